This is an optimization exercise on Yosys and OpenROAD, whose aim is small area, not a production implementation.
The RTL was checked by simulation tests, not by an equivalence proof against the original design.
Order is by start time. A run may have started before the one above it ended, and the first run may already hold edits.
The series may have gaps, and a smaller design here may also do less where the tests do not look.
Power figures rest on the tool's default switching activity, not on a simulated workload.

## flow/config.mk

```make
export PLATFORM = sky130hd
export DESIGN_NAME = uart_frame_trx
export DESIGN_NICKNAME = uart_frame_trx
export VERILOG_FILES = /design/flow/design.v
export SDC_FILE = /design/flow/constraint.sdc
export NUM_CORES = 4
export LEC_CHECK = 0
export CAP_MARGIN = 20
export CORE_MARGIN = 2
export CORE_UTILIZATION = 40
export SLEW_MARGIN = 20
```

## flow/constraint.sdc

```tcl
create_clock -name core_clock -period 10.0 [get_ports {clk}]
set_input_delay 2.0000 -clock core_clock [delete_from_list [all_inputs] [get_ports {clk}]]
set_output_delay 2.0000 -clock core_clock [all_outputs]
set_load 0.01 [all_outputs]
```

## flow/design.v

```verilog
`timescale 1ns/1ps
module uart_frame_trx(
  input         clk,
  input         rst_n,
  input  [1:0]  mode,
  input         isHigh,
  input  [31:0] datain,
  input  [31:0] extra_data,
  input  [31:0] one_more_data,
  output        tx,
  output        tx_busy,
  input         rx,
  output [16:0] freq_out,
  output [16:0] amp_out,
  output        frame_error,
  output        frame_sig,
  output [3:0]  led
);
reg  [7:0] k;
reg        started;    
reg  [4:0] st;         
reg  [7:0] dout;       
wire take = (k == 8'd251);
wire m11 = mode[0] & mode[1];
wire m1x = mode[0] ^ mode[1];
reg [7:0] nbyte;
always @* begin
  case (st[3:0])
    4'd0:  nbyte = 8'd80;
    4'd1:  nbyte = m11 ? (isHigh ? 8'd51 : 8'd52) : (isHigh ? 8'd49 : 8'd50);
    4'd2:  nbyte = datain[31:24];
    4'd3:  nbyte = datain[23:16];
    4'd4:  nbyte = datain[15:8];
    4'd5:  nbyte = datain[7:0];
    4'd6:  nbyte = m11 ? extra_data[31:24] : 8'd13;
    4'd7:  nbyte = m11 ? extra_data[23:16] : 8'd10;
    4'd8:  nbyte = extra_data[15:8];
    4'd9:  nbyte = extra_data[7:0];
    4'd10: nbyte = one_more_data[31:24];
    4'd11: nbyte = one_more_data[23:16];
    4'd12: nbyte = one_more_data[15:8];
    4'd13: nbyte = one_more_data[7:0];
    4'd14: nbyte = 8'd13;
    default: nbyte = 8'd10;
  endcase
end
always @(posedge clk or negedge rst_n) begin
  if (!rst_n) begin
    k <= 8'd252;
    started <= 1'b0;
    st <= 5'd0;
    dout <= 8'd0;
  end else begin
    k <= (k == 8'd254) ? 8'd0 : k + 8'd1;
    if (take) begin
      started <= 1'b1;
      if (m11) begin
        if (!st[4]) dout <= nbyte;
        st <= (st == 5'd15) ? 5'd0 : st + 5'd1;
      end else if (m1x) begin
        if (st[4:3] == 2'b00) dout <= nbyte;
        st <= (st == 5'd7) ? 5'd0 : st + 5'd1;
      end
    end
  end
end
reg txb;
always @* begin
  case (k[7:4])
    4'd0: txb = 1'b0;
    4'd1: txb = dout[0];
    4'd2: txb = dout[1];
    4'd3: txb = dout[2];
    4'd4: txb = dout[3];
    4'd5: txb = dout[4];
    4'd6: txb = dout[5];
    4'd7: txb = dout[6];
    4'd8: txb = dout[7];
    4'd9: txb = ^dout;
    default: txb = 1'b1;
  endcase
end
assign tx      = started ? txb : (k != 8'd252);
assign tx_busy = started & (k < 8'd168);
localparam [7:0] R_NEW  = 8'd156;
localparam [7:0] R_IDLE = 8'd157;
reg       rxbuf, rxfall;
reg [7:0] rc;
reg [7:0] sr;          
wire can_start = (rc == R_IDLE) | (rc == 8'd154) | (rc == 8'd155);
wire start     = rxfall & can_start;
wire sample    = (rc[3:0] == 4'd8) & (rc[7:4] >= 4'd1) & (rc[7:4] <= 4'd8);
wire proc      = (rc == 8'd155) | (rc == R_NEW);
always @(posedge clk or negedge rst_n) begin
  if (!rst_n) begin
    rxbuf <= 1'b1;
    rxfall <= 1'b0;
    rc <= R_IDLE;
  end else begin
    rxbuf <= rx;
    rxfall <= rxbuf & ~rx;
    if (rc <= 8'd153)
      rc <= rc + 8'd1;
    else if (rc == 8'd154)
      rc <= start ? R_NEW : 8'd155;
    else if (rc == R_NEW)
      rc <= 8'd1;
    else
      rc <= start ? 8'd0 : R_IDLE;
  end
end
always @(posedge clk)
  if (sample) sr <= {rx, sr[7:1]};
reg  [3:0]  fs;
reg         fsig, ferr, led2, led3;
reg  [11:0] acc_a;
reg  [16:0] acc_f;
reg  [16:0] fout;
reg  [11:0] aout;
wire [7:0]  dig  = sr - 8'd48;
wire [16:0] base = (fs == 4'd2) ? {5'd0, acc_a} :
                   ((fs == 4'd6) | (fs == 4'd7) | (fs == 4'd8)) ? acc_f : 17'd0;
wire [16:0] sum  = base * 17'd10 + {9'd0, dig};
wire cr_ok = (fs == 4'd11) & (sr == 8'd13);
wire lf_ok = (fs == 4'd12) & (sr == 8'd10);
always @(posedge clk or negedge rst_n) begin
  if (!rst_n) begin
    fs <= 4'd0;
    fsig <= 1'b0;
    ferr <= 1'b0;
    led2 <= 1'b1;
    led3 <= 1'b1;
    fout <= 17'd100;
    aout <= 12'd20;
  end else begin
    fsig <= proc & (cr_ok | lf_ok);
    if (proc) begin
      if (fs == 4'd0) begin
        if (sr == 8'd80) fs <= 4'd1;
      end else if (fs == 4'd11) begin
        if (cr_ok) begin
          led2 <= 1'b0;
          fs <= 4'd12;
        end else begin
          ferr <= 1'b1;
          fs <= 4'd0;
        end
      end else if (fs == 4'd12) begin
        if (lf_ok) begin
          led3 <= 1'b0;
          fout <= acc_f;
          aout <= acc_a;
        end else
          ferr <= 1'b1;
        fs <= 4'd0;
      end else
        fs <= fs + 4'd1;
    end
  end
end
always @(posedge clk)
  if (proc) begin
    if ((fs == 4'd1) | (fs == 4'd2)) acc_a <= sum[11:0];
    if ((fs == 4'd5) | (fs == 4'd6) | (fs == 4'd7) | (fs == 4'd8)) acc_f <= sum;
  end
assign freq_out    = fout;
assign amp_out     = {5'd0, aout};
assign frame_error = ferr;
assign frame_sig   = fsig;
assign led         = {led3, led2, 2'b10};
endmodule
```

## flow/run.sh

```bash
#!/bin/bash
# synth_recipe.tcl (not shown) runs the flow's synth.tcl, then flattens the netlist and writes it again
# the make line also repeats each setting of config.mk as NAME=value (left out here)
make -C /OpenROAD-flow-scripts/flow DESIGN_CONFIG=/design/flow/config.mk WORK_HOME=/design/flow/orfs CLKGATE_MAP_FILE= SYNTH_SCRIPT=/design/flow/synth_recipe.tcl finish
```

==> results.toml, run 1 <==
[sta]
rsz0062_at_grt = "no"
fin_crit_sh = 0.456
finalClockSkew_ps = 8.52
fin_ws_ps = 5440
finalSetupTns_ps = 0
worst_pin_slew_ps = 1040
finalHoldViolCount = 0
fmax_mhz = 220
fin_crit_ps = 4560
setup_viol = 0
slew-limit-headroom = 0.287
maxSlewViolCount = 0

[route]
wl_um = 17600
detail_route.wl_per_cell_um = 16.9
initialDrtViolationCount = 289
viasPerCell = 5.43
first_pass_iters = 5
drtAntennaViolNets = 0
num_vias = 5635
route.detailed.drc = 0

[power_and_ir_drop]
swShare = 0.207
switchingPower_mw = 0.174
power_frac_comb = 0.067
p_leak_nw = 3.69
power_frac_seq = 0.535
power_density_mw_per_mm2 = 96.0
p_clk_frac = 0.398
ir_worst_vdd_mv = 0.0874
power.internal_mw = 0.664

[clocking]
cts-resized-gates = 0
cts_tree = "built"
clock_latency_ps = 340
cts_setup_buffers = 0
cts-buffers-inserted = 9
cts_sinks = 106
ctsHoldBuffers = 0
htreeDepth = 3
clock_path_buffers = 2
path_clk_slew_ps = 70
root_buffer = "clkbuf_16"

[setup_path]
cp_top_family = "adder cells"
start_kind = "flop"
cp.required_ps = 10090
crit_arrival_ps = 4650
max_stage_delay_ps = 450
cp-end-kind = "flop"
path_cells = "inv_1, ha_1, o21ai_0, nand2_1, a22o_1, ha_1, ha_1, fa_1, xor2_1, ha_1, or3_1, o31ai_1, nor3_2, nand4_1, xnor3_1"
crit_buf_inv = 1
crit_fanout = 16
cp_common_cell = "ha_1"
worst-setup-path-type = "flop to flop"
crit_slowest_cell = "o31ai_1"

[global_routing]
grt_pass1_vias = 5431
gr-total-overflow = 0
antenna_found_initial = 0
grt_usage = 0.193
grt_first_pass_wirelength_um = 28100
grt_max_degree = 50

[placed_design]
place_area_mm2 = 0.00844
pre_cts_ws_ps = 5210
post-dp-hpwl_um = 13500
place.port_buffers = 136
dp.cells = 1021
globalplace.congestion = 0.881

[yosys]
synthArstFlopShare = 0.651
synth_top_flop_cell = "dfrtp_1"
synth.distinct_cells = 78
synth_seq_cells = 106
synth_top_area_frac = 0.181
yosys_warnings = 1
syn-instance-count = 689
seq_area_frac_synth = 0.413
netlist_top_cells_count = "60 x nand2_1, 54 x ha_1, 50 x dfrtp_1"
synth.most_common_cell = "nand2_1"
synth_edf_count = 37
avgSynthCellArea_um2 = 10.1
yosysTopAreaCell = "dfrtp_1"
synth_area_leaders = "dfrtp_1 18%, edfxtp_1 16%, ha_1 9.7%"
synthesis.area_mm2 = 0.00693

[floorplan]
die_h_um = 136
pin_count = 144
placementRows = 48
start_util = 0.405
die-width_um = 136
die_area_mm2 = 0.0184
fp.coreArea_mm2 = 0.0171

[flow_run]
drv_cap = 0

[finish]
final_net_count = 965
area_growth_pct = 25.8
final_area_mm2 = 0.00872
n_antenna_cell = 0
fill_cells = 1605
stdcell_count = 1037
layout-drive-gt1-share = 0.102
finish.utilization = 0.509

[hold_path]
hold_path_class = "flop to flop"

[status]
outcome = "complete, no violations"
sequential cells by signal (all words and copies together) (netlist names):
register / cells
rxfall: 1
acc_f: 17
aout: 12
ferr: 1
led3: 1
st: 5
k: 8
sr: 8
led2: 1
fsig: 1
dout: 8
fs: 4
acc_a: 12
rxbuf: 1
fout: 17
rc: 8
started: 1
worst paths after layout:
kind / from / endpoint / slack, ps / cells past startpoint
setup / recovery: fs[0] / acc_f[16] / 5440 / 15
min in group asynchronous: rst_n / fout[15] / 1620 / 1
hold / removal: led2 / led2 / 490 / 1
hold reg to reg: led2 / led2 / 490 / 1
max in group asynchronous: rst_n / st[2] / 7350 / 2
setup reg to reg: fs[0] / acc_f[16] / 5440 / 15
layout make-up:
class / instances / area, um2 / area share
clock inverters: 5 / 37.5 / 0.00430
flip-flops and latches: 106 / 2860 / 0.328
inverters: 27 / 101 / 0.0116
multi-input cells: 521 / 3790 / 0.435
clock buffers: 11 / 243 / 0.0278
well taps: 225 / 282 / 0.0323
repair buffers: 142 / 1400 / 0.161
cells in the final DEF, fill, tap and decap left out, types with 7 or more instances in the layout:
cell type / count
nor2_1: 39
clkdlybuf4s50_1: 135
xor2_1: 18
and2_1: 8
ha_1: 54
nand2b_1: 8
dfstp_2: 19
nand3_1: 20
xnor2_1: 23
nand2_1: 60
clkbuf_16: 9
o21a_1: 9
nor3_1: 9
conb_1: 7
inv_1: 27
a31oi_1: 10
nand4_1: 7
edfxtp_1: 37
o21ai_0: 41
o21ai_1: 8
a22oi_1: 16
dfrtp_1: 50
a22o_1: 17
mux2_2: 29
a221oi_1: 8
nor2b_1: 9
a21oi_1: 31
per-stage QoR:
step                      hold slack (ps)  total power, mW
final                                 494            0.837
after global routing                  512            0.872
after CTS                             496            0.849
after detailed placement              467            0.513
after global placement                458            0.512
after floorplan                       455            0.467
per-layer routing:
| metal | track usage | vias up | share of wire |
|---|---|---|---|
| li1 | - | 2761 | - |
| met1 | 0.270 | 2727 | 0.47 |
| met2 | 0.311 | 134 | 0.48 |
| met3 | 0.0355 | 13 | 0.039 |
| met4 | 0.0469 | 0 | 0.012 |
| met5 | 0 | - | 0 |
kinds of logic (layout without fill, tap and decap cells):
family / Yosys count / count (layout) / share of synthesized area
muxes: 40 / 40 / 0.0641
buffers and inverters: 67 / 185 / 0.0428
xor gates and xnor gates: 42 / 42 / 0.0551
and+or+nand+nor: 182 / 182 / 0.127
other: 2 / 7 / 0.00108
DFF: 106 / 106 / 0.413
adders and majority gates: 56 / 56 / 0.103
AOI/OAI and AO/OA: 194 / 194 / 0.194
power groups by stage:
stage | clock (mW) | combinational [mW] | sequential, mW
after floorplan | 0 | 0.0102 | 0.456
after global placement | 0 | 0.0557 | 0.456
after CTS | 0.345 | 0.0566 | 0.448
final | 0.333 | 0.0562 | 0.448
after detailed placement | 0 | 0.0564 | 0.456
after global routing | 0.363 | 0.0609 | 0.448
==> run 2: changes to the inputs <==
--- a/flow/design.v
+++ b/flow/design.v
@@ -82,45 +82,73 @@
 end
 assign tx      = started ? txb : (k != 8'd252);
 assign tx_busy = started & (k < 8'd168);
-localparam [7:0] R_NEW  = 8'd156;
-localparam [7:0] R_IDLE = 8'd157;
-reg       rxbuf, rxfall;
+localparam [7:0] R_145  = 8'd145;
+localparam [7:0] R_146  = 8'd146;
+localparam [7:0] R_NEW  = 8'd147;
+localparam [7:0] R_IDLE = 8'd148;
+localparam [7:0] P_145  = 8'd153;
+localparam [7:0] P_146  = 8'd154;
+localparam [7:0] P_IDLE = 8'd156;
+reg       rxbuf;
 reg [7:0] rc;
 reg [7:0] sr;          
-wire can_start = (rc == R_IDLE) | (rc == 8'd154) | (rc == 8'd155);
-wire start     = rxfall & can_start;
-wire sample    = (rc[3:0] == 4'd8) & (rc[7:4] >= 4'd1) & (rc[7:4] <= 4'd8);
-wire proc      = (rc == 8'd155) | (rc == R_NEW);
+wire fall   = rxbuf & ~rx;
+wire sample = ~rc[7] & (rc[3:0] == 4'd15);
+wire win    = rc[7] & ((rc[6:4] == 3'd0) | (rc == 8'd144));   
+wire win8   = (rc[7:3] == 5'b10000);                            
+wire win12  = win8 | (rc[7:2] == 6'b100010);                    
+wire proc   = (rc == R_146) | (rc == P_146) | (rc == R_NEW);
 always @(posedge clk or negedge rst_n) begin
   if (!rst_n) begin
     rxbuf <= 1'b1;
-    rxfall <= 1'b0;
     rc <= R_IDLE;
   end else begin
     rxbuf <= rx;
-    rxfall <= rxbuf & ~rx;
-    if (rc <= 8'd153)
-      rc <= rc + 8'd1;
-    else if (rc == 8'd154)
-      rc <= start ? R_NEW : 8'd155;
-    else if (rc == R_NEW)
-      rc <= 8'd1;
-    else
-      rc <= start ? 8'd0 : R_IDLE;
+    case (rc)
+      8'd144:  rc <= fall ? P_145 : R_145;
+      R_145:   rc <= fall ? P_146 : R_146;
+      P_145:   rc <= R_NEW;
+      R_146:   rc <= fall ? P_IDLE : R_IDLE;
+      R_IDLE:  rc <= fall ? P_IDLE : R_IDLE;
+      P_146:   rc <= 8'd247;
+      P_IDLE:  rc <= 8'd247;
+      R_NEW:   rc <= 8'd248;
+      default: rc <= rc + 8'd1;
+    endcase
   end
 end
 always @(posedge clk)
-  if (sample) sr <= {rx, sr[7:1]};
+  if (sample | win8) sr <= {rc[7] ? sr[0] : rx, sr[7:1]};
 reg  [3:0]  fs;
 reg         fsig, ferr, led2, led3;
-reg  [11:0] acc_a;
-reg  [16:0] acc_f;
+reg  [11:0] acc_a;     
+reg  [16:0] acc_f;     
 reg  [16:0] fout;
 reg  [11:0] aout;
-wire [7:0]  dig  = sr - 8'd48;
-wire [16:0] base = (fs == 4'd2) ? {5'd0, acc_a} :
-                   ((fs == 4'd6) | (fs == 4'd7) | (fs == 4'd8)) ? acc_f : 17'd0;
-wire [16:0] sum  = base * 17'd10 + {9'd0, dig};
+reg  h1, h2, h3;       
+reg  ca, cb;           
+reg  bw;               
+wire amp_dig  = (fs == 4'd1) | (fs == 4'd2);
+wire freq_dig = (fs == 4'd5) | (fs == 4'd6) | (fs == 4'd7) | (fs == 4'd8);
+wire first    = (fs == 4'd1) | (fs == 4'd5);
+wire obit     = ~first & (amp_dig ? acc_a[0] : acc_f[0]);
+wire c48      = (rc[2:1] == 2'b10);
+wire dbit     = win8 & (sr[0] ^ c48 ^ bw);
+wire bw_n     = (~sr[0] & (c48 | bw)) | (c48 & bw);
+wire s1       = h1 ^ h3 ^ dbit;
+wire k1       = (h1 & h3) | (h1 & dbit) | (h3 & dbit);
+wire sbit     = s1 ^ ca ^ cb;
+wire k2       = (s1 & ca) | (s1 & cb) | (ca & cb);
+always @(posedge clk) begin
+  h1 <= win & obit;
+  h2 <= win & h1;
+  h3 <= win & h2;
+  ca <= win & k1;
+  cb <= win & k2;
+  bw <= win & bw_n;
+  if (win12 & amp_dig) acc_a <= {sbit, acc_a[11:1]};
+  if (win & freq_dig)  acc_f <= {sbit, acc_f[16:1]};
+end
 wire cr_ok = (fs == 4'd11) & (sr == 8'd13);
 wire lf_ok = (fs == 4'd12) & (sr == 8'd10);
 always @(posedge clk or negedge rst_n) begin
@@ -158,11 +186,6 @@
     end
   end
 end
-always @(posedge clk)
-  if (proc) begin
-    if ((fs == 4'd1) | (fs == 4'd2)) acc_a <= sum[11:0];
-    if ((fs == 4'd5) | (fs == 4'd6) | (fs == 4'd7) | (fs == 4'd8)) acc_f <= sum;
-  end
 assign freq_out    = fout;
 assign amp_out     = {5'd0, aout};
 assign frame_error = ferr;
==> flow/flow/run.sh (new file) <==
#!/bin/bash
# Standard layout, but with the smallest buffer on the ports.
set -euo pipefail
export BUFFER_PORTS_ARGS="-buffer_cell sky130_fd_sc_hd__buf_1"
bash standard.sh synth > synth.log 2>&1
bash standard.sh > layout.log 2>&1
==> flow/standard.sh (new file) <==
#!/bin/bash
# synth_recipe.tcl (not shown) runs the flow's synth.tcl, then flattens the netlist and writes it again
# the make line also repeats each setting of config.mk as NAME=value (left out here)
make -C /OpenROAD-flow-scripts/flow DESIGN_CONFIG=/design/flow/config.mk WORK_HOME=/design/flow/orfs CLKGATE_MAP_FILE= SYNTH_SCRIPT=/design/flow/synth_recipe.tcl "${@:-finish}"
--- a/flow/config.mk
+++ b/flow/config.mk
@@ -8,4 +8,5 @@
 export CAP_MARGIN = 20
 export CORE_MARGIN = 2
 export CORE_UTILIZATION = 40
+export CTS_BUF_LIST = sky130_fd_sc_hd__clkbuf_4 sky130_fd_sc_hd__clkbuf_8
 export SLEW_MARGIN = 20
removed: flow/run.sh
==> run 2 against run 1 <==
First-iteration DRC count fell by 5.5%. Worst setup slack gained 430 ps. Highest routed layer unchanged. Largest cell class is now registers. Critical path type is now flop to primary output. Clock power shrank 26%.
==> results.toml, run 2 <==
[status]
outcome = "complete, no violations"

[route]
first_pass_iters = 5
drtAntennaViolNets = 0
initialDrtViolationCount = 273
detail_route.wl_per_cell_um = 16.5
route.detailed.drc = 0
wl_um = 14300
num_vias = 4728
viasPerCell = 5.45

[sta]
whs_ps = 455
setup_viol = 0
fin_crit_ps = 4130
slew-limit-headroom = 0.394
finalClockSkew_ps = 12.6
rsz0062_at_grt = "no"
fmax_mhz = 242
finalHoldViolCount = 0
finalSetupTns_ps = 0
fin_crit_sh = 0.413
maxSlewViolCount = 0
worst_pin_slew_ps = 909

[power_and_ir_drop]
power_density_mw_per_mm2 = 108
ir_worst_vdd_mv = 0.0713
p_leak_nw = 2.72

[global_routing]
grt_usage = 0.174
grt_first_pass_wirelength_um = 22800
gr-total-overflow = 0
antenna_found_initial = 0
grt_pass1_vias = 4550
grt_max_degree = 69

[placed_design]
dp.cells = 851
post-dp-hpwl_um = 10200
globalplace.congestion = 0.892
place.port_buffers = 136

[setup_path]
crit_buf_inv = 1
reg2reg_from = "rc[2]"
max_stage_delay_ps = 650
crit_slowest_cell = "dfstp_2"
cp.depth = 5
worst-setup-path-type = "flop to primary output"
endpoint = "tx"
r2r-end = "acc_a[11]"
crit_arrival_ps = 2130
r2r_cells = 7
cp.required_ps = 8000
start_kind = "flop"
cp-end-kind = "primary output"
rrSetupSlack_ps = 7020
cp_top_family = "flip-flops"
path_cells = "mux4_2, nand2_1, a21oi_1, a311o_1, buf_1"
crit_start = "k[4]"
crit_fanout = 10

[yosys]
netlist_top_cells_count = "51 x dfrtp_1, 37 x edfxtp_1, 33 x a21oi_1"
synth_top_area_frac = 0.207
synthArstFlopShare = 0.613
synthesis.area_mm2 = 0.00618
synth_area_leaders = "dfrtp_1 21%, edfxtp_1 18%, dfstp_2 7.2%"
synth_edf_count = 37
synth.distinct_cells = 81
avgSynthCellArea_um2 = 11.1
seq_area_frac_synth = 0.478
synth.most_common_cell = "dfrtp_1"
synth_seq_cells = 111
syn-instance-count = 556
synth_top_flop_cell = "dfrtp_1"
yosysTopAreaCell = "dfrtp_1"
yosys_warnings = 1

[floorplan]
placementRows = 45
pin_count = 144
die_area_mm2 = 0.0165
start_util = 0.408
die_h_um = 128
fp.coreArea_mm2 = 0.0151
die-width_um = 128

[clocking]
cts_setup_buffers = 0
htreeDepth = 3
cts_sinks = 111
cts_tree = "built"
cts-buffers-inserted = 9
ctsHoldBuffers = 0
path_clk_slew_ps = 100
clock_latency_ps = 370
cts-resized-gates = 0
root_buffer = "clkbuf_8"
clock_path_buffers = 2

[finish]
final_net_count = 798
fill_cells = 1429
largestRegisters = "acc_f (17), fout (17)"
n_antenna_cell = 0
layout-drive-gt1-share = 0.125
stdcell_count = 868
ff_latch_area_mm2 = 0.00295
layout_common_cells = "135 x buf_1, 51 x dfrtp_1, 37 x edfxtp_1, 33 x a21oi_1, 30 x nand2_1"
area_growth_pct = 12.8
mostFrequentLayoutCell = "buf_1"
multi_input_area_mm2 = 0.00293

[hold_path]
hold_path_class = "flop to flop"

[flow_run]
drv_cap = 0
[run 2: logic make-up after synthesis]
group                    count (synthesis)  share of synthesized area
XOR/XNOR                                15                     0.0213
multiplexers                            46                      0.100
buffers and inverters                   66                     0.0504
AND/OR/NAND/NOR                        144                      0.130
flip-flops                             111                      0.478
AO/OA/AOI/OAI                          151                      0.172
adder cells (fa/ha/maj)                 21                     0.0462
other                                    2                    0.00122
[run 2: how the worst min path moves through the flow]
stage / to / start / slack [ps] / depth (start not counted)
floorplan: h3 / h2 / 410 / 1
CTS: acc_f[2] / acc_f[3] / 460 / 0
detailed placement: acc_f[8] / acc_f[9] / 440 / 0
global route: acc_f[2] / acc_f[3] / 470 / 0
global placement: h3 / h2 / 420 / 1
finish: acc_f[2] / acc_f[3] / 460 / 0
[run 2: area by class of cell]
type / instances / area share
Sequential cell: 111 / 0.424
Multi-Input combinational cell: 384 / 0.421
Timing Repair Buffer: 142 / 0.0817
Tap cell: 188 / 0.0338
Clock buffer: 9 / 0.0178
Inverter: 27 / 0.0145
Clock inverter: 7 / 0.00772
[run 2: report_power, final]
part | leakage [nW] | switching [mW] | internal [mW]
registers | 1.13 | 0.000501 | 0.468
logic | 1.50 | 0.0203 | 0.0156
clock network | 0.0912 | 0.153 | 0.0935
[run 2: metal layers]
layer  wire length, um  track usage  vias to the layer above
met2              6950        0.271                      112
met4               168       0.0478                        0
met1              6600        0.245                     2313
met5                 0            0                        -
li1                  -            -                     2286
met3               590       0.0371                       17
[run 2: per-stage QoR]
stage               area, um2  total power, mW  setup WS [ps]  utilization
global placement         6770            0.513           6280        0.447
detailed placement       6770            0.513           6200        0.447
CTS                      6950            0.762           5860        0.459
finish                   6970            0.751           5870        0.460
floorplan                6200            0.491           6350            -
global route             6970            0.785           5740        0.460
[run 2: worst register-to-register path, stage by stage, from the launching register on]
cell and delay (ps):
dfstp_2 700, inv_1 90, nor2_1 170, fa_1 430, or3_1 370, fa_1 490
inv_1 50, fa_1 450
==> run 3: changes to the inputs <==
--- a/flow/config.mk
+++ b/flow/config.mk
@@ -8,5 +8,7 @@
 export CAP_MARGIN = 20
 export CORE_MARGIN = 2
 export CORE_UTILIZATION = 40
-export CTS_BUF_LIST = sky130_fd_sc_hd__clkbuf_4 sky130_fd_sc_hd__clkbuf_8
+export CTS_BUF_LIST = sky130_fd_sc_hd__clkbuf_8
+export CTS_CLUSTER_DIAMETER = 100
+export CTS_CLUSTER_SIZE = 30
 export SLEW_MARGIN = 20
==> run 3 against run 2 <==
Core utilization is the same. Synthesized cell count unchanged. Critical path depth unchanged. Clock-buffer cell count stayed put. Register-to-register slack about the same. Cell count unchanged. Area after synthesis is the same. Worst setup slack is the same. Routed wire length unchanged. Non-clock buffer count did not move. Global-route usage unchanged.
==> results.toml, run 3 <==
[status]
outcome = "complete, no violations"

[sta]
maxSlewViolCount = 0
setup_viol = 0
finalClockSkew_ps = 12.6
finalHoldViolCount = 0
fin_ws_ps = 5870
slew-limit-headroom = 0.394
worst_pin_slew_ps = 909
fmax_mhz = 242
finalSetupTns_ps = 0
fin_crit_ps = 4130
rsz0062_at_grt = "no"
fin_crit_sh = 0.413
whs_ps = 455

[floorplan]
pin_count = 144
fp.coreArea_mm2 = 0.0151
die_area_mm2 = 0.0165
placementRows = 45
die_h_um = 128
die-width_um = 128
start_util = 0.408

[clocking]
htreeDepth = 3
ctsHoldBuffers = 0
cts_sinks = 111
clock_path_buffers = 2
cts_setup_buffers = 0
root_buffer = "clkbuf_8"
path_clk_slew_ps = 100
cts_tree = "built"
clock_latency_ps = 370
cts-buffers-inserted = 9
cts-resized-gates = 0

[global_routing]
grt_first_pass_wirelength_um = 22800
grt_usage = 0.174
grt_max_degree = 69
antenna_found_initial = 0
gr-total-overflow = 0
grt_pass1_vias = 4550

[route]
viasPerCell = 5.45
drtAntennaViolNets = 0
wl_um = 14300
first_pass_iters = 5
initialDrtViolationCount = 273
num_vias = 4728
route.detailed.drc = 0
detail_route.wl_per_cell_um = 16.5

[setup_path]
r2r_cells = 7
reg2reg_from = "rc[2]"
r2r-end = "acc_a[11]"
path_cells = "mux4_2, nand2_1, a21oi_1, a311o_1, buf_1"
rrSetupSlack_ps = 7020
crit_start = "k[4]"
crit_slowest_cell = "dfstp_2"
max_stage_delay_ps = 650
worst-setup-path-type = "flop to primary output"
start_kind = "flop"
cp-end-kind = "primary output"
crit_fanout = 10
cp.required_ps = 8000
crit_arrival_ps = 2130

[yosys]
synth_top_family_by_area = "compound AO/OA/AOI/OAI gates"
yosys_warnings = 1
seq_area_frac_synth = 0.478
synth_xor_area_frac = 0.0213
synth_top_area_frac = 0.207
synth_top_flop_cell = "dfrtp_1"
synth_area_leaders = "dfrtp_1 21%, edfxtp_1 18%, dfstp_2 7.2%"
synth.distinct_cells = 81
muxShareOfSynthArea = 0.100
synth_seq_cells = 111
synthArstFlopShare = 0.613
netlist_top_cells_count = "51 x dfrtp_1, 37 x edfxtp_1, 33 x a21oi_1"
synthesis.area_mm2 = 0.00618
synth.most_common_cell = "dfrtp_1"
syn-instance-count = 556
synthAdderAreaFrac = 0.0462
synthSimpleGateAreaFrac = 0.130
yosysTopAreaCell = "dfrtp_1"
synth_edf_count = 37
synth-compound-area-share = 0.172
avgSynthCellArea_um2 = 11.1

[finish]
layout_common_cells = "135 x buf_1, 51 x dfrtp_1, 37 x edfxtp_1, 33 x a21oi_1, 30 x nand2_1"
mostFrequentLayoutCell = "buf_1"
fill_cells = 1429
layout-drive-gt1-share = 0.125
final_net_count = 798
n_antenna_cell = 0
largestRegisters = "acc_f (17), fout (17)"
area_growth_pct = 12.8
stdcell_count = 868

[hold_path]
whs_endpoint = "acc_f[2]"
min_path_cells = 0
hold_path_class = "flop to flop"
hp-start = "acc_f[3]"

[placed_design]
globalplace.congestion = 0.892
dp.cells = 851
pre_cts_ws_ps = 6200
post-dp-hpwl_um = 10200
place.port_buffers = 136

[power_and_ir_drop]
ir_worst_vdd_mv = 0.0713
p_leak_nw = 2.72
power_density_mw_per_mm2 = 108

[flow_run]
drv_cap = 0
run 3: cell counts after synthesis:
No cell type changed its count.
run 3: layer usage:
metal,wire length [um],global-route usage,vias to the layer above
li1,-,-,2286
met1,6600,0.245,2313
met2,6950,0.271,112
met3,590,0.0371,17
met4,168,0.0478,0
met5,0,0,-
run 3: logic make-up (layout without fill, tap and decap cells):
logic type                 Yosys count  in the layout
and+or+nand+nor                    144            144
AOI/OAI and AO/OA                  151            151
buffers and inverters               66            185
adders and majority gates           21             21
other                                2              7
muxes                               46             46
DFF                                111            111
xor gates and xnor gates            15             15
run 3: worst max path at each step:
stage,cells after the start,to,slack (ps)
2_1_floorplan,5,tx,6350
3_3_place_gp,5,tx,6280
3_5_place_dp,8,dout[1],6200
4_1_cts,5,tx,5860
5_1_grt,5,tx,5740
6_report,5,tx,5870
run 3: cell type report:
class                           count  area (um2)  share of cell area
Clock buffer                        9         124              0.0178
Clock inverter                      7        53.8             0.00772
Inverter                           27         101              0.0145
Multi-Input combinational cell    384        2930               0.421
Sequential cell                   111        2950               0.424
Tap cell                          188         235              0.0338
Timing Repair Buffer              142         569              0.0817
run 3: report_power, final:
group | switching [mW] | total (mW) | leakage (nW) | internal [mW]
registers | 0.000501 | 0.468 | 1.13 | 0.468
logic | 0.0203 | 0.0358 | 1.50 | 0.0156
clock network | 0.153 | 0.247 | 0.0912 | 0.0935
total | 0.174 | 0.751 | 2.72 | 0.577
run 3: critical path, delay by kind of cell (launching register included):
kind            cells  cell delay (ps)
buf+inv             1              140
simple gates        1               80
mux                 1              520
flops               1              650
compound gates      2              380
run 3: stage by stage:
stage	cell area, um2	power [mW]	util
after floorplan	6200	0.491	-
after CTS	6950	0.762	0.459
after detailed placement	6770	0.513	0.447
after global placement	6770	0.513	0.447
after global routing	6970	0.785	0.460
final	6970	0.751	0.460
==> run 4: changes to the inputs <==
--- a/flow/config.mk
+++ b/flow/config.mk
@@ -9,6 +9,6 @@
 export CORE_MARGIN = 2
 export CORE_UTILIZATION = 40
 export CTS_BUF_LIST = sky130_fd_sc_hd__clkbuf_8
-export CTS_CLUSTER_DIAMETER = 100
-export CTS_CLUSTER_SIZE = 30
+export CTS_CLUSTER_DIAMETER = 150
+export CTS_CLUSTER_SIZE = 40
 export SLEW_MARGIN = 20
==> run 4 against run 3 <==
Still clean. Via count unchanged. Clock skew unchanged. Sequential share of layout area unchanged. Global-route usage unchanged. Non-clock buffer count unchanged. Combinational power about the same. Register-to-register slack about the same. Synthesized cell count unchanged. First-iteration DRC count unchanged. Power unchanged. Largest cell class unchanged. Largest power group unchanged. Highest routed layer unchanged.
==> results.toml, run 4 <==
[global_routing]
gr-total-overflow = 0
grt_first_pass_wirelength_um = 22800
grt_pass1_vias = 4550
grt_usage = 0.174
antenna_found_initial = 0
grt_max_degree = 69

[sta]
worst_pin_slew_ps = 909
maxSlewViolCount = 0
slew-limit-headroom = 0.394
rsz0062_at_grt = "no"
fin_crit_ps = 4130
fmax_mhz = 242
fin_crit_sh = 0.413
finalHoldViolCount = 0
finalClockSkew_ps = 12.6
setup_viol = 0
finalSetupTns_ps = 0

[yosys]
synth.distinct_cells = 81
seq_area_frac_synth = 0.478
synthesis.area_mm2 = 0.00618
yosys_warnings = 1
synth_top_area_frac = 0.207
yosysTopAreaCell = "dfrtp_1"
synth_area_leaders = "dfrtp_1 21%, edfxtp_1 18%, dfstp_2 7.2%"
synthArstFlopShare = 0.613
synth_seq_cells = 111
netlist_top_cells_count = "51 x dfrtp_1, 37 x edfxtp_1, 33 x a21oi_1"
synth_top_flop_cell = "dfrtp_1"
synth.most_common_cell = "dfrtp_1"
avgSynthCellArea_um2 = 11.1
syn-instance-count = 556
synth_edf_count = 37

[setup_path]
worst-setup-path-type = "flop to primary output"
crit_fanout = 10
cp.required_ps = 8000
path_cells = "mux4_2, nand2_1, a21oi_1, a311o_1, buf_1"
max_stage_delay_ps = 650
crit_slowest_cell = "dfstp_2"
cp-end-kind = "primary output"
start_kind = "flop"
crit_arrival_ps = 2130

[clocking]
cts_sinks = 111
htreeDepth = 3
root_buffer = "clkbuf_8"
clock_path_buffers = 2
clock_latency_ps = 370
ctsHoldBuffers = 0
cts-resized-gates = 0
cts_tree = "built"
cts_setup_buffers = 0
path_clk_slew_ps = 100
cts-buffers-inserted = 9

[finish]
fill_cells = 1429
stdcell_count = 868
mostFrequentLayoutCell = "buf_1"
layout_common_cells = "135 x buf_1, 51 x dfrtp_1, 37 x edfxtp_1, 33 x a21oi_1, 30 x nand2_1"
area_growth_pct = 12.8
final_area_mm2 = 0.00697
layout-drive-gt1-share = 0.125
ff_latch_area_mm2 = 0.00295
n_antenna_cell = 0
largestRegisters = "acc_f (17), fout (17)"
multi_input_area_mm2 = 0.00293
final_net_count = 798

[floorplan]
die_area_mm2 = 0.0165
placementRows = 45
die-width_um = 128
die_h_um = 128
fp.coreArea_mm2 = 0.0151
start_util = 0.408
pin_count = 144

[placed_design]
post-dp-hpwl_um = 10200
place.port_buffers = 136
dp.cells = 851
place_area_mm2 = 0.00677
globalplace.congestion = 0.892

[route]
drtAntennaViolNets = 0
wl_um = 14300
route.detailed.drc = 0
viasPerCell = 5.45
detail_route.wl_per_cell_um = 16.5
num_vias = 4728
first_pass_iters = 5
initialDrtViolationCount = 273

[flow_run]
drv_cap = 0

[status]
outcome = "complete, no violations"

[power_and_ir_drop]
ir_worst_vdd_mv = 0.0713
p_total_mw = 0.751
p_leak_nw = 2.72
power_density_mw_per_mm2 = 108

[hold_path]
hold_path_class = "flop to flop"
-- run 4: cell counts after synthesis --
Identical to the previous run, type by type.
-- run 4: cells by family (layout without fill, tap and decap cells) --
kind of cell               after synthesis  after routing  share of synthesized area
AOI/OAI and AO/OA                      151            151                      0.172
xor gates and xnor gates                15             15                     0.0213
adders and majority gates               21             21                     0.0462
buffers and inverters                   66            185                     0.0504
DFF                                    111            111                      0.478
muxes                                   46             46                      0.100
other                                    2              7                    0.00122
and+or+nand+nor                        144            144                      0.130
-- run 4: power by group --
| group | internal, mW | switching (mW) |
|---|---|---|
| Combinational | 0.0156 | 0.0203 |
| Clock | 0.0935 | 0.153 |
| Sequential | 0.468 | 0.000501 |
-- run 4: worst max-delay path: cells and delay by family, from the launching register on --
family / cells / cell delay (ps)
mux: 1 / 520
buf+inv: 1 / 140
flops: 1 / 650
simple gates: 1 / 80
compound gates: 2 / 380
-- run 4: routing by layer --
| layer | part of all wire | up-vias | routed length [um] | track usage |
|---|---|---|---|---|
| met1 | 0.46 | 2313 | 6600 | 0.245 |
| met5 | 0 | - | 0 | 0 |
| met2 | 0.49 | 112 | 6950 | 0.271 |
| met4 | 0.012 | 0 | 168 | 0.0478 |
| li1 | - | 2286 | - | - |
| met3 | 0.041 | 17 | 590 | 0.0371 |
-- run 4: area by class of cell --
cell class / count / area share
clock buffers: 9 / 0.0178
multi-input cells: 384 / 0.421
inverters: 27 / 0.0145
repair buffers: 142 / 0.0817
well taps: 188 / 0.0338
flip-flops and latches: 111 / 0.424
clock inverters: 7 / 0.00772
-- run 4: worst paths after layout --
path / start / to / slack, ps / cells past startpoint
setup reg to reg: rc[2] / acc_a[11] / 7020 / 7
hold / removal: acc_f[3] / acc_f[2] / 460 / 0
hold reg to reg: acc_f[3] / acc_f[2] / 460 / 0
setup / recovery: k[4] / tx / 5870 / 5
min in group asynchronous: rst_n / aout[6] / 1780 / 2
max in group asynchronous: rst_n / rc[0] / 7580 / 2
-- run 4: metrics by stage --
stage | hold WS, ps | setup slack (ps) | util
final | 455 | 5870 | 0.460
after global routing | 475 | 5740 | 0.460
after CTS | 461 | 5860 | 0.459
after detailed placement | 440 | 6200 | 0.447
after global placement | 420 | 6280 | 0.447
after floorplan | 414 | 6350 | -
==> run 5: changes to the inputs <==
--- a/flow/design.v
+++ b/flow/design.v
@@ -91,13 +91,14 @@
 localparam [7:0] P_IDLE = 8'd156;
 reg       rxbuf;
 reg [7:0] rc;
-reg [7:0] sr;          
-wire fall   = rxbuf & ~rx;
-wire sample = ~rc[7] & (rc[3:0] == 4'd15);
-wire win    = rc[7] & ((rc[6:4] == 3'd0) | (rc == 8'd144));   
-wire win8   = (rc[7:3] == 5'b10000);                            
-wire win12  = win8 | (rc[7:2] == 6'b100010);                    
-wire proc   = (rc == R_146) | (rc == P_146) | (rc == R_NEW);
+wire       fall   = rxbuf & ~rx;
+wire       sample = ~rc[7] & (rc[3:0] == 4'd15);
+wire [2:0] bi     = rc[6:4];                                        
+wire       win9   = (rc[7:3] == 5'b10000) | (rc == 8'd136);         
+wire       win4   = (rc[7:2] == 6'b100000);                         
+wire       clr    = (rc[7:3] == 5'b11111);                          
+wire       step   = sample | win9;
+wire       proc   = (rc == R_146) | (rc == P_146) | (rc == R_NEW);
 always @(posedge clk or negedge rst_n) begin
   if (!rst_n) begin
     rxbuf <= 1'b1;
@@ -117,14 +118,18 @@
     endcase
   end
 end
-always @(posedge clk)
-  if (sample | win8) sr <= {rc[7] ? sr[0] : rx, sr[7:1]};
 reg  [3:0]  fs;
 reg         fsig, ferr, led2, led3;
 reg  [11:0] acc_a;     
 reg  [16:0] acc_f;     
 reg  [16:0] fout;
 reg  [11:0] aout;
+reg  m;
+wire expbit = fs[3] ? (fs[0] ? ((bi == 3'd0) | (bi == 3'd2) | (bi == 3'd3))
+                             : ((bi == 3'd1) | (bi == 3'd3)))
+                    : ((bi == 3'd4) | (bi == 3'd6));
+always @(posedge clk)
+  if (sample) m <= ((bi == 3'd0) | m) & (rx ~^ expbit);
 reg  h1, h2, h3;       
 reg  ca, cb;           
 reg  bw;               
@@ -132,25 +137,27 @@
 wire freq_dig = (fs == 4'd5) | (fs == 4'd6) | (fs == 4'd7) | (fs == 4'd8);
 wire first    = (fs == 4'd1) | (fs == 4'd5);
 wire obit     = ~first & (amp_dig ? acc_a[0] : acc_f[0]);
-wire c48      = (rc[2:1] == 2'b10);
-wire dbit     = win8 & (sr[0] ^ c48 ^ bw);
-wire bw_n     = (~sr[0] & (c48 | bw)) | (c48 & bw);
+wire c48      = (bi[2:1] == 2'b10);
+wire dbit     = sample & (rx ^ c48 ^ bw);
+wire bw_n     = (~rx & (c48 | bw)) | (c48 & bw);
 wire s1       = h1 ^ h3 ^ dbit;
 wire k1       = (h1 & h3) | (h1 & dbit) | (h3 & dbit);
 wire sbit     = s1 ^ ca ^ cb;
 wire k2       = (s1 & ca) | (s1 & cb) | (ca & cb);
 always @(posedge clk) begin
-  h1 <= win & obit;
-  h2 <= win & h1;
-  h3 <= win & h2;
-  ca <= win & k1;
-  cb <= win & k2;
-  bw <= win & bw_n;
-  if (win12 & amp_dig) acc_a <= {sbit, acc_a[11:1]};
-  if (win & freq_dig)  acc_f <= {sbit, acc_f[16:1]};
-end
-wire cr_ok = (fs == 4'd11) & (sr == 8'd13);
-wire lf_ok = (fs == 4'd12) & (sr == 8'd10);
+  if (step | clr) begin
+    h1 <= ~clr & obit;
+    h2 <= ~clr & h1;
+    h3 <= ~clr & h2;
+    ca <= ~clr & k1;
+    cb <= ~clr & k2;
+    bw <= ~clr & bw_n;
+  end
+  if (amp_dig & (sample | win4)) acc_a <= {sbit, acc_a[11:1]};
+  if (freq_dig & step)           acc_f <= {sbit, acc_f[16:1]};
+end
+wire cr_ok = (fs == 4'd11) & m;
+wire lf_ok = (fs == 4'd12) & m;
 always @(posedge clk or negedge rst_n) begin
   if (!rst_n) begin
     fs <= 4'd0;
@@ -164,7 +171,7 @@
     fsig <= proc & (cr_ok | lf_ok);
     if (proc) begin
       if (fs == 4'd0) begin
-        if (sr == 8'd80) fs <= 4'd1;
+        if (m) fs <= 4'd1;
       end else if (fs == 4'd11) begin
         if (cr_ok) begin
           led2 <= 1'b0;
==> flow/flow/run.sh (replaced) <==
#!/bin/bash
# Standard layout, with an area-oriented abc script in synthesis and the
# smallest buffer on the ports.
set -euo pipefail
W=$PWD
export FLOW_SYNTH_TCL=$W/synth_recipe.tcl
export AREA_ABC_SCRIPT=$W/flow/area.abc
export BUFFER_PORTS_ARGS="-buffer_cell sky130_fd_sc_hd__buf_1"
bash standard.sh SYNTH_SCRIPT=$W/flow/synth_area.tcl synth > synth.log 2>&1
bash standard.sh SYNTH_SCRIPT=$W/flow/synth_area.tcl finish > layout.log 2>&1
==> flow/flow/area.abc (new file) <==
strash
&get -n
&st
&deepsyn -T 60
&dch -f
&nf -R 1000 -p -a
&put
strash
&get -n
&st
&dch -f
&nf -R 1000 -p -a
&put
==> flow/flow/synth_area.tcl (new file) <==
# The standard flow's synthesis script, with abc run on an area-oriented script instead of
# ORFS's speed script. Registers are mapped before abc, so they are unchanged.
proc abc {args} {
  set i [lsearch $args -script]
  if { $i >= 0 } {
    set args [lreplace $args $i [expr {$i + 1}] -script $::env(AREA_ABC_SCRIPT)]
  }
  puts "abc with area script: $args"
  yosys abc {*}$args
}
source $::env(FLOW_SYNTH_TCL)
--- a/flow/config.mk
+++ b/flow/config.mk
@@ -9,6 +9,4 @@
 export CORE_MARGIN = 2
 export CORE_UTILIZATION = 40
 export CTS_BUF_LIST = sky130_fd_sc_hd__clkbuf_8
-export CTS_CLUSTER_DIAMETER = 150
-export CTS_CLUSTER_SIZE = 40
 export SLEW_MARGIN = 20
==> run 5 against run 4 <==
Hold slack about the same. Power decreased by 1.8%. Clock-buffer cell count is 1 higher. Maximum frequency decreased by 0.41%. Highest routed layer unchanged. Cell count fell by 9.0%. Design area down 12%. Critical path depth up 3. Die area down 15%. Clock power increased by 8.9%. Synthesized cell count shrank 16%.
==> results.toml, run 5 <==
[status]
outcome = "complete, no violations"

[setup_path]
cp.required_ps = 10100
crit_buf_inv = 3
cp-end-kind = "flop"
reg2reg_from = "rc[6]"
crit_slowest_cell = "fa_1"
r2r_cells = 7
crit_arrival_ps = 4240
cp_top_family = "adder cells"
start_kind = "input pin"
crit_fanout = 5
rrSetupSlack_ps = 7190
r2r-end = "cb"
cp_common_cell = "fa_1"
max_stage_delay_ps = 490
path_cells = "buf_1, clkinv_1, fa_1, or3_1, fa_1, clkinv_1, fa_1, nor2b_1"
worst-setup-path-type = "input pin to flop"

[clocking]
htreeDepth = 3
cts-resized-gates = 0
clock_latency_ps = 360
cts_tree = "built"
root_buffer = "clkbuf_8"
cts_sinks = 104
clock_path_buffers = 2
path_clk_slew_ps = 100
cts-buffers-inserted = 9
cts_setup_buffers = 0
ctsHoldBuffers = 0

[hold_path]
min_path_cells = 0
whs_endpoint = "acc_f[15]"
hp-start = "acc_f[16]"
hold_path_class = "flop to flop"

[sta]
slew-limit-headroom = 0.341
worst_pin_slew_ps = 987
fin_crit_ps = 4140
finalHoldViolCount = 0
fin_crit_sh = 0.414
finalClockSkew_ps = 9.92
whs_ps = 456
setup_viol = 0
maxSlewViolCount = 0
rsz0062_at_grt = "no"
finalSetupTns_ps = 0
fmax_mhz = 241

[placed_design]
globalplace.congestion = 0.861
place_area_mm2 = 0.00594
place.port_buffers = 136
post-dp-hpwl_um = 9930

[yosys]
synth_top_flop_cell = "dfrtp_1"
syn-instance-count = 466
synthesis.area_mm2 = 0.00522
avgSynthCellArea_um2 = 11.2
synth_seq_cells = 104
seq_area_frac_synth = 0.537
synth.distinct_cells = 47
yosysTopAreaCell = "dfrtp_1"
synth_area_leaders = "dfrtp_1 24%, edfxtp_1 21%, dfstp_2 8.6%"
synth.most_common_cell = "dfrtp_1"
synth_top_area_frac = 0.244
netlist_top_cells_count = "51 x dfrtp_1, 41 x nand2_1, 36 x edfxtp_1"
synthArstFlopShare = 0.654
yosys_warnings = 1
synth_edf_count = 36

[global_routing]
grt_usage = 0.192
gr-total-overflow = 0
grtUsageMet1 = 0.236
grt_use_met2 = 0.323
grt_first_pass_wirelength_um = 21500
grt_max_degree = 69
antenna_found_initial = 0
grt-busiest-layer = "met2"
grt_pass1_vias = 4314
use_met3 = 0.0309

[finish]
largestRegisters = "acc_f (17), fout (17)"
n_antenna_cell = 0
finish.utilization = 0.485
fill_cells = 1254
multi_input_area_mm2 = 0.00229
ff_latch_area_mm2 = 0.00280
layout_common_cells = "135 x buf_1, 51 x dfrtp_1, 41 x nand2_1, 36 x edfxtp_1, 30 x o21ai_0"
final_net_count = 736
layout-drive-gt1-share = 0.0631
mostFrequentLayoutCell = "buf_1"
area_growth_pct = 17.6
final_area_mm2 = 0.00614

[route]
first_pass_iters = 5
viasPerCell = 5.40
detail_route.wl_per_cell_um = 16.6
route.detailed.drc = 0
num_vias = 4265
drtAntennaViolNets = 0
wl_um = 13100
initialDrtViolationCount = 325

[floorplan]
die-width_um = 118
die_area_mm2 = 0.0140
fp.coreArea_mm2 = 0.0127
die_h_um = 118
pin_count = 144
start_util = 0.412
placementRows = 41

[power_and_ir_drop]
p_leak_nw = 2.46
ir_worst_vdd_mv = 0.0558
p_total_mw = 0.737
power_density_mw_per_mm2 = 120

[flow_run]
drv_cap = 0
[run 5: logic make-up (layout without fill, tap and decap cells)]
logic type                 count (synthesis)  after routing  share of synthesized area
AOI/OAI and AO/OA                        113            113                      0.144
xor gates and xnor gates                  17             17                     0.0285
adders and majority gates                 21             21                     0.0546
buffers and inverters                     33            180                     0.0302
DFF                                      104            104                      0.537
muxes                                     30             30                     0.0668
other                                      2              7                    0.00144
and+or+nand+nor                          146            146                      0.137
[run 5: final cells by class]
| class | count | share of cell area |
|---|---|---|
| Sequential cell | 104 | 0.457 |
| Inverter | 24 | 0.0147 |
| Multi-Input combinational cell | 334 | 0.372 |
| Clock buffer | 10 | 0.0224 |
| Tap cell | 172 | 0.0351 |
| Clock inverter | 6 | 0.0106 |
| Timing Repair Buffer | 140 | 0.0882 |
[run 5: worst register-to-register path, cell delays in order, from the launching register on]
cell	delay [ps]
dfrtp_1	500
nor2b_1	210
fa_1	420
or3_1	370
fa_1	490
clkinv_1	70
fa_1	350
nor2b_1	140
[run 5: worst max-delay path by stage]
stage | from | endpoint | slack, ps | cells after the start
floorplan | rx | cb | 5850 | 7
global placement | rx | cb | 5510 | 8
detailed placement | rx | cb | 5450 | 8
CTS | rx | cb | 5840 | 8
global route | rx | cb | 5740 | 8
finish | rx | cb | 5860 | 8
[run 5: per-layer routing]
| metal | up-vias | wire [um] |
|---|---|---|
| li1 | 2011 | - |
| met1 | 2047 | 5540 |
| met2 | 181 | 6280 |
| met3 | 26 | 758 |
| met4 | 0 | 534 |
| met5 | - | 0 |
[run 5: power breakdown]
group,switching (mW),internal [mW]
Combinational,0.0180,0.0119
Sequential,0.0000708,0.439
Clock,0.145,0.124
Total,0.163,0.575
[run 5: stage by stage]
stage	std cells	setup WS, ps
after floorplan	471	5850
after global placement	774	5510
after detailed placement	774	5450
after CTS	790	5840
after global routing	790	5740
final	790	5860
==> run 6: changes to the inputs <==
--- a/flow/flow/run.sh
+++ b/flow/flow/run.sh
@@ -6,5 +6,6 @@
 export FLOW_SYNTH_TCL=$W/synth_recipe.tcl
 export AREA_ABC_SCRIPT=$W/flow/area.abc
 export BUFFER_PORTS_ARGS="-buffer_cell sky130_fd_sc_hd__buf_1"
+export CTS_ARGS="-sink_clustering_enable -repair_clock_nets -buf_list sky130_fd_sc_hd__clkbuf_8 -dont_use_dummy_load"
 bash standard.sh SYNTH_SCRIPT=$W/flow/synth_area.tcl synth > synth.log 2>&1
 bash standard.sh SYNTH_SCRIPT=$W/flow/synth_area.tcl finish > layout.log 2>&1
==> run 6 against run 5 <==
Still clean on timing, DRC and antenna. Synthesized cell count is the same. Via count decreased by 1.5%. Worst setup slack worse by 23 ps. Clock power down 24%. Register-to-register slack hardly changed. Power fell by 8.8%. Clock skew up 15 ps. Routed wire length shrank 1.1%. Die area unchanged. Cell count is 0.89% lower. Maximum frequency decreased by 0.54%. Sequential share of layout area increased by 0.59 points. Critical path type unchanged. Critical endpoint unchanged.
==> results.toml, run 6 <==
[clocking]
cts_tree = "built"
ctsHoldBuffers = 0
root_buffer = "clkbuf_8"
path_clk_slew_ps = 90
cts-resized-gates = 0
cts_sinks = 104
clock_latency_ps = 360
cts_setup_buffers = 0
htreeDepth = 3
cts-buffers-inserted = 9
clock_path_buffers = 2

[setup_path]
r2r_cells = 7
crit_slowest_cell = "fa_1"
path_cells = "buf_1, clkinv_1, fa_1, or3_1, fa_1, clkinv_1, fa_1, nor2b_1"
cp.depth = 8
cp_top_family = "adder cells"
cp-end-kind = "flop"
cp_common_cell = "fa_1"
start_kind = "input pin"
crit_buf_inv = 3
crit_arrival_ps = 4240
cp.required_ps = 10070
worst-setup-path-type = "input pin to flop"
max_stage_delay_ps = 490
crit_fanout = 5

[power_and_ir_drop]
ir_worst_vdd_mv = 0.0559
power_density_mw_per_mm2 = 111
p_leak_nw = 2.41

[sta]
maxSlewViolCount = 0
rsz0062_at_grt = "no"
fin_crit_ps = 4170
fin_crit_sh = 0.417
finalClockSkew_ps = 25.4
worst_pin_slew_ps = 993
finalSetupTns_ps = 0
setup_viol = 0
fmax_mhz = 240
whs_ps = 436
slew-limit-headroom = 0.337
finalHoldViolCount = 0

[global_routing]
grt_first_pass_wirelength_um = 21400
grt_pass1_vias = 4317
antenna_found_initial = 0
grt_max_degree = 69
gr-total-overflow = 0
grt_usage = 0.192

[route]
detail_route.wl_per_cell_um = 16.6
first_pass_iters = 5
wl_um = 13000
viasPerCell = 5.37
num_vias = 4201
initialDrtViolationCount = 353
drtAntennaViolNets = 0
route.detailed.drc = 0

[finish]
area_growth_pct = 16.1
layout_common_cells = "135 x buf_1, 51 x dfrtp_1, 41 x nand2_1, 36 x edfxtp_1, 30 x o21ai_0"
final_net_count = 736
n_antenna_cell = 0
mostFrequentLayoutCell = "buf_1"
stdcell_count = 783
layout-drive-gt1-share = 0.0540
largestRegisters = "acc_f (17), fout (17)"

[floorplan]
die_area_mm2 = 0.0140
pin_count = 144
die_h_um = 118
start_util = 0.412
placementRows = 41
die-width_um = 118
fp.coreArea_mm2 = 0.0127

[flow_run]
drv_cap = 0

[yosys]
netlist_top_cells_count = "51 x dfrtp_1, 41 x nand2_1, 36 x edfxtp_1"
avgSynthCellArea_um2 = 11.2
synthArstFlopShare = 0.654
synthesis.area_mm2 = 0.00522
synth_top_flop_cell = "dfrtp_1"
synth_top_area_frac = 0.244
synth_edf_count = 36
synth.distinct_cells = 47
yosysTopAreaCell = "dfrtp_1"
synth_seq_cells = 104
seq_area_frac_synth = 0.537
synth.most_common_cell = "dfrtp_1"
syn-instance-count = 466
yosys_warnings = 1
synth_area_leaders = "dfrtp_1 24%, edfxtp_1 21%, dfstp_2 8.6%"

[placed_design]
globalplace.congestion = 0.861
dp.cells = 774
place.port_buffers = 136
post-dp-hpwl_um = 9930

[status]
outcome = "complete, no violations"

[hold_path]
min_path_cells = 0
hold_path_class = "flop to flop"
## run 6: worst register-to-register path, stage by stage, from the launching register on
cell      delay (ps)
dfrtp_1          490
nor2b_1          210
fa_1             420
or3_1            370
fa_1             490
clkinv_1          70
fa_1             350
nor2b_1          140
## run 6: cell type report
class	count	area, um2
fill	1266	6610
sequential	104	2800
multi-input combinational	334	2290
timing repair buffer	140	542
tap	172	215
clock buffer	9	124
inverter	24	90.1
## run 6: kinds of logic (layout without fill, tap and decap cells)
kind of cell               after synthesis  after routing  share of synthesized area
xor gates and xnor gates                17             17                     0.0285
other                                    2              7                    0.00144
AOI/OAI and AO/OA                      113            113                      0.144
buffers and inverters                   33            173                     0.0302
adders and majority gates               21             21                     0.0546
DFF                                    104            104                      0.537
and+or+nand+nor                        146            146                      0.137
muxes                                   30             30                     0.0668
## run 6: metal layers
metal	wire [um]	vias to the layer above	global-route usage	part of all wire
li1	-	2004	-	-
met1	5460	1996	0.234	0.42
met2	6230	175	0.321	0.48
met3	768	26	0.0314	0.059
met4	507	0	0.109	0.039
met5	0	-	0	0
## run 6: worst paths after layout
check	slack [ps]	to	from
max in group asynchronous	7580	rc[5]	rst_n
worst max-delay path	5830	cb	rx
worst min-delay path	440	acc_f[15]	acc_f[16]
worst min register to register	440	acc_f[15]	acc_f[16]
min in group asynchronous	1840	fout[8]	rst_n
worst max register to register	7200	cb	rc[6]
## run 6: power by group
group	internal [mW]	switching (mW)	leakage, nW
logic	0.0119	0.0178	1.17
registers	0.439	0.0000696	1.18
clock network	0.0811	0.123	0.0647
## run 6: through the flow
stage | setup slack [ps] | util | cell area (um2) | power [mW]
after floorplan | 5850 | - | 5240 | 0.455
after global placement | 5510 | 0.469 | 5940 | 0.477
after detailed placement | 5450 | 0.469 | 5940 | 0.478
after CTS | 5820 | 0.478 | 6060 | 0.682
after global routing | 5720 | 0.478 | 6060 | 0.703
final | 5830 | 0.478 | 6060 | 0.673
==> run 7: changes to the inputs <==
==> flow/flow/run.sh (replaced) <==
#!/bin/bash
# Standard layout, with an area-oriented abc script in synthesis and the
# smallest buffer on the ports.
set -euo pipefail
W=$PWD
export FLOW_SYNTH_TCL=$W/synth_recipe.tcl
export AREA_ABC_SCRIPT=$W/flow/area.abc
export BUFFER_PORTS_ARGS="-buffer_cell sky130_fd_sc_hd__buf_1"
export CTS_ARGS="-sink_clustering_enable -repair_clock_nets -buf_list sky130_fd_sc_hd__clkbuf_8 -dont_use_dummy_load -sink_clustering_size 50 -sink_clustering_max_diameter 300"
bash standard.sh SYNTH_SCRIPT=$W/flow/synth_area.tcl synth > synth.log 2>&1
bash standard.sh SYNTH_SCRIPT=$W/flow/synth_area.tcl finish > layout.log 2>&1
==> run 7 against run 6 <==
Critical endpoint unchanged. Largest cell class unchanged. Routed wire length stayed put. Clock skew stayed put. Register-to-register slack hardly changed. Die area stayed put. Flip-flop and latch count stayed put. Largest power group unchanged.
==> results.toml, run 7 <==
[yosys]
netlist_top_cells_count = "51 x dfrtp_1, 41 x nand2_1, 36 x edfxtp_1"
synth_top_area_frac = 0.244
seq_area_frac_synth = 0.537
yosys_warnings = 1
synth.distinct_cells = 47
synth_top_flop_cell = "dfrtp_1"
synth.most_common_cell = "dfrtp_1"
avgSynthCellArea_um2 = 11.2
syn-instance-count = 466
synthesis.area_mm2 = 0.00522
synthArstFlopShare = 0.654
synth_edf_count = 36
synth_area_leaders = "dfrtp_1 24%, edfxtp_1 21%, dfstp_2 8.6%"
synth_seq_cells = 104
yosysTopAreaCell = "dfrtp_1"

[finish]
largestRegisters = "acc_f (17), fout (17)"
area_growth_pct = 16.1
final_net_count = 736
fill_cells = 1266
layout_common_cells = "135 x buf_1, 51 x dfrtp_1, 41 x nand2_1, 36 x edfxtp_1, 30 x o21ai_0"
n_antenna_cell = 0
mostFrequentLayoutCell = "buf_1"
layout-drive-gt1-share = 0.0540

[sta]
worst_pin_slew_ps = 993
finalHoldViolCount = 0
setup_viol = 0
finalSetupTns_ps = 0
fmax_mhz = 240
finalClockSkew_ps = 25.4
fin_ws_ps = 5830
fin_crit_ps = 4170
slew-limit-headroom = 0.337
rsz0062_at_grt = "no"
fin_crit_sh = 0.417
maxSlewViolCount = 0

[floorplan]
fp.coreArea_mm2 = 0.0127
placementRows = 41
pin_count = 144
die-width_um = 118
start_util = 0.412
die_area_mm2 = 0.0140
die_h_um = 118

[global_routing]
antenna_found_initial = 0
grt_max_degree = 69
grt_first_pass_wirelength_um = 21400
grt_usage = 0.192
grt_pass1_vias = 4317
gr-total-overflow = 0

[route]
detail_route.wl_per_cell_um = 16.6
initialDrtViolationCount = 353
drtAntennaViolNets = 0
viasPerCell = 5.37
route.detailed.drc = 0
first_pass_iters = 5
wl_um = 13000
num_vias = 4201

[clocking]
cts_tree = "built"
cts_sinks = 104
clock_path_buffers = 2
htreeDepth = 3
cts-resized-gates = 0
root_buffer = "clkbuf_8"
ctsHoldBuffers = 0
path_clk_slew_ps = 90
cts_setup_buffers = 0
cts-buffers-inserted = 9
clock_latency_ps = 360

[power_and_ir_drop]
swShare = 0.209
power_frac_seq = 0.652
power_frac_comb = 0.044
power.internal_mw = 0.532
power_density_mw_per_mm2 = 111
switchingPower_mw = 0.141
p_total_mw = 0.673
p_leak_nw = 2.41
p_clk_frac = 0.303
ir_worst_vdd_mv = 0.0559

[setup_path]
cp.required_ps = 10070
crit_start = "rx"
rrSetupSlack_ps = 7200
cp-end-kind = "flop"
endpoint = "cb"
crit_fanout = 5
crit_arrival_ps = 4240
worst-setup-path-type = "input pin to flop"
reg2reg_from = "rc[6]"
r2r-end = "cb"
r2r_cells = 7
start_kind = "input pin"

[placed_design]
pre_cts_ws_ps = 5450
post-dp-hpwl_um = 9930
globalplace.congestion = 0.861
place.port_buffers = 136

[flow_run]
drv_cap = 0

[hold_path]
hold_path_class = "flop to flop"

[status]
outcome = "complete, no violations"
-- run 7: cell counts after synthesis --
No cell type changed its count.
-- run 7: worst min-delay path by stage --
stage,from,endpoint,slack (ps),depth (start not counted)
2_1_floorplan,acc_a[1],acc_a[0],420,0
3_3_place_gp,acc_a[10],acc_a[9],420,0
3_5_place_dp,acc_f[16],acc_f[15],430,0
4_1_cts,acc_f[16],acc_f[15],440,0
5_1_grt,acc_a[11],acc_a[10],470,0
6_report,acc_f[16],acc_f[15],440,0
-- run 7: cell type report --
type,instances,area [um2],area share
Sequential cell,104,2800,0.463
Clock buffer,9,124,0.0204
Multi-Input combinational cell,334,2290,0.377
Tap cell,172,215,0.0355
Inverter,24,90.1,0.0149
Timing Repair Buffer,140,542,0.0894
-- run 7: routing by layer --
layer  part of all wire  vias to the layer above  wire length, um  track usage
met5                  0                        -                0            0
met4              0.039                        0              507        0.109
met3              0.059                       26              768       0.0314
met2               0.48                      175             6230        0.321
met1               0.42                     1996             5460        0.234
li1                   -                     2004                -            -
-- run 7: cells by family after synthesis --
| group | after synthesis | share of synthesized area |
|---|---|---|
| flip-flops | 104 | 0.537 |
| buffers and inverters | 33 | 0.0302 |
| AO/OA/AOI/OAI | 113 | 0.144 |
| XOR/XNOR | 17 | 0.0285 |
| AND/OR/NAND/NOR | 146 | 0.137 |
| multiplexers | 30 | 0.0668 |
| other | 2 | 0.00144 |
| adder cells (fa/ha/maj) | 21 | 0.0546 |
-- run 7: through the flow --
step           utilization  instances  area (um2)  hold slack (ps)
6_report             0.478        783        6060              436
5_1_grt              0.478        783        6060              465
4_1_cts              0.478        783        6060              441
3_5_place_dp         0.469        774        5940              433
3_3_place_gp         0.469        774        5940              425
2_1_floorplan            -        471        5240              419
-- run 7: worst max-delay path, cell delays in order --
cell and delay [ps]:
buf_1 200, clkinv_1 150, fa_1 480, or3_1 370
fa_1 490, clkinv_1 70, fa_1 350, nor2b_1 140
-- run 7: power groups by stage --
stage	combinational [mW]	sequential, mW	clock (mW)
after floorplan	0.00787	0.447	0
after global placement	0.0301	0.447	0
after detailed placement	0.0302	0.447	0
after CTS	0.0303	0.439	0.213
after global routing	0.0338	0.439	0.231
final	0.0297	0.439	0.204
==> run 8: changes to the inputs <==
==> flow/flow/run.sh (replaced) <==
#!/bin/bash
# Standard layout, with an area-oriented abc script in synthesis and the
# smallest buffer on the ports.
set -euo pipefail
W=$PWD
export FLOW_SYNTH_TCL=$W/synth_recipe.tcl
export AREA_ABC_SCRIPT=$W/flow/area.abc
export BUFFER_PORTS_ARGS="-buffer_cell sky130_fd_sc_hd__buf_1"
export CTS_ARGS="-sink_clustering_enable -repair_clock_nets -buf_list sky130_fd_sc_hd__clkbuf_8 -dont_use_dummy_load -sink_clustering_size 40 -sink_clustering_max_diameter 300 -sink_buffer_max_cap_derate 1.0"
bash standard.sh SYNTH_SCRIPT=$W/flow/synth_area.tcl synth > synth.log 2>&1
bash standard.sh SYNTH_SCRIPT=$W/flow/synth_area.tcl finish > layout.log 2>&1
==> run 8 against run 7 <==
Global-route usage unchanged. Worst setup slack unchanged. Register-to-register slack about the same. Critical path type unchanged. Largest power group unchanged. Highest routed layer unchanged.
==> results.toml, run 8 <==
[status]
outcome = "complete, no violations"

[global_routing]
grt_use_met2 = 0.321
grt_max_degree = 69
antenna_found_initial = 0
grt-busiest-layer = "met2"
grt_pass1_vias = 4317
grt_usage = 0.192
grt_first_pass_wirelength_um = 21400
use_met3 = 0.0314
gr-total-overflow = 0
grtUsageMet1 = 0.234

[finish]
finish.utilization = 0.478
area_growth_pct = 16.1
final_area_mm2 = 0.00606
largestRegisters = "acc_f (17), fout (17)"
layout-drive-gt1-share = 0.0540
mostFrequentLayoutCell = "buf_1"
fill_cells = 1266
n_antenna_cell = 0
final_net_count = 736
layout_common_cells = "135 x buf_1, 51 x dfrtp_1, 41 x nand2_1, 36 x edfxtp_1, 30 x o21ai_0"
stdcell_count = 783

[yosys]
netlist_top_cells_count = "51 x dfrtp_1, 41 x nand2_1, 36 x edfxtp_1"
synth.distinct_cells = 47
syn-instance-count = 466
synth_seq_cells = 104
yosys_warnings = 1
synthesis.area_mm2 = 0.00522
seq_area_frac_synth = 0.537
synth_top_area_frac = 0.244
avgSynthCellArea_um2 = 11.2
synth_area_leaders = "dfrtp_1 24%, edfxtp_1 21%, dfstp_2 8.6%"
synth_edf_count = 36
yosysTopAreaCell = "dfrtp_1"
synthArstFlopShare = 0.654
synth.most_common_cell = "dfrtp_1"
synth_top_flop_cell = "dfrtp_1"

[floorplan]
fp.coreArea_mm2 = 0.0127
die_h_um = 118
pin_count = 144
die_area_mm2 = 0.0140
placementRows = 41
die-width_um = 118
start_util = 0.412

[clocking]
cts_tree = "built"
htreeDepth = 3
cts-resized-gates = 0
cts_sinks = 104
cts-buffers-inserted = 9
ctsHoldBuffers = 0
cts_setup_buffers = 0
path_clk_slew_ps = 90
root_buffer = "clkbuf_8"
clock_path_buffers = 2
clock_latency_ps = 360

[power_and_ir_drop]
switchingPower_mw = 0.141
power_frac_seq = 0.652
ir_worst_vdd_mv = 0.0559
p_leak_nw = 2.41
power.internal_mw = 0.532
p_total_mw = 0.673
p_clk_frac = 0.303
swShare = 0.209
power_density_mw_per_mm2 = 111
power_frac_comb = 0.044

[setup_path]
cp_common_cell = "fa_1"
reg2reg_from = "rc[6]"
r2r_cells = 7
rrSetupSlack_ps = 7200
start_kind = "input pin"
crit_arrival_ps = 4240
cp.required_ps = 10070
worst-setup-path-type = "input pin to flop"
max_stage_delay_ps = 490
path_cells = "buf_1, clkinv_1, fa_1, or3_1, fa_1, clkinv_1, fa_1, nor2b_1"
cp-end-kind = "flop"
crit_slowest_cell = "fa_1"
r2r-end = "cb"
crit_fanout = 5

[hold_path]
hp-start = "acc_f[16]"
whs_endpoint = "acc_f[15]"
min_path_cells = 0
hold_path_class = "flop to flop"

[route]
viasPerCell = 5.37
num_vias = 4201
first_pass_iters = 5
wl_um = 13000
drtAntennaViolNets = 0
initialDrtViolationCount = 353
route.detailed.drc = 0
detail_route.wl_per_cell_um = 16.6

[sta]
setup_viol = 0
maxSlewViolCount = 0
finalClockSkew_ps = 25.4
finalSetupTns_ps = 0
rsz0062_at_grt = "no"
fmax_mhz = 240
slew-limit-headroom = 0.337
fin_ws_ps = 5830
worst_pin_slew_ps = 993
finalHoldViolCount = 0
fin_crit_ps = 4170
fin_crit_sh = 0.417
whs_ps = 436

[flow_run]
drv_cap = 0

[placed_design]
dp.cells = 774
pre_cts_ws_ps = 5450
globalplace.congestion = 0.861
post-dp-hpwl_um = 9930
place_area_mm2 = 0.00594
place.port_buffers = 136
## run 8: cell counts after synthesis
Identical to the previous run, type by type.
## run 8: metal layers
layer  part of all wire  up-vias
met5                  0        -
met4              0.039        0
met3              0.059       26
met2               0.48      175
met1               0.42     1996
li1                   -     2004
## run 8: cell families after synthesis
family,synth area share
buf+inv,0.0302
mux,0.0668
xor+xnor,0.0285
flops,0.537
simple gates,0.137
compound gates,0.144
other cells,0.00144
fa+ha+maj,0.0546
## run 8: power groups by stage
stage                     sequential, mW  clock, mW  combinational [mW]
after floorplan                    0.447          0             0.00787
final                              0.439      0.204              0.0297
after global placement             0.447          0              0.0301
after detailed placement           0.447          0              0.0302
after CTS                          0.439      0.213              0.0303
after global routing               0.439      0.231              0.0338
## run 8: layout make-up
type	instances	area [um2]	area share
timing repair buffer	140	542	0.0894
tap	172	215	0.0355
clock buffer	9	124	0.0204
sequential	104	2800	0.463
multi-input combinational	334	2290	0.377
inverter	24	90.1	0.0149
## run 8: worst max path at each step
stage          startpoint  end  depth (start not counted)
3_5_place_dp           rx   cb                          8
3_3_place_gp           rx   cb                          8
2_1_floorplan          rx   cb                          7
6_report               rx   cb                          8
5_1_grt                rx   cb                          8
4_1_cts                rx   cb                          8
## run 8: worst max-delay path, delay by kind of cell
family	cells	cell delay (ps)
and+or+nand+nor	2	510
adders and majority gates	3	1320
buffers and inverters	3	420
==> run 9: changes to the inputs <==
==> flow/flow/run.sh (replaced) <==
#!/bin/bash
# Standard layout, with an area-oriented abc script in synthesis and the
# smallest buffer on the ports.
set -euo pipefail
W=$PWD
export FLOW_SYNTH_TCL=$W/synth_recipe.tcl
export AREA_ABC_SCRIPT=$W/flow/area.abc
export BUFFER_PORTS_ARGS="-buffer_cell sky130_fd_sc_hd__buf_1"
export CTS_ARGS="-sink_clustering_enable -repair_clock_nets -root_buf sky130_fd_sc_hd__clkbuf_8 -buf_list sky130_fd_sc_hd__clkbuf_4 -dont_use_dummy_load"
bash standard.sh SYNTH_SCRIPT=$W/flow/synth_area.tcl synth > synth.log 2>&1
bash standard.sh SYNTH_SCRIPT=$W/flow/synth_area.tcl finish > layout.log 2>&1
==> run 9 against run 8 <==
Sequential power hardly changed. Largest power group unchanged. Combinational power hardly changed. Largest cell class unchanged. Highest routed layer unchanged. Power stayed put.
==> results.toml, run 9 <==
[sta]
maxSlewViolCount = 0
fin_crit_ps = 4170
finalSetupTns_ps = 0
slew-limit-headroom = 0.337
rsz0062_at_grt = "no"
whs_ps = 436
setup_viol = 0
finalHoldViolCount = 0
fmax_mhz = 240
finalClockSkew_ps = 25.4
worst_pin_slew_ps = 993
fin_crit_sh = 0.417

[yosys]
yosys_warnings = 1
synth_area_leaders = "dfrtp_1 24%, edfxtp_1 21%, dfstp_2 8.6%"
seq_area_frac_synth = 0.537
syn-instance-count = 466
synth_top_area_frac = 0.244
synth.distinct_cells = 47
avgSynthCellArea_um2 = 11.2
synth_seq_cells = 104
synth_top_flop_cell = "dfrtp_1"
synth_edf_count = 36
netlist_top_cells_count = "51 x dfrtp_1, 41 x nand2_1, 36 x edfxtp_1"
synthArstFlopShare = 0.654
synth.most_common_cell = "dfrtp_1"
yosysTopAreaCell = "dfrtp_1"
synthesis.area_mm2 = 0.00522

[status]
outcome = "complete, no violations"

[global_routing]
antenna_found_initial = 0
grt_pass1_vias = 4317
grt_max_degree = 69
gr-total-overflow = 0
grt_usage = 0.192
grt_first_pass_wirelength_um = 21400

[power_and_ir_drop]
ir_worst_vdd_mv = 0.0559
power_density_mw_per_mm2 = 111
p_leak_nw = 2.41

[route]
wl_um = 13000
viasPerCell = 5.37
detail_route.wl_per_cell_um = 16.6
first_pass_iters = 5
num_vias = 4201
initialDrtViolationCount = 353
drtAntennaViolNets = 0
route.detailed.drc = 0

[finish]
final_area_mm2 = 0.00606
mostFrequentLayoutCell = "buf_1"
layout_common_cells = "135 x buf_1, 51 x dfrtp_1, 41 x nand2_1, 36 x edfxtp_1, 30 x o21ai_0"
final_net_count = 736
area_growth_pct = 16.1
finish.utilization = 0.478
n_antenna_cell = 0
layout-drive-gt1-share = 0.0540
largestRegisters = "acc_f (17), fout (17)"

[floorplan]
pin_count = 144
placementRows = 41
die_h_um = 118
start_util = 0.412
fp.coreArea_mm2 = 0.0127
die_area_mm2 = 0.0140
die-width_um = 118

[placed_design]
place_area_mm2 = 0.00594
place.port_buffers = 136
post-dp-hpwl_um = 9930
globalplace.congestion = 0.861

[clocking]
cts_sinks = 104
path_clk_slew_ps = 90
clock_path_buffers = 2
htreeDepth = 3
cts-buffers-inserted = 9
cts_setup_buffers = 0
clock_latency_ps = 360
cts-resized-gates = 0
root_buffer = "clkbuf_8"
cts_tree = "built"
ctsHoldBuffers = 0

[setup_path]
cp-end-kind = "flop"
start_kind = "input pin"
crit_fanout = 5
crit_arrival_ps = 4240
cp.required_ps = 10070
worst-setup-path-type = "input pin to flop"

[flow_run]
drv_cap = 0

[hold_path]
hold_path_class = "flop to flop"
run 9: power by group:
part	internal (mW)	leakage (nW)	switching [mW]
sequential	0.439	1.18	0.0000696
clock	0.0811	0.0647	0.123
combinational	0.0119	1.17	0.0178
total	0.532	2.41	0.141
run 9: stage by stage:
stage / setup slack, ps / total power, mW / std cells
2_1_floorplan: 5850 / 0.455 / 471
3_3_place_gp: 5510 / 0.477 / 774
3_5_place_dp: 5450 / 0.478 / 774
4_1_cts: 5820 / 0.682 / 783
5_1_grt: 5720 / 0.703 / 783
6_report: 5830 / 0.673 / 783
run 9: path summary, 6_finish.rpt:
check,slack (ps),from,end,depth (start not counted)
worst max-delay path,5830,rx,cb,8
worst min-delay path,440,acc_f[16],acc_f[15],0
worst max register to register,7200,rc[6],cb,7
worst min register to register,440,acc_f[16],acc_f[15],0
max in group asynchronous,7580,rst_n,rc[5],2
min in group asynchronous,1840,rst_n,fout[8],2
run 9: kinds of logic (layout without fill, tap and decap cells):
kind of cell	count (synthesis)	count (layout)	synth area share
and+or+nand+nor	146	146	0.137
AOI/OAI and AO/OA	113	113	0.144
DFF	104	104	0.537
buffers and inverters	33	173	0.0302
muxes	30	30	0.0668
adders and majority gates	21	21	0.0546
xor gates and xnor gates	17	17	0.0285
other	2	7	0.00144
run 9: worst max-delay path, stage by stage:
cell and delay [ps]:
buf_1 200, clkinv_1 150, fa_1 480, or3_1 370, fa_1 490, clkinv_1 70
fa_1 350, nor2b_1 140
run 9: area by class of cell:
type,count,area [um2]
repair buffers,140,542
fillers,1266,6610
well taps,172,215
flip-flops and latches,104,2800
inverters,24,90.1
multi-input cells,334,2290
clock buffers,9,124
run 9: routing by layer:
| layer | up-vias | global-route usage | share of wire |
|---|---|---|---|
| met3 | 26 | 0.0314 | 0.059 |
| met2 | 175 | 0.321 | 0.48 |
| met5 | - | 0 | 0 |
| met1 | 1996 | 0.234 | 0.42 |
| met4 | 0 | 0.109 | 0.039 |
| li1 | 2004 | - | - |
==> run 10: changes to the inputs <==
==> flow/flow/run.sh (replaced) <==
#!/bin/bash
# Standard layout, with an area-oriented abc script in synthesis and the
# smallest buffer on the ports.
set -euo pipefail
W=$PWD
export FLOW_SYNTH_TCL=$W/synth_recipe.tcl
export AREA_ABC_SCRIPT=$W/flow/area.abc
export BUFFER_PORTS_ARGS="-buffer_cell sky130_fd_sc_hd__buf_1"
export CTS_ARGS="-sink_clustering_enable -repair_clock_nets -buf_list sky130_fd_sc_hd__clkbuf_8 -dont_use_dummy_load"
bash standard.sh SYNTH_SCRIPT=$W/flow/synth_area.tcl synth > synth.log 2>&1
bash standard.sh SYNTH_SCRIPT=$W/flow/synth_area.tcl finish > layout.log 2>&1
--- a/flow/config.mk
+++ b/flow/config.mk
@@ -9,4 +9,5 @@
 export CORE_MARGIN = 2
 export CORE_UTILIZATION = 40
 export CTS_BUF_LIST = sky130_fd_sc_hd__clkbuf_8
+export GPL_TIMING_DRIVEN = 0
 export SLEW_MARGIN = 20
==> run 10 against run 9 <==
Still clean. Hold slack better by 5.1 ps. Clock skew fell by 1.0 ps. Area after synthesis did not move. Design area up 2.1%. Routed wire length up 2.0%. Synthesized cell count did not move. Clock power hardly changed. First-iteration DRC count down 8.8%. Largest cell class unchanged. Highest routed layer unchanged.
==> results.toml, run 10 <==
[status]
outcome = "complete, no violations"

[power_and_ir_drop]
power_density_mw_per_mm2 = 109
ir_worst_vdd_mv = 0.0535
p_total_mw = 0.674
p_leak_nw = 2.48

[yosys]
synthArstFlopShare = 0.654
synth_edf_count = 36
synth.most_common_cell = "dfrtp_1"
seq_area_frac_synth = 0.537
netlist_top_cells_count = "51 x dfrtp_1, 41 x nand2_1, 36 x edfxtp_1"
synth_top_flop_cell = "dfrtp_1"
syn-instance-count = 466
synth_seq_cells = 104
synthesis.area_mm2 = 0.00522
yosys_warnings = 1
yosysTopAreaCell = "dfrtp_1"
synth.distinct_cells = 47
synth_area_leaders = "dfrtp_1 24%, edfxtp_1 21%, dfstp_2 8.6%"
avgSynthCellArea_um2 = 11.2
synth_top_area_frac = 0.244

[global_routing]
grt_pass1_vias = 4335
grt_use_met2 = 0.328
use_met3 = 0.0367
grt_max_degree = 32
grt-busiest-layer = "met2"
grt_usage = 0.195
gr-total-overflow = 0
grtUsageMet1 = 0.233
antenna_found_initial = 0
grt_first_pass_wirelength_um = 21800

[hold_path]
hp-start = "acc_f[11]"
hold_path_class = "flop to flop"

[clocking]
cts_setup_buffers = 0
htreeDepth = 3
root_buffer = "clkbuf_8"
path_clk_slew_ps = 90
cts-buffers-inserted = 9
clock_path_buffers = 2
cts-resized-gates = 0
cts_tree = "built"
ctsHoldBuffers = 0
cts_sinks = 104
clock_latency_ps = 360

[setup_path]
path_cells = "buf_1, clkinv_1, fa_1, or3_1, fa_1, clkinv_1, fa_1, nor2b_1"
crit_buf_inv = 3
reg2reg_from = "rc[6]"
cp.required_ps = 10080
crit_fanout = 5
worst-setup-path-type = "input pin to flop"
max_stage_delay_ps = 490
start_kind = "input pin"
cp_common_cell = "fa_1"
crit_arrival_ps = 4270
cp_top_family = "adder cells"
cp-end-kind = "flop"
crit_slowest_cell = "fa_1"
crit_start = "rx"

[finish]
area_growth_pct = 18.5
largestRegisters = "acc_f (17), fout (17)"
final_area_mm2 = 0.00619
n_antenna_cell = 0
final_net_count = 746
layout_common_cells = "135 x buf_1, 51 x dfrtp_1, 41 x nand2_1, 36 x edfxtp_1, 30 x o21ai_0"
layout-drive-gt1-share = 0.0725
mostFrequentLayoutCell = "buf_1"
fill_cells = 1245

[floorplan]
fp.coreArea_mm2 = 0.0127
die_h_um = 118
die-width_um = 118
die_area_mm2 = 0.0140
start_util = 0.412
placementRows = 41
pin_count = 144

[sta]
setup_viol = 0
fin_crit_sh = 0.418
fin_crit_ps = 4180
finalClockSkew_ps = 24.4
maxSlewViolCount = 0
fmax_mhz = 239
rsz0062_at_grt = "no"
slew-limit-headroom = 0.361
finalHoldViolCount = 0
finalSetupTns_ps = 0
fin_ws_ps = 5820
worst_pin_slew_ps = 956

[placed_design]
pre_cts_ws_ps = 5440
place_area_mm2 = 0.00607
globalplace.congestion = 0.877
place.port_buffers = 136
post-dp-hpwl_um = 10400

[route]
drtAntennaViolNets = 0
route.detailed.drc = 0
detail_route.wl_per_cell_um = 16.7
wl_um = 13200
num_vias = 4259
initialDrtViolationCount = 322
first_pass_iters = 5
viasPerCell = 5.37

[flow_run]
drv_cap = 0
## run 10: path summary, 6_finish.rpt
path | endpoint | slack (ps) | cells past startpoint
max reg2reg | cb | 7200 | 7
min reg2reg | acc_f[10] | 440 | 0
max | cb | 5820 | 8
max in group asynchronous | k[5] | 7930 | 2
min in group asynchronous | fout[0] | 1510 | 1
min | acc_f[10] | 440 | 0
## run 10: cell families after synthesis
family | count (synthesis) | share of synthesized area
xor gates and xnor gates | 17 | 0.0285
adders and majority gates | 21 | 0.0546
AOI/OAI and AO/OA | 113 | 0.144
other | 2 | 0.00144
buffers and inverters | 33 | 0.0302
muxes | 30 | 0.0668
and+or+nand+nor | 146 | 0.137
DFF | 104 | 0.537
## run 10: final cells by class
class / count / area [um2] / area share
tap: 172 / 215 / 0.0348
buffer: 9 / 67.6 / 0.0109
timing repair buffer: 141 / 594 / 0.0960
sequential: 104 / 2800 / 0.453
multi-input combinational: 334 / 2290 / 0.371
inverter: 24 / 90.1 / 0.0146
clock buffer: 9 / 124 / 0.0200
## run 10: worst register-to-register path: cells and delay by family, from the launching register on
family,cells,cell delay [ps]
buf+inv,1,80
fa+ha+maj,3,1270
simple gates,3,710
flops,1,490
## run 10: power by group
group          internal, mW  switching [mW]  total (mW)
Combinational        0.0149          0.0188      0.0337
Sequential            0.439       0.0000536       0.439
Clock                0.0811           0.121       0.202
## run 10: per-layer routing
layer	wire length, um	share of wire
met5	0	0
met4	580	0.044
met3	836	0.063
met1	5470	0.41
met2	6340	0.48
## run 10: per-stage QoR
| step | util | std cells | hold WS [ps] |
|---|---|---|---|
| after floorplan | - | 471 | 419 |
| after global placement | 0.471 | 779 | 423 |
| after detailed placement | 0.479 | 784 | 429 |
| after CTS | 0.488 | 793 | 437 |
| after global routing | 0.488 | 793 | 453 |
| final | 0.488 | 793 | 441 |
==> run 11: changes to the inputs <==
==> flow/flow/run.sh (replaced) <==
#!/bin/bash
# Standard layout, with an area-oriented abc script in synthesis (adders
# left to abc rather than mapped to half/full-adder cells first) and the
# smallest buffer on the ports.
set -euo pipefail
W=$PWD
export FLOW_SYNTH_TCL=$W/synth_recipe.tcl
export AREA_ABC_SCRIPT=$W/flow/area.abc
export BUFFER_PORTS_ARGS="-buffer_cell sky130_fd_sc_hd__buf_1"
export CTS_ARGS="-sink_clustering_enable -repair_clock_nets -buf_list sky130_fd_sc_hd__clkbuf_8 -dont_use_dummy_load"
bash standard.sh SYNTH_SCRIPT=$W/flow/synth_area.tcl ADDER_MAP_FILE= synth > synth.log 2>&1
bash standard.sh SYNTH_SCRIPT=$W/flow/synth_area.tcl ADDER_MAP_FILE= finish > layout.log 2>&1
--- a/flow/config.mk
+++ b/flow/config.mk
@@ -9,5 +9,4 @@
 export CORE_MARGIN = 2
 export CORE_UTILIZATION = 40
 export CTS_BUF_LIST = sky130_fd_sc_hd__clkbuf_8
-export GPL_TIMING_DRIVEN = 0
 export SLEW_MARGIN = 20
==> run 11 against run 10 <==
Clock power is essentially flat. Still clean. Via count fell by 5.2%. Clock skew is 9.3 ps higher. Core utilization down 1.1 points. Cell count fell by 7.9%. Combinational power down 18%. Global-route usage is 0.45 points lower. Hold slack worse by 5.3 ps.
==> results.toml, run 11 <==
[yosys]
yosysTopAreaCell = "dfrtp_1"
synth_area_leaders = "dfrtp_1 26%, edfxtp_1 22%, dfstp_2 9.1%"
synth_seq_cells = 104
synthesis.area_mm2 = 0.00489
netlist_top_cells_count = "51 x dfrtp_1, 46 x nor2_1, 39 x nand2_1"
seq_area_frac_synth = 0.574
synthArstFlopShare = 0.654
syn-instance-count = 436
synth.distinct_cells = 44
synth_edf_count = 36
synth_top_flop_cell = "dfrtp_1"
avgSynthCellArea_um2 = 11.2
synth.most_common_cell = "dfrtp_1"
yosys_warnings = 1
synth_top_area_frac = 0.261

[setup_path]
start_kind = "flop"
crit_slowest_cell = "a2111oi_0"
cp_common_cell = "xor2_1"
crit_fanout = 3
cp-end-kind = "primary output"
max_stage_delay_ps = 450
cp.required_ps = 8000
path_cells = "xor2_1, xnor2_1, o21ai_0, a21oi_1, xor2_1, a2111oi_0, a31oi_1, buf_1"
crit_arrival_ps = 2200
cp_top_family = "compound AO/OA/AOI/OAI gates"
worst-setup-path-type = "flop to primary output"
crit_buf_inv = 1

[global_routing]
grt_max_degree = 69
grt_pass1_vias = 3940
antenna_found_initial = 0
grt_usage = 0.191
gr-total-overflow = 0
grt_first_pass_wirelength_um = 19200

[sta]
slew-limit-headroom = 0.374
fmax_mhz = 238
finalHoldViolCount = 0
worst_pin_slew_ps = 932
finalSetupTns_ps = 0
whs_ps = 436
setup_viol = 0
finalClockSkew_ps = 33.7
fin_crit_sh = 0.420
maxSlewViolCount = 0
fin_crit_ps = 4200
rsz0062_at_grt = "no"

[clocking]
cts_sinks = 104
cts_setup_buffers = 0
root_buffer = "clkbuf_8"
clock_path_buffers = 2
cts_tree = "built"
clock_latency_ps = 380
path_clk_slew_ps = 100
cts-buffers-inserted = 9
cts-resized-gates = 0
ctsHoldBuffers = 0
htreeDepth = 3

[placed_design]
post-dp-hpwl_um = 9370
dp.cells = 721
globalplace.congestion = 0.928
place.port_buffers = 136

[flow_run]
drv_cap = 0

[finish]
layout_common_cells = "135 x buf_1, 51 x dfrtp_1, 46 x nor2_1, 39 x nand2_1, 36 x edfxtp_1"
layout-drive-gt1-share = 0.0583
fill_cells = 1183
final_net_count = 687
mostFrequentLayoutCell = "buf_1"
ff_latch_area_mm2 = 0.00280
area_growth_pct = 16.8
multi_input_area_mm2 = 0.00202
largestRegisters = "acc_f (17), fout (17)"
n_antenna_cell = 0
stdcell_count = 730

[power_and_ir_drop]
p_leak_nw = 2.24
power_density_mw_per_mm2 = 117
ir_worst_vdd_mv = 0.0589
p_total_mw = 0.668

[floorplan]
pin_count = 144
die-width_um = 115
start_util = 0.409
die_area_mm2 = 0.0131
placementRows = 40
fp.coreArea_mm2 = 0.0120
die_h_um = 115

[route]
num_vias = 4039
initialDrtViolationCount = 340
wl_um = 12100
route.detailed.drc = 0
detail_route.wl_per_cell_um = 16.6
drtAntennaViolNets = 0
viasPerCell = 5.53
first_pass_iters = 5

[status]
outcome = "complete, no violations"

[hold_path]
hold_path_class = "flop to flop"
[run 11: cell types whose count changed in the layout (fill, tap and decap cells not counted), sizes merged, moves of 5 or more]
cell    delta
a22oi      +9
ha        -18
nor2      +18
o21ai      -8
nor3      +12
clkinv    -19
a31oi      -5
nand3     -11
a32oi     -10
a221oi     +5
buf        -8
[run 11: path summary, 6_finish.rpt]
kind	start	end	slack [ps]	cells after the start
worst min-delay path	acc_a[11]	acc_a[10]	440	0
max in group asynchronous	rst_n	rc[6]	7570	2
min in group asynchronous	rst_n	fout[4]	1820	2
worst max register to register	rc[4]	aout[0]	7040	8
worst max-delay path	dout[2]	tx	5800	8
worst min register to register	acc_a[11]	acc_a[10]	440	0
[run 11: worst register-to-register path, delay by kind of cell, from the launching register on]
family,cells,cell delay (ps)
muxes,1,370
and+or+nand+nor,5,1270
DFF,1,600
buffers and inverters,1,260
AOI/OAI and AO/OA,1,350
[run 11: through the flow]
step | worst slack [ps] | utilization | instance area (um2)
after global placement | 6200 | 0.467 | 5590
after global routing | 5570 | 0.477 | 5710
after CTS | 5770 | 0.477 | 5710
after detailed placement | 6180 | 0.467 | 5590
after floorplan | 6280 | - | 4910
final | 5800 | 0.477 | 5710
[run 11: layout make-up]
cell class,count,area share
inverter,5,0.00329
sequential,104,0.491
multi-input combinational,323,0.354
clock buffer,9,0.0217
tap,147,0.0322
timing repair buffer,142,0.0975
[run 11: cell families (layout without fill, tap and decap cells)]
group / count (synthesis) / in the layout / synth area share
XOR/XNOR: 19 / 19 / 0.0340
buffers and inverters: 14 / 156 / 0.0177
other: 2 / 7 / 0.00154
multiplexers: 33 / 33 / 0.0758
AO/OA/AOI/OAI: 104 / 104 / 0.141
adder cells (fa/ha/maj): 1 / 1 / 0.00205
flip-flops: 104 / 104 / 0.574
AND/OR/NAND/NOR: 159 / 159 / 0.155
[run 11: layer usage]
metal | wire length, um | global-route usage | up-vias | part of all wire
met1 | 4980 | 0.221 | 1902 | 0.41
met2 | 5910 | 0.327 | 195 | 0.49
li1 | - | - | 1911 | -
met3 | 790 | 0.0413 | 31 | 0.065
met4 | 465 | 0.107 | 0 | 0.038
met5 | 0 | 0 | - | 0
[run 11: where the power goes]
| group | switching (mW) | total, mW | internal (mW) |
|---|---|---|---|
| Clock | 0.120 | 0.201 | 0.0809 |
| Combinational | 0.0170 | 0.0276 | 0.0106 |
| Sequential | 0.0000436 | 0.439 | 0.439 |
| Total | 0.138 | 0.668 | 0.530 |
==> run 12: changes to the inputs <==
==> flow/flow/area.abc (replaced) <==
strash
&get -n
&st
&deepsyn -T 60
&put
dch -f
amap -m -F 4 -A 8
==> run 12 against run 11 <==
Combinational power rose by 5%. Die area fell by 2.2%. Worst setup slack improved by 150 ps. Power rose by 0.59%. Design area fell by 2.1%. Synthesized cell count rose by 2.1%. Flip-flop and latch count did not move. Critical endpoint unchanged. Largest cell class unchanged.
==> results.toml, run 12 <==
[setup_path]
cp-end-kind = "primary output"
cp_common_cell = "a21oi_1"
worst-setup-path-type = "flop to primary output"
crit_slowest_cell = "dfrtp_1"
crit_arrival_ps = 2060
crit_fanout = 4
max_stage_delay_ps = 330
cp.required_ps = 8000
path_cells = "clkinv_1, nor2_1, a21oi_1, nor2_1, a21oi_1, a21oi_1, o21ai_0, xor2_1, o221a_1, a31oi_1, buf_1"
start_kind = "flop"

[yosys]
yosys_warnings = 1
synth_top_area_frac = 0.267
synth_top_flop_cell = "dfrtp_1"
avgSynthCellArea_um2 = 10.7
synth.most_common_cell = "nor2_1"
seq_area_frac_synth = 0.587
netlist_top_cells_count = "68 x nor2_1, 51 x dfrtp_1, 43 x clkinv_1"
yosysTopAreaCell = "dfrtp_1"
synth_seq_cells = 104
synth_edf_count = 36
synth_area_leaders = "dfrtp_1 27%, edfxtp_1 23%, dfstp_2 9.3%"
synth.distinct_cells = 42
synthArstFlopShare = 0.654
synthesis.area_mm2 = 0.00478
syn-instance-count = 445

[clocking]
cts_tree = "built"
path_clk_slew_ps = 80
root_buffer = "clkbuf_8"
clock_path_buffers = 2
cts_setup_buffers = 0
cts_sinks = 104
htreeDepth = 3
clock_latency_ps = 360
cts-buffers-inserted = 9
cts-resized-gates = 0
ctsHoldBuffers = 0

[finish]
area_growth_pct = 16.9
stdcell_count = 734
fill_cells = 1060
final_area_mm2 = 0.00559
largestRegisters = "acc_f (17), fout (17)"
layout_common_cells = "135 x buf_1, 68 x nor2_1, 51 x dfrtp_1, 43 x clkinv_1, 36 x edfxtp_1"
final_net_count = 695
mostFrequentLayoutCell = "buf_1"
n_antenna_cell = 0
finish.utilization = 0.485
layout-drive-gt1-share = 0.0558

[placed_design]
pre_cts_ws_ps = 6310
dp.cells = 725
post-dp-hpwl_um = 9580
place_area_mm2 = 0.00547
globalplace.congestion = 0.900
place.port_buffers = 136

[floorplan]
placementRows = 39
start_util = 0.415
die-width_um = 113
die_area_mm2 = 0.0128
fp.coreArea_mm2 = 0.0115
die_h_um = 113
pin_count = 144

[route]
wl_um = 12500
initialDrtViolationCount = 331
detail_route.wl_per_cell_um = 17.1
viasPerCell = 5.67
route.detailed.drc = 0
drtAntennaViolNets = 0
num_vias = 4164
first_pass_iters = 8

[power_and_ir_drop]
power_density_mw_per_mm2 = 120
ir_worst_vdd_mv = 0.0630
p_leak_nw = 2.04
p_total_mw = 0.672

[sta]
setup_viol = 0
fin_crit_sh = 0.406
whs_ps = 450
worst_pin_slew_ps = 998
fin_crit_ps = 4060
slew-limit-headroom = 0.328
finalHoldViolCount = 0
finalClockSkew_ps = 31.9
finalSetupTns_ps = 0
maxSlewViolCount = 0
fmax_mhz = 247
fin_ws_ps = 5940
rsz0062_at_grt = "no"

[flow_run]
drv_cap = 0

[hold_path]
hold_path_class = "flop to flop"

[global_routing]
grt_first_pass_wirelength_um = 20300
antenna_found_initial = 0
grt_max_degree = 69
grt_pass1_vias = 4126
gr-total-overflow = 0
grt_usage = 0.201

[status]
outcome = "complete, no violations"
==> run 12: changes by cell type after synthesis, sizes merged, moves of 11 or more <==
cell    before  now
clkinv       5   43
nor2        46   68
nand2       39   19
mux2        32    0
xnor2       11    0
o22a         0   35
==> run 12: critical path, delay by kind of cell (launching register included) <==
family / cells / cell delay [ps]
buffers and inverters: 2 / 280
AOI/OAI and AO/OA: 6 / 730
xor gates and xnor gates: 1 / 160
and+or+nand+nor: 2 / 210
DFF: 1 / 330
==> run 12: cell type report <==
| class | instances | area [um2] | share of cell area |
|---|---|---|---|
| well taps | 143 | 179 | 0.0320 |
| multi-input cells | 294 | 1770 | 0.317 |
| clock buffers | 9 | 124 | 0.0222 |
| inverters | 43 | 161 | 0.0289 |
| repair buffers | 141 | 549 | 0.0983 |
| flip-flops and latches | 104 | 2800 | 0.502 |
==> run 12: power by group <==
group	switching (mW)	total (mW)	internal (mW)
combinational	0.0173	0.0289	0.0116
clock	0.123	0.204	0.0812
sequential	0.0000651	0.439	0.439
==> run 12: layer usage <==
metal	track usage	wire length [um]	vias up
met2	0.354	6260	187
li1	-	-	1983
met4	0.0927	404	0
met1	0.244	5200	1970
met5	0	0	-
met3	0.0289	669	24
==> run 12: worst paths after layout <==
| kind | endpoint | start | slack (ps) | cells after the start |
|---|---|---|---|---|
| setup / recovery | tx | dout[0] | 5940 | 11 |
| hold / removal | acc_a[10] | acc_a[11] | 450 | 0 |
| setup reg to reg | fout[15] | rc[7] | 6500 | 7 |
| hold reg to reg | acc_a[10] | acc_a[11] | 450 | 0 |
| max in group asynchronous | dout[1] | rst_n | 7580 | 2 |
| min in group asynchronous | aout[7] | rst_n | 1840 | 2 |
==> run 12: cells by family after synthesis <==
kind of cell	Yosys count	share of synthesized area
flip-flops	104	0.587
buffers and inverters	52	0.0479
XOR/XNOR	2	0.00367
AND/OR/NAND/NOR	135	0.125
AO/OA/AOI/OAI	150	0.235
other	2	0.00157
==> run 13: changes to the inputs <==
==> flow/flow/area.abc (replaced) <==
strash
&get -n
&st
&deepsyn -T 60
&put
dch -f
amap -m -F 8 -A 16 -C 1000
==> run 13 against run 12 <==
Largest power group unchanged. Clock power about the same. Non-clock buffer count unchanged. Still clean on timing, DRC and antenna. Via count decreased by 0.24%. Worst setup slack got worse by 22 ps. Critical path depth decreased by 2. Flip-flop and latch count unchanged. Synthesized cell count decreased by 0.45%. Die area about the same. Maximum frequency decreased by 0.55%. Routed wire length decreased by 0.26%. Cell count decreased by 0.27%. Highest routed layer unchanged.
==> results.toml, run 13 <==
[yosys]
synth_area_leaders = "dfrtp_1 27%, edfxtp_1 23%, dfstp_2 9.4%"
synthArstFlopShare = 0.654
synthesis.area_mm2 = 0.00478
synth_top_area_frac = 0.267
synth_seq_cells = 104
yosys_warnings = 1
syn-instance-count = 443
synth_top_flop_cell = "dfrtp_1"
synth_edf_count = 36
seq_area_frac_synth = 0.587
synth.distinct_cells = 41
netlist_top_cells_count = "63 x nor2_1, 51 x dfrtp_1, 44 x clkinv_1"
synth.most_common_cell = "nor2_1"
avgSynthCellArea_um2 = 10.8
yosysTopAreaCell = "dfrtp_1"

[finish]
layout_common_cells = "135 x buf_1, 63 x nor2_1, 51 x dfrtp_1, 44 x clkinv_1, 36 x edfxtp_1"
n_antenna_cell = 0
mostFrequentLayoutCell = "buf_1"
layout-drive-gt1-share = 0.0577
final_net_count = 693
largestRegisters = "acc_f (17), fout (17)"
area_growth_pct = 17.1

[route]
num_vias = 4154
drtAntennaViolNets = 0
first_pass_iters = 5
wl_um = 12500
detail_route.wl_per_cell_um = 17.1
route.detailed.drc = 0
viasPerCell = 5.67
initialDrtViolationCount = 387

[sta]
finalSetupTns_ps = 0
worst_pin_slew_ps = 880
maxSlewViolCount = 0
finalHoldViolCount = 0
setup_viol = 0
fin_crit_sh = 0.408
fmax_mhz = 245
rsz0062_at_grt = "no"
fin_crit_ps = 4080
finalClockSkew_ps = 32.7
whs_ps = 448
slew-limit-headroom = 0.413

[setup_path]
cp-end-kind = "primary output"
r2r-end = "fout[0]"
crit_start = "dout[3]"
rrSetupSlack_ps = 6560
r2r_cells = 7
reg2reg_from = "rc[4]"
endpoint = "tx"
crit_fanout = 3
crit_arrival_ps = 2080
worst-setup-path-type = "flop to primary output"
cp.required_ps = 8000
start_kind = "flop"

[floorplan]
start_util = 0.415
pin_count = 144
die_area_mm2 = 0.0128
fp.coreArea_mm2 = 0.0115
placementRows = 39
die_h_um = 113
die-width_um = 113

[clocking]
cts_tree = "built"
cts-resized-gates = 0
clock_latency_ps = 370
cts_sinks = 104
htreeDepth = 3
path_clk_slew_ps = 110
cts_setup_buffers = 0
root_buffer = "clkbuf_8"
clock_path_buffers = 2
ctsHoldBuffers = 0
cts-buffers-inserted = 9

[flow_run]
drv_cap = 0

[global_routing]
use_met3 = 0.0402
grt_usage = 0.200
antenna_found_initial = 0
grt_pass1_vias = 4141
gr-total-overflow = 0
grt_first_pass_wirelength_um = 20300
grt_use_met2 = 0.343
grt_max_degree = 69
grt-busiest-layer = "met2"
grtUsageMet1 = 0.242

[placed_design]
post-dp-hpwl_um = 9490
globalplace.congestion = 0.936
place.port_buffers = 136

[power_and_ir_drop]
power_density_mw_per_mm2 = 120
ir_worst_vdd_mv = 0.0507
p_leak_nw = 2.02

[status]
outcome = "complete, no violations"

[hold_path]
hold_path_class = "flop to flop"
run 13: cell count changes after synthesis, moves of 3 or more:
cell | before | now
nand2_1 | 19 | 23
nor2_1 | 68 | 63
nand4_1 | 5 | 2
o22a_1 | 35 | 31
o22ai_1 | 6 | 9
run 13: per-layer routing:
layer | vias to the layer above | routed length, um
met5 | - | 0
met1 | 1963 | 5190
li1 | 1968 | -
met4 | 0 | 432
met2 | 195 | 6140
met3 | 28 | 740
run 13: worst min path at each step:
stage / from / endpoint / cells after the start
after detailed placement: acc_a[8] / acc_a[7] / 0
after global placement: acc_f[14] / acc_f[13] / 0
after CTS: acc_a[10] / acc_a[9] / 0
after floorplan: k[0] / k[0] / 1
final: acc_f[9] / acc_f[8] / 0
after global routing: acc_f[15] / acc_f[14] / 0
run 13: worst max-delay path, cell delays in order, from the launching register on:
cell	delay [ps]
dfrtp_1	380
clkinv_1	90
o22ai_1	170
o21ai_0	130
a21oi_1	130
o21ai_0	110
xor2_1	160
o221a_1	230
a31oi_1	150
buf_1	180
run 13: final cells by class:
class / instances / area (um2)
inverter: 44 / 165
clock buffer: 9 / 124
fill: 1107 / 5920
multi-input combinational: 291 / 1770
timing repair buffer: 141 / 549
sequential: 104 / 2800
tap: 143 / 179
run 13: cell families (layout without fill, tap and decap cells):
family / count (synthesis) / count (layout) / share of synthesized area
DFF: 104 / 104 / 0.587
and+or+nand+nor: 130 / 130 / 0.120
other: 2 / 7 / 0.00157
AOI/OAI and AO/OA: 153 / 153 / 0.241
buffers and inverters: 53 / 194 / 0.0487
xor gates and xnor gates: 1 / 1 / 0.00183
run 13: metrics by stage:
stage	instances	cell area, um2	setup WS, ps	power, mW	util
2_1_floorplan	448	4800	4340	0.455	-
3_3_place_gp	723	5460	6320	0.477	0.474
3_5_place_dp	723	5460	6270	0.477	0.474
4_1_cts	732	5590	5860	0.684	0.485
5_1_grt	732	5590	5760	0.704	0.486
6_report	732	5590	5920	0.674	0.486
run 13: where the power goes:
group          switching [mW]  leakage [nW]  internal, mW
registers           0.0000710          1.16         0.439
logic                  0.0179         0.801        0.0116
clock network           0.125        0.0647        0.0811
==> run 14: changes to the inputs <==
==> flow/flow/area.abc (replaced) <==
strash
&get -n
&st
&deepsyn -T 60
&put
dch -f
amap -m -F 4 -A 8
--- a/flow/config.mk
+++ b/flow/config.mk
@@ -7,6 +7,6 @@
 export LEC_CHECK = 0
 export CAP_MARGIN = 20
 export CORE_MARGIN = 2
-export CORE_UTILIZATION = 40
+export CORE_UTILIZATION = 65
 export CTS_BUF_LIST = sky130_fd_sc_hd__clkbuf_8
 export SLEW_MARGIN = 20
==> run 14 against run 13 <==
Still clean. Clock skew down 11 ps. Core utilization up 29 points. Maximum frequency down 1.1%. Design area down 1.1%. Clock-buffer cell count unchanged. Routed wire length down 1.8%. Critical path type unchanged. Critical endpoint unchanged. Largest cell class unchanged.
==> results.toml, run 14 <==
[setup_path]
crit_arrival_ps = 2120
worst-setup-path-type = "flop to primary output"
crit_fanout = 4
start_kind = "flop"
cp.required_ps = 8000
cp-end-kind = "primary output"
rrSetupSlack_ps = 6480

[yosys]
synthesis.area_mm2 = 0.00478
muxShareOfSynthArea = 0
synth_xor_area_frac = 0.00366
avgSynthCellArea_um2 = 10.7
synth.most_common_cell = "nor2_1"
yosys_warnings = 1
yosysTopAreaCell = "dfrtp_1"
synth_edf_count = 36
synth_top_area_frac = 0.267
synth_area_leaders = "dfrtp_1 27%, edfxtp_1 23%, dfstp_2 9.3%"
synth_top_family_by_area = "compound AO/OA/AOI/OAI gates"
synthAdderAreaFrac = 0
synthSimpleGateAreaFrac = 0.125
synthArstFlopShare = 0.654
seq_area_frac_synth = 0.587
synth_top_flop_cell = "dfrtp_1"
synth_seq_cells = 104
netlist_top_cells_count = "68 x nor2_1, 51 x dfrtp_1, 43 x clkinv_1"
syn-instance-count = 445
synth-compound-area-share = 0.235
synth.distinct_cells = 42

[clocking]
cts_tree = "built"
cts_setup_buffers = 0
cts_sinks = 104
path_clk_slew_ps = 100
ctsHoldBuffers = 0
root_buffer = "clkbuf_8"
clock_path_buffers = 2
htreeDepth = 3
cts-buffers-inserted = 9
clock_latency_ps = 350
cts-resized-gates = 0

[sta]
fin_ws_ps = 5880
maxSlewViolCount = 0
setup_viol = 0
finalClockSkew_ps = 21.4
fin_crit_ps = 4120
rsz0062_at_grt = "no"
slew-limit-headroom = 0.345
fmax_mhz = 243
finalHoldViolCount = 0
finalSetupTns_ps = 0
worst_pin_slew_ps = 976
fin_crit_sh = 0.412

[global_routing]
grt_max_degree = 69
grt_pass1_vias = 4174
gr-total-overflow = 0
grt_usage = 0.315
grt_first_pass_wirelength_um = 20300
antenna_found_initial = 0

[floorplan]
die_area_mm2 = 0.00806
placementRows = 31
pin_count = 144
fp.coreArea_mm2 = 0.00718
die-width_um = 89.8
start_util = 0.666
die_h_um = 89.8

[finish]
final_net_count = 694
mostFrequentLayoutCell = "buf_1"
n_antenna_cell = 0
layout-drive-gt1-share = 0.0559
largestRegisters = "acc_f (17), fout (17)"
fill_cells = 489
area_growth_pct = 15.8
layout_common_cells = "135 x buf_1, 68 x nor2_1, 51 x dfrtp_1, 43 x clkinv_1, 36 x edfxtp_1"
finish.utilization = 0.771

[power_and_ir_drop]
p_clk_frac = 0.303
ir_worst_vdd_mv = 0.0782
p_leak_nw = 2.04
power_density_mw_per_mm2 = 121
switchingPower_mw = 0.140
power.internal_mw = 0.532
power_frac_comb = 0.044
swShare = 0.209
power_frac_seq = 0.653

[route]
drtAntennaViolNets = 0
wl_um = 12300
detail_route.wl_per_cell_um = 17.8
num_vias = 4289
route.detailed.drc = 0
first_pass_iters = 9
viasPerCell = 6.22
initialDrtViolationCount = 429

[status]
outcome = "complete, no violations"

[flow_run]
drv_cap = 0

[placed_design]
place.port_buffers = 136
globalplace.congestion = 0.991
post-dp-hpwl_um = 9170
pre_cts_ws_ps = 5930

[hold_path]
hold_path_class = "flop to flop"
==> run 14: cell type report <==
| type | count | area (um2) | share of cell area |
|---|---|---|---|
| Multi-Input combinational cell | 294 | 1780 | 0.321 |
| Timing Repair Buffer | 140 | 542 | 0.0979 |
| Sequential cell | 104 | 2800 | 0.507 |
| Clock buffer | 9 | 124 | 0.0224 |
| Inverter | 43 | 161 | 0.0292 |
| Tap cell | 99 | 124 | 0.0224 |
==> run 14: layer usage <==
| layer | global-route usage | part of all wire | vias up |
|---|---|---|---|
| met1 | 0.433 | 0.40 | 2032 |
| met5 | 0 | 0 | - |
| li1 | - | - | 1982 |
| met4 | 0.0885 | 0.022 | 0 |
| met2 | 0.518 | 0.49 | 248 |
| met3 | 0.0637 | 0.081 | 27 |
==> run 14: final timing paths <==
kind | from | to | cells after the start
setup / recovery | dout[0] | tx | 11
hold / removal | acc_f[5] | acc_f[4] | 0
setup reg to reg | rc[7] | aout[7] | 7
hold reg to reg | acc_f[5] | acc_f[4] | 0
max in group asynchronous | rst_n | st[2] | 2
min in group asynchronous | rst_n | fs[0] | 2
==> run 14: kinds of logic (layout without fill, tap and decap cells) <==
| logic type | after synthesis | count (layout) |
|---|---|---|
| other | 2 | 7 |
| AOI/OAI and AO/OA | 150 | 150 |
| and+or+nand+nor | 135 | 135 |
| DFF | 104 | 104 |
| buffers and inverters | 52 | 192 |
| xor gates and xnor gates | 2 | 2 |
==> run 14: per-stage QoR <==
| stage | power, mW | cell area [um2] | instances | hold slack [ps] |
|---|---|---|---|---|
| after floorplan | 0.455 | 4800 | 450 | 427 |
| after global placement | 0.476 | 5400 | 680 | 430 |
| after detailed placement | 0.477 | 5400 | 680 | 437 |
| after CTS | 0.673 | 5530 | 689 | 447 |
| after global routing | 0.698 | 5530 | 689 | 471 |
| final | 0.672 | 5530 | 689 | 450 |
==> run 14: power groups by stage <==
stage / clock (mW) / sequential (mW) / combinational, mW
6_report: 0.204 / 0.439 / 0.0295
5_1_grt: 0.226 / 0.439 / 0.0328
4_1_cts: 0.205 / 0.439 / 0.0292
3_5_place_dp: 0 / 0.447 / 0.0292
3_3_place_gp: 0 / 0.447 / 0.0285
2_1_floorplan: 0 / 0.447 / 0.00745
==> run 14: critical path, stage by stage (launching register included) <==
cell and delay, ps:
dfrtp_1 330, clkinv_1 110, nor2_1 130, a21oi_1 70, nor2_1 100, a21oi_1 70, a21oi_1 170, o21ai_0 140
xor2_1 160, o221a_1 220, a31oi_1 140, buf_1 170
==> run 15: changes to the inputs <==
--- a/flow/design.v
+++ b/flow/design.v
@@ -16,7 +16,8 @@
   output        frame_sig,
   output [3:0]  led
 );
-reg  [7:0] k;
+reg  [7:0] kq;         
+wire [7:0] k = kq ^ 8'd252;
 reg        started;    
 reg  [4:0] st;         
 reg  [7:0] dout;       
@@ -46,12 +47,12 @@
 end
 always @(posedge clk or negedge rst_n) begin
   if (!rst_n) begin
-    k <= 8'd252;
+    kq <= 8'd0;
     started <= 1'b0;
     st <= 5'd0;
     dout <= 8'd0;
   end else begin
-    k <= (k == 8'd254) ? 8'd0 : k + 8'd1;
+    kq <= ((k == 8'd254) ? 8'd0 : k + 8'd1) ^ 8'd252;
     if (take) begin
       started <= 1'b1;
       if (m11) begin
@@ -89,9 +90,11 @@
 localparam [7:0] P_145  = 8'd153;
 localparam [7:0] P_146  = 8'd154;
 localparam [7:0] P_IDLE = 8'd156;
-reg       rxbuf;
-reg [7:0] rc;
-wire       fall   = rxbuf & ~rx;
+reg       rxbufn;      
+reg [7:0] rq;          
+wire [7:0] rc = rq ^ R_IDLE;
+reg [7:0] rc_n;
+wire       fall   = ~rxbufn & ~rx;
 wire       sample = ~rc[7] & (rc[3:0] == 4'd15);
 wire [2:0] bi     = rc[6:4];                                        
 wire       win9   = (rc[7:3] == 5'b10000) | (rc == 8'd136);         
@@ -99,23 +102,26 @@
 wire       clr    = (rc[7:3] == 5'b11111);                          
 wire       step   = sample | win9;
 wire       proc   = (rc == R_146) | (rc == P_146) | (rc == R_NEW);
+always @* begin
+  case (rc)
+    8'd144:  rc_n = fall ? P_145 : R_145;
+    R_145:   rc_n = fall ? P_146 : R_146;
+    P_145:   rc_n = R_NEW;
+    R_146:   rc_n = fall ? P_IDLE : R_IDLE;
+    R_IDLE:  rc_n = fall ? P_IDLE : R_IDLE;
+    P_146:   rc_n = 8'd247;
+    P_IDLE:  rc_n = 8'd247;
+    R_NEW:   rc_n = 8'd248;
+    default: rc_n = rc + 8'd1;
+  endcase
+end
 always @(posedge clk or negedge rst_n) begin
   if (!rst_n) begin
-    rxbuf <= 1'b1;
-    rc <= R_IDLE;
+    rxbufn <= 1'b0;
+    rq <= 8'd0;
   end else begin
-    rxbuf <= rx;
-    case (rc)
-      8'd144:  rc <= fall ? P_145 : R_145;
-      R_145:   rc <= fall ? P_146 : R_146;
-      P_145:   rc <= R_NEW;
-      R_146:   rc <= fall ? P_IDLE : R_IDLE;
-      R_IDLE:  rc <= fall ? P_IDLE : R_IDLE;
-      P_146:   rc <= 8'd247;
-      P_IDLE:  rc <= 8'd247;
-      R_NEW:   rc <= 8'd248;
-      default: rc <= rc + 8'd1;
-    endcase
+    rxbufn <= ~rx;
+    rq <= rc_n ^ R_IDLE;
   end
 end
 reg  [3:0]  fs;
--- a/flow/config.mk
+++ b/flow/config.mk
@@ -7,6 +7,6 @@
 export LEC_CHECK = 0
 export CAP_MARGIN = 20
 export CORE_MARGIN = 2
-export CORE_UTILIZATION = 65
+export CORE_UTILIZATION = 40
 export CTS_BUF_LIST = sky130_fd_sc_hd__clkbuf_8
 export SLEW_MARGIN = 20
==> run 15 against run 14 <==
Worst setup slack worse by 370 ps. Via count decreased by 1.0%. Flip-flop and latch count stayed put. Critical path type is now flop to flop. Largest cell class unchanged.
==> results.toml, run 15 <==
[status]
outcome = "complete, no violations"

[yosys]
synth.distinct_cells = 42
syn-instance-count = 462
synth_seq_cells = 104
synth_top_area_frac = 0.316
avgSynthCellArea_um2 = 10.4
synthArstFlopShare = 0.654
synth_edf_count = 36
yosys_warnings = 1
yosysTopAreaCell = "dfrtp_1"
netlist_top_cells_count = "68 x nor2_1, 61 x dfrtp_1, 55 x clkinv_1"
synth_top_flop_cell = "dfrtp_1"
seq_area_frac_synth = 0.578
synth.most_common_cell = "nor2_1"
synth_area_leaders = "dfrtp_1 32%, edfxtp_1 22%, o22a_1 5.4%"
synthesis.area_mm2 = 0.00483

[floorplan]
pin_count = 144
die_h_um = 114
die_area_mm2 = 0.0130
start_util = 0.405
placementRows = 40
die-width_um = 114
fp.coreArea_mm2 = 0.0119

[power_and_ir_drop]
ir_worst_vdd_mv = 0.0544
swShare = 0.211
p_leak_nw = 2.06
power_frac_comb = 0.044
p_clk_frac = 0.304
power.internal_mw = 0.531
power_density_mw_per_mm2 = 119
p_total_mw = 0.673
power_frac_seq = 0.652
switchingPower_mw = 0.142

[finish]
multi_input_area_mm2 = 0.00179
fill_cells = 1151
area_growth_pct = 16.9
n_antenna_cell = 0
largestRegisters = "acc_f (17), fout (17)"
mostFrequentLayoutCell = "buf_1"
ff_latch_area_mm2 = 0.00279
final_net_count = 712
layout-drive-gt1-share = 0.0395
finish.utilization = 0.474
final_area_mm2 = 0.00564
layout_common_cells = "135 x buf_1, 67 x nor2_1, 61 x dfrtp_1, 55 x clkinv_1, 36 x edfxtp_1"

[setup_path]
cp-end-kind = "flop"
max_stage_delay_ps = 730
crit_buf_inv = 4
r2r_cells = 13
path_cells = "nor4_1, clkinv_1, nor2_1, o211ai_1, nor3_1, o22ai_1, or4b_1, nor2b_1, clkinv_1, nor2_2, buf_4, clkinv_1, o22a_1"
cp_top_family = "simple AND/OR/NAND/NOR gates"
rrSetupSlack_ps = 5510
cp.depth = 13
start_kind = "flop"
crit_fanout = 32
cp.required_ps = 10230
crit_arrival_ps = 4720
r2r-end = "fout[1]"
crit_slowest_cell = "clkinv_1"
worst-setup-path-type = "flop to flop"
cp_common_cell = "clkinv_1"
reg2reg_from = "rq[6]"

[sta]
fin_crit_ps = 4490
maxSlewViolCount = 0
fin_crit_sh = 0.449
finalSetupTns_ps = 0
setup_viol = 0
whs_ps = 445
fmax_mhz = 223
slew-limit-headroom = 0.421
finalClockSkew_ps = 30.6
rsz0062_at_grt = "no"
worst_pin_slew_ps = 868
finalHoldViolCount = 0

[clocking]
cts_sinks = 104
path_clk_slew_ps = 80
root_buffer = "clkbuf_8"
htreeDepth = 3
clock_latency_ps = 370
ctsHoldBuffers = 0
cts-resized-gates = 0
cts_setup_buffers = 0
clock_path_buffers = 2
cts_tree = "built"
cts-buffers-inserted = 9

[global_routing]
grt_max_degree = 69
grt_first_pass_wirelength_um = 21300
grt_usage = 0.211
gr-total-overflow = 0
grt_pass1_vias = 4234
antenna_found_initial = 0

[placed_design]
place_area_mm2 = 0.00552
post-dp-hpwl_um = 10300
globalplace.congestion = 1.02
place.port_buffers = 136

[route]
detail_route.wl_per_cell_um = 17.6
highest_layer = "met4"
met3_length_um = 816
route.detailed.drc = 0
drtAntennaViolNets = 0
viasPerCell = 5.62
first_pass_iters = 5
num_vias = 4246
met1Wirelength_um = 5370
route.met2.wl_um = 6660
initialDrtViolationCount = 315
wl_um = 13300

[hold_path]
whs_endpoint = "acc_f[15]"
min_path_cells = 0
hold_path_class = "flop to flop"
hp-start = "acc_f[16]"

[flow_run]
drv_cap = 0
-- run 15: power groups by stage --
stage          Combinational, mW  Sequential (mW)  Clock, mW
2_1_floorplan            0.00715            0.447          0
3_3_place_gp              0.0299            0.447          0
3_5_place_dp              0.0301            0.447          0
4_1_cts                   0.0301            0.438      0.214
5_1_grt                   0.0333            0.438      0.230
6_report                  0.0297            0.438      0.205
-- run 15: stage by stage --
stage / cells / setup slack (ps)
global placement: 746 / 5660
finish: 755 / 5510
CTS: 755 / 5470
floorplan: 467 / 5100
global route: 755 / 5060
detailed placement: 746 / 5470
-- run 15: cell families (layout without fill, tap and decap cells) --
group | Yosys count | count (layout) | share of synthesized area
simple gates | 135 | 135 | 0.121
flops | 104 | 104 | 0.578
xor+xnor | 1 | 1 | 0.00182
buf+inv | 64 | 205 | 0.0568
compound gates | 156 | 156 | 0.241
other cells | 2 | 7 | 0.00156
-- run 15: how the worst max path moves through the flow --
stage	slack [ps]	to	startpoint
2_1_floorplan	5100	aout[0]	rq[6]
3_3_place_gp	5660	aout[5]	rq[6]
3_5_place_dp	5470	fout[9]	rq[6]
4_1_cts	5470	fout[1]	rq[6]
5_1_grt	5060	fout[1]	rq[6]
6_report	5510	fout[1]	rq[6]
-- run 15: area by class of cell --
type | count | share of cell area
multi-input combinational | 299 | 0.317
clock buffer | 9 | 0.0220
tap | 147 | 0.0326
sequential | 104 | 0.495
timing repair buffer | 141 | 0.0974
inverter | 55 | 0.0366
-- run 15: routing by layer --
layer	GRT usage	vias up
met1	0.253	1988
met2	0.374	202
met5	0	-
met4	0.0976	0
li1	-	2028
met3	0.0335	28
==> run 16: changes to the inputs <==
--- a/flow/design.v
+++ b/flow/design.v
@@ -16,8 +16,7 @@
   output        frame_sig,
   output [3:0]  led
 );
-reg  [7:0] kq;         
-wire [7:0] k = kq ^ 8'd252;
+reg  [7:0] k;
 reg        started;    
 reg  [4:0] st;         
 reg  [7:0] dout;       
@@ -47,12 +46,12 @@
 end
 always @(posedge clk or negedge rst_n) begin
   if (!rst_n) begin
-    kq <= 8'd0;
+    k <= 8'd252;
     started <= 1'b0;
     st <= 5'd0;
     dout <= 8'd0;
   end else begin
-    kq <= ((k == 8'd254) ? 8'd0 : k + 8'd1) ^ 8'd252;
+    k <= (k == 8'd254) ? 8'd0 : k + 8'd1;
     if (take) begin
       started <= 1'b1;
       if (m11) begin
@@ -90,11 +89,9 @@
 localparam [7:0] P_145  = 8'd153;
 localparam [7:0] P_146  = 8'd154;
 localparam [7:0] P_IDLE = 8'd156;
-reg       rxbufn;      
-reg [7:0] rq;          
-wire [7:0] rc = rq ^ R_IDLE;
-reg [7:0] rc_n;
-wire       fall   = ~rxbufn & ~rx;
+reg       rxbuf;
+reg [7:0] rc;
+wire       fall   = rxbuf & ~rx;
 wire       sample = ~rc[7] & (rc[3:0] == 4'd15);
 wire [2:0] bi     = rc[6:4];                                        
 wire       win9   = (rc[7:3] == 5'b10000) | (rc == 8'd136);         
@@ -102,26 +99,23 @@
 wire       clr    = (rc[7:3] == 5'b11111);                          
 wire       step   = sample | win9;
 wire       proc   = (rc == R_146) | (rc == P_146) | (rc == R_NEW);
-always @* begin
-  case (rc)
-    8'd144:  rc_n = fall ? P_145 : R_145;
-    R_145:   rc_n = fall ? P_146 : R_146;
-    P_145:   rc_n = R_NEW;
-    R_146:   rc_n = fall ? P_IDLE : R_IDLE;
-    R_IDLE:  rc_n = fall ? P_IDLE : R_IDLE;
-    P_146:   rc_n = 8'd247;
-    P_IDLE:  rc_n = 8'd247;
-    R_NEW:   rc_n = 8'd248;
-    default: rc_n = rc + 8'd1;
-  endcase
-end
 always @(posedge clk or negedge rst_n) begin
   if (!rst_n) begin
-    rxbufn <= 1'b0;
-    rq <= 8'd0;
+    rxbuf <= 1'b1;
+    rc <= R_IDLE;
   end else begin
-    rxbufn <= ~rx;
-    rq <= rc_n ^ R_IDLE;
+    rxbuf <= rx;
+    case (rc)
+      8'd144:  rc <= fall ? P_145 : R_145;
+      R_145:   rc <= fall ? P_146 : R_146;
+      P_145:   rc <= R_NEW;
+      R_146:   rc <= fall ? P_IDLE : R_IDLE;
+      R_IDLE:  rc <= fall ? P_IDLE : R_IDLE;
+      P_146:   rc <= 8'd247;
+      P_IDLE:  rc <= 8'd247;
+      R_NEW:   rc <= 8'd248;
+      default: rc <= rc + 8'd1;
+    endcase
   end
 end
 reg  [3:0]  fs;
--- a/flow/config.mk
+++ b/flow/config.mk
@@ -5,8 +5,8 @@
 export SDC_FILE = /design/flow/constraint.sdc
 export NUM_CORES = 4
 export LEC_CHECK = 0
-export CAP_MARGIN = 20
+export CAP_MARGIN = 0
 export CORE_MARGIN = 2
 export CORE_UTILIZATION = 40
 export CTS_BUF_LIST = sky130_fd_sc_hd__clkbuf_8
-export SLEW_MARGIN = 20
+export SLEW_MARGIN = 0
==> run 16 against run 15 <==
Cell count decreased by 2.8%. Worst setup slack improved by 440 ps. First-iteration DRC count increased by 5.1%. Critical path depth decreased by 2. Sequential power about the same. Non-clock buffer count unchanged. Flip-flop and latch count unchanged. Combinational power decreased by 3%. Clock skew increased by 1.2 ps. Hold slack improved by 4.5 ps. Global-route usage decreased by 1.0 points. Register-to-register slack improved by 990 ps.
==> results.toml, run 16 <==
[route]
first_pass_iters = 8
wl_um = 12500
viasPerCell = 5.67
route.detailed.drc = 0
drtAntennaViolNets = 0
detail_route.wl_per_cell_um = 17.1
initialDrtViolationCount = 331
num_vias = 4164

[yosys]
synth-compound-area-share = 0.235
synth_top_family_by_area = "compound AO/OA/AOI/OAI gates"
seq_area_frac_synth = 0.587
syn-instance-count = 445
yosysTopAreaCell = "dfrtp_1"
yosys_warnings = 1
avgSynthCellArea_um2 = 10.7
synth_area_leaders = "dfrtp_1 27%, edfxtp_1 23%, dfstp_2 9.3%"
synth_xor_area_frac = 0.00366
netlist_top_cells_count = "68 x nor2_1, 51 x dfrtp_1, 43 x clkinv_1"
synth.distinct_cells = 42
synth_top_flop_cell = "dfrtp_1"
synthesis.area_mm2 = 0.00478
synthArstFlopShare = 0.654
synthAdderAreaFrac = 0
synth.most_common_cell = "nor2_1"
muxShareOfSynthArea = 0
synthSimpleGateAreaFrac = 0.125
synth_edf_count = 36
synth_top_area_frac = 0.267
synth_seq_cells = 104

[status]
outcome = "complete, no violations"

[sta]
fin_crit_sh = 0.406
rsz0062_at_grt = "no"
worst_pin_slew_ps = 998
finalClockSkew_ps = 31.9
fmax_mhz = 247
setup_viol = 0
finalHoldViolCount = 0
maxSlewViolCount = 0
fin_crit_ps = 4060
slew-limit-headroom = 0.328
finalSetupTns_ps = 0

[setup_path]
start_kind = "flop"
rrSetupSlack_ps = 6500
crit_slowest_cell = "dfrtp_1"
r2r_cells = 7
max_stage_delay_ps = 330
cp.required_ps = 8000
crit_fanout = 4
path_cells = "clkinv_1, nor2_1, a21oi_1, nor2_1, a21oi_1, a21oi_1, o21ai_0, xor2_1, o221a_1, a31oi_1, buf_1"
reg2reg_from = "rc[7]"
cp-end-kind = "primary output"
r2r-end = "fout[15]"
crit_arrival_ps = 2060
worst-setup-path-type = "flop to primary output"
cp_common_cell = "a21oi_1"

[placed_design]
globalplace.congestion = 0.900
place.port_buffers = 136
post-dp-hpwl_um = 9580
dp.cells = 725

[clocking]
htreeDepth = 3
cts_sinks = 104
clock_latency_ps = 360
clock_path_buffers = 2
cts-buffers-inserted = 9
root_buffer = "clkbuf_8"
cts_tree = "built"
path_clk_slew_ps = 80
cts_setup_buffers = 0
cts-resized-gates = 0
ctsHoldBuffers = 0

[hold_path]
hold_path_class = "flop to flop"
min_path_cells = 0
hp-start = "acc_a[11]"
whs_endpoint = "acc_a[10]"

[finish]
layout_common_cells = "135 x buf_1, 68 x nor2_1, 51 x dfrtp_1, 43 x clkinv_1, 36 x edfxtp_1"
area_growth_pct = 16.9
layout-drive-gt1-share = 0.0558
mostFrequentLayoutCell = "buf_1"
largestRegisters = "acc_f (17), fout (17)"
final_net_count = 695
stdcell_count = 734
n_antenna_cell = 0

[global_routing]
grt_usage = 0.201
gr-total-overflow = 0
antenna_found_initial = 0
grt_pass1_vias = 4126
grt_first_pass_wirelength_um = 20300
grt_max_degree = 69

[power_and_ir_drop]
ir_worst_vdd_mv = 0.0630
power_density_mw_per_mm2 = 120
p_leak_nw = 2.04

[floorplan]
die-width_um = 113
die_h_um = 113
start_util = 0.415
pin_count = 144
die_area_mm2 = 0.0128
placementRows = 39
fp.coreArea_mm2 = 0.0115

[flow_run]
drv_cap = 0
run 16: routing by layer:
layer | up-vias | wire, um | global-route usage
met5 | - | 0 | 0
met4 | 0 | 404 | 0.0927
met3 | 24 | 669 | 0.0289
met2 | 187 | 6260 | 0.354
met1 | 1970 | 5200 | 0.244
li1 | 1983 | - | -
run 16: metrics by stage:
stage                      util  power (mW)  area [um2]  hold slack, ps  setup slack (ps)
final                     0.485       0.672        5590             450              5940
after global routing      0.485       0.698        5590             461              5670
after CTS                 0.485       0.681        5590             449              5920
after detailed placement  0.475       0.477        5470             438              6310
after global placement    0.475       0.476        5470             431              6320
after floorplan               -       0.455        4800             427              4370
run 16: power breakdown:
| part | switching (mW) | total [mW] | internal [mW] | leakage (nW) |
|---|---|---|---|---|
| logic | 0.0173 | 0.0289 | 0.0116 | 0.809 |
| clock network | 0.123 | 0.204 | 0.0812 | 0.0647 |
| registers | 0.0000651 | 0.439 | 0.439 | 1.17 |
| total | 0.140 | 0.672 | 0.532 | 2.04 |
run 16: area by class of cell:
| type | instances | area [um2] |
|---|---|---|
| repair buffers | 141 | 549 |
| flip-flops and latches | 104 | 2800 |
| well taps | 143 | 179 |
| inverters | 43 | 161 |
| multi-input cells | 294 | 1770 |
| clock buffers | 9 | 124 |
| fillers | 1060 | 5930 |
run 16: kinds of logic (layout without fill, tap and decap cells):
| logic type | count (synthesis) | after routing |
|---|---|---|
| AO/OA/AOI/OAI | 150 | 150 |
| flip-flops | 104 | 104 |
| buffers and inverters | 52 | 193 |
| AND/OR/NAND/NOR | 135 | 135 |
| other | 2 | 7 |
| XOR/XNOR | 2 | 2 |
run 16: critical path, delay by kind of cell (launching register included):
| kind | cells | cell delay (ps) |
|---|---|---|
| AND/OR/NAND/NOR | 2 | 210 |
| XOR/XNOR | 1 | 160 |
| flip-flops | 1 | 330 |
| AO/OA/AOI/OAI | 6 | 730 |
| buffers and inverters | 2 | 280 |
run 16: how the worst max path moves through the flow:
stage	from	to	slack, ps	depth (start not counted)
6_report	dout[0]	tx	5940	11
5_1_grt	dout[0]	tx	5670	11
4_1_cts	dout[0]	tx	5920	11
3_5_place_dp	dout[0]	tx	6310	11
3_3_place_gp	dout[0]	tx	6320	11
2_1_floorplan	rc[7]	aout[0]	4370	6

## afterwards: timing with drivers on the ports
How much do the figures lean on ideal ports? The routed layouts below were timed once more, with nothing changed but the port constraints.
Step 1 sets driving cells, clkbuf_16 on the clock port and buf_2 on the other inputs (assumed; they add their load-dependent delay and slew).
Step 2 also shifts input and output timing later by t, the mid clock arrival at the registers, as if the neighbouring blocks saw the same clock.
Slacks: ideal / step 1 / step 2; pairs: ideal / step 1.
run | t, ns | setup slack, ns | worst setup path at the end | worst register clock-pin slew, ns | pins driven straight from the clock port
run 1 | 0.385 | 5.445 / 5.445 / 5.095 | input to register | 0.07 / 0.07 | 1
run 2 | 0.397 | 5.873 / 5.840 / 6.190 | input to register | 0.11 / 0.11 | 1
run 3 | 0.397 | 5.873 / 5.840 / 6.190 | input to register | 0.11 / 0.11 | 1
run 4 | 0.397 | 5.873 / 5.840 / 6.190 | input to register | 0.11 / 0.11 | 1
run 5 | 0.391 | 5.856 / 5.853 / 5.463 | input to register | 0.10 / 0.10 | 1
run 6 | 0.382 | 5.834 / 5.831 / 5.449 | input to register | 0.10 / 0.10 | 1
run 7 | 0.382 | 5.834 / 5.831 / 5.449 | input to register | 0.10 / 0.10 | 1
run 8 | 0.382 | 5.834 / 5.831 / 5.449 | input to register | 0.10 / 0.10 | 1
run 9 | 0.382 | 5.834 / 5.831 / 5.449 | input to register | 0.10 / 0.10 | 1
run 10 | 0.380 | 5.818 / 5.811 / 5.431 | input to register | 0.10 / 0.10 | 1
run 11 | 0.389 | 5.798 / 5.767 / 6.142 | input to register | 0.10 / 0.10 | 1
run 12 | 0.380 | 5.945 / 5.912 / 6.292 | register to output | 0.11 / 0.11 | 1
run 13 | 0.388 | 5.923 / 5.892 / 6.280 | register to output | 0.11 / 0.11 | 1
run 14 | 0.377 | 5.879 / 5.845 / 5.907 | input to register | 0.10 / 0.10 | 1
run 15 | 0.386 | 5.507 / 5.507 / 5.507 | register to register | 0.11 / 0.11 | 1
run 16 | 0.380 | 5.945 / 5.912 / 6.292 | register to output | 0.11 / 0.11 | 1
After both steps every run listed still meets setup and hold. The setup slack of run 5, which loses most, moves by -0.003 ns with the drivers and by -0.393 ns with both steps.
